This design comes from an exercise in tuning for small area and a short achievable clock period on the open sky130 flow, not from production work. In this exercise RTL edits were held to simulation tests only and were not proved equivalent to the original. The runs stand in the order in which they began. Some may have run side by side, so a run need not build on the results above it, and the first need not be the original design. Some runs may be left out. An edit can pass the tests and still lose a function that they never use. Power is estimated from default activity; no workload was simulated.

File: design/flow/config.mk
export PLATFORM = sky130hd
export DESIGN_NAME = fifo
export DESIGN_NICKNAME = fifo
export VERILOG_FILES = /design/flow/design.v
export SDC_FILE = /design/flow/constraint.sdc
export NUM_CORES = 4
export LEC_CHECK = 0
export CAP_MARGIN = 20
export CORE_MARGIN = 2
export CORE_UTILIZATION = 40
export SETUP_SLACK_MARGIN = 0.7
export SLEW_MARGIN = 20
File: design/flow/run.sh
#!/bin/bash
# synth_recipe.tcl (not shown) runs the flow's synth.tcl, then flattens the netlist and writes it again
# the make line also repeats each setting of config.mk as NAME=value (left out here)
make -C /OpenROAD-flow-scripts/flow DESIGN_CONFIG=/design/flow/config.mk WORK_HOME=/design/flow/orfs CLKGATE_MAP_FILE= SYNTH_SCRIPT=/design/flow/synth_recipe.tcl finish
File: design/flow/constraint.sdc
create_clock -name core_clock -period 2.4 [get_ports {clk}]
set_input_delay 0.4800 -clock core_clock [delete_from_list [all_inputs] [get_ports {clk}]]
set_output_delay 0.4800 -clock core_clock [all_outputs]
set_load 0.01 [all_outputs]
File: design/flow/design.v
module fifo(clk,rst,din,dout,wen,ren,full,empty,fifo_cnt);
 input clk,rst;     
 input [31:0] din;  
 input wen,ren;               
 output reg [4:0] fifo_cnt;   
 output reg [31:0] dout;      
 output full,empty;           
 reg [31:0] mem [0:15];       
 reg [3:0] rptr,wptr;         
 assign empty = (fifo_cnt == 0)? 1 : 0;
 assign full  = (fifo_cnt == 16)? 1 : 0;
 always @(posedge clk)begin
  if(!rst)
   fifo_cnt <= 0;   
  else begin
   case ({wen,ren})
    2'b00: fifo_cnt <= fifo_cnt;   
    2'b01: fifo_cnt <= (fifo_cnt==0) ? 0: fifo_cnt - 1;    
    2'b10: fifo_cnt <= (fifo_cnt==16) ? 16: fifo_cnt + 1;  
    2'b11: fifo_cnt <= (fifo_cnt==0) ? 1: fifo_cnt;   
   endcase
  end
 end
always @(posedge clk) begin
 if(!rst) begin
  wptr <=0;   
  rptr <=0;   
 end
 else begin
  wptr <= ((wen && !full)) || ((wen && ren)) ? wptr + 1 : wptr;
  rptr <= ((ren && !empty)) ? rptr + 1 : rptr;
 end
end
always @(posedge clk) begin
 if(wen && !full)
  mem[wptr] <=din;  
 else if (wen && ren)
  mem[wptr] <=din;
end
always @(posedge clk) begin
 if(ren && !empty) begin
  dout <= mem[rptr];   
end
end
endmodule
==> reports/metrics.yaml, run 1 <==
timing:
  fin_ws_ps: 150
  fin_tns_setup_ps: 0
  relSlewSlack_pct: 50.6
  timing.final.crit_share_pct: 93.7
  finalSetupViolCount: 0
  finalHoldViolations: 0
  period_minus_slack_ps: 2250
  tightestPinTransition_ps: 738
  finClkSkew_ps: 15.9
  rsz0062_at_grt: "true"
  maxSlewViolCount: 0
  timing.fmax_mhz: 445
global_route:
  track_usage_pct: 19.6
  grt_overflow: 0
  antenna_found_initial: 0
  grt_pass1_vias: 10889
  grt_pass1_wl_um: 75500
  grt_max_degree: 37
power:
  swShare_pct: 24.1
  p_leak_uw: 0.00918
  p_seq_share_pct: 45.4
  clkPwrFrac_pct: 35.4
  peakVddDrop_uv: 588
  internal_power_uw: 18700
  p_comb_share_pct: 19.3
  power_density_nw_per_um2: 882
  p_sw_uw: 5920
yosys:
  yosysMostFrequentCell: "edfxtp_1"
  synthTopCellsByArea: "edfxtp_1, mux4_2, a22oi_1"
  synth_cells: 947
  synth.avg_cell_area_um2: 22.2
  yosys.area.top_type_share_pct: 77.6
  synth_flop_cell: "edfxtp_1"
  synth-seq-area-share_pct: 78.9
  synth_edf_count: 544
  yosysWarnings: 1
  synth-seq-cells: 557
  synth_common_cells: "edfxtp_1, mux4_2, a22oi_1"
  synth_area_leader_cell: "edfxtp_1"
  syn_area_um2: 21000
  ys_types: 41
  synthesis.nets: 991
  synthArstFlopShare_pct: 0
finish:
  fill_cells: 3947
  seqCellArea_um2: 16600
  n_antenna_cell: 0
  drive_gt1_share_pct: 40.8
  final_util_pct: 53.3
  finalNonFillerCells: 1954
  finalNetCount: 1265
  syn_to_final_growth_pct: 32.4
  multi_input_area_um2: 4700
clock_network:
  cts_tree: "done"
  clkTransAtPathRegs_ps: 60
  ctsLongestPathBuffers: 3
  clk_latency_ps: 600
  cts.sinks: 557
  cts_htree_levels: 2
  hold_buffers: 0
  numCtsBuffers: 56
  cts_root_buf: "clkbuf_16"
place:
  gp_congestion: 0.774
  dp_hpwl_um: 29800
  dp.cells: 1732
  pre_cts_ws_ps: -9.71
  portBuffers: 74
die:
  io_pins: 75
  die_h_um: 233
  die_w_um: 233
  rows: 84
  dieArea_um2: 54500
  start_util_pct: 40.3
  core_um2: 52200
worst_setup_path:
  worst-setup-path-type: "register to register"
  endpoint_kind: "register"
  crit_top_cell: "buf_12"
  crit_buf_inv: 7
  ff2ff_setup_slack_ps: 150
  crit_chain: "inv_4 > ha_4 > buf_4 > or3b_4 > o211ai_4 > buf_6 > buf_12 > nor2_4 > buf_12 > buf_8 > buf_16"
  r2r_start: "fifo_cnt[0]$_SDFFE_PN0P_"
  critPathArrivalTime_ps: 2610
  cp_max_fo: 4
  crit_required_ps: 2760
  setup.worst_path.start_class: "register"
  r2r-end: "mem[15][4]$_DFFE_PP_"
  crit_family: "buffers and inverters"
  slowest_stage: "or3b_4"
  crit_path_max_incr_delay_ps: 410
  rr_worst_depth: 11
detailed_routing:
  dr.pass1.iters: 5
  num_vias: 10637
  ant_nets: 0
  wirelength_um: 52600
  viasPerCell: 5.44
  drcViolationCount: 0
  drt-wirelength-per-cell_um: 26.9
  drt-initial-drc-count: 854
worst_hold_path:
  hp-start: "wptr[1]$_SDFFE_PN0P_"
  whs_endpoint: "wptr[1]$_SDFFE_PN0P_"
  holdPathStages: 2
  hp-class: "register to register"
outcome:
  status: "timing/DRC/antenna clean"
job:
  cap_violations: 0
[cell type report]
cell class / instances / area share [%]
clock buffers: 64 / 5.21
inverters: 9 / 0.233
repair inverters: 1 / 0.0404
well taps: 688 / 3.09
clock inverters: 39 / 1.34
repair buffers: 268 / 13.6
flip-flops and latches: 557 / 59.6
multi-input cells: 328 / 16.9
[layer usage]
layer	part of all wire [%]	track usage, %	wire (um)	vias up
met1	40	25.5	21000	5617
met4	3.3	7.29	1710	0
met2	51	33.5	27000	385
li1	-	-	-	4548
met3	5.4	2.75	2840	87
met5	0	0	0	-
[metrics by stage]
step	power, uW	hold slack, ps	instance area (um2)
after floorplan	13600	512	21400
after global placement	14700	515	23700
after detailed placement	14700	518	23700
after CTS	24500	585	27300
after global routing	25400	629	27900
final	24600	606	27900
[cells by family after synthesis]
| kind of cell | share of synthesized area (%) |
|---|---|
| AOI/OAI and AO/OA | 2.97 |
| DFF | 78.9 |
| and+or+nand+nor | 2.27 |
| adders and majority gates | 0.476 |
| xor gates and xnor gates | 0.333 |
| buffers and inverters | 1.29 |
| muxes | 13.8 |
[sequential cells by signal, indices dropped and copies added (netlist names)]
signal,count
rptr,4
fifo_cnt,5
dout,32
mem,512
wptr,4
[tightest hold or removal path: cells and delay by family (launching register included)]
family           cells  cell delay (ps)
DFF                  1              360
muxes                1              140
and+or+nand+nor      1               60
[placed cells by master (no fill, tap or decap), types with 5 or more instances in the layout]
| cell type | netlist | final |
|---|---|---|
| a22oi_1 | 65 | 14 |
| a22oi_2 | 0 | 51 |
| inv_1 | 8 | 5 |
| dfxtp_4 | 0 | 6 |
| buf_4 | 0 | 68 |
| clkbuf_1 | 31 | 7 |
| buf_6 | 2 | 31 |
| mux4_2 | 128 | 128 |
| nand2_1 | 45 | 37 |
| clkinv_2 | 0 | 11 |
| bufinv_16 | 0 | 6 |
| clkbuf_16 | 0 | 61 |
| o21ai_0 | 5 | 5 |
| ha_1 | 8 | 7 |
| dfxtp_1 | 13 | 5 |
| xnor2_1 | 7 | 6 |
| nor2_4 | 0 | 13 |
| clkinvlp_4 | 0 | 6 |
| buf_12 | 0 | 64 |
| clkinv_1 | 0 | 10 |
| buf_8 | 0 | 6 |
| buf_16 | 0 | 25 |
| dlymetal6s2s_1 | 0 | 31 |
| edfxtp_1 | 544 | 544 |
| and2_1 | 7 | 6 |
| clkdlybuf4s50_1 | 0 | 35 |
[power groups by stage]
stage | logic [uW] | registers (uW) | clock network [uW]
2_1_floorplan | 2200 | 11400 | 0
3_3_place_gp | 3340 | 11400 | 0
3_5_place_dp | 3350 | 11400 | 0
4_1_cts | 4520 | 11200 | 8840
5_1_grt | 5000 | 11200 | 9200
6_report | 4740 | 11100 | 8690
[worst max-delay path by stage]
stage | start | end | cells after the start | slack [ps]
2_1_floorplan | fifo_cnt[1]$_SDFFE_PN0P_ | mem[0][0]$_DFFE_PP_ | 6 | -20
3_3_place_gp | ren | mem[1][8]$_DFFE_PP_ | 6 | -10
3_5_place_dp | ren | mem[1][8]$_DFFE_PP_ | 6 | -10
4_1_cts | fifo_cnt[0]$_SDFFE_PN0P_ | empty | 5 | 120
5_1_grt | fifo_cnt[0]$_SDFFE_PN0P_ | mem[7][11]$_DFFE_PP_ | 11 | 110
6_report | fifo_cnt[0]$_SDFFE_PN0P_ | mem[15][4]$_DFFE_PP_ | 11 | 150
[repair_timing]
action | in CTS | in global routing
setup endpoints to repair | 586 | 619
buffers inserted | 71 | 20
cloned | 22 | 6
resized for setup | 123 | 84
pin swaps | 22 | 21
==> run 2, diff against run 1 <==
==> design/flow/design.v (replaced) <==
module fifo(clk,rst,din,dout,wen,ren,full,empty,fifo_cnt);
 input clk,rst;
 input [31:0] din;
 input wen,ren;
 output reg [4:0] fifo_cnt;
 output reg [31:0] dout;
 output full;
 output reg empty;
 reg [31:0] mem [0:15];
 reg [3:0]  rptr, wptr;
 assign full = fifo_cnt[4];
 wire rd = ren & ~empty;            
 wire wr = wen & (~full | ren);     
 always @(posedge clk) begin
  if (!rst) begin
   fifo_cnt <= 5'd0;
   empty    <= 1'b1;
   wptr     <= 4'd0;
   rptr     <= 4'd0;
  end else begin
   fifo_cnt <= fifo_cnt + {4'd0, wr} - {4'd0, rd};
   empty    <= empty ? ~wen : (fifo_cnt == 5'd1 && rd && !wr);
   if (wr) wptr <= wptr + 4'd1;
   if (rd) rptr <= rptr + 4'd1;
  end
 end
 wire slot_we = ~full | (wen & ren);
 integer i;
 always @(posedge clk) begin
  for (i = 0; i < 16; i = i + 1)
   if (slot_we && wptr == i) mem[i] <= din;
 end
 always @(posedge clk) begin
  if (rd) dout <= mem[rptr];
 end
endmodule
--- a/design/flow/config.mk
+++ b/design/flow/config.mk
@@ -7,6 +7,6 @@
 export LEC_CHECK = 0
 export CAP_MARGIN = 20
 export CORE_MARGIN = 2
-export CORE_UTILIZATION = 40
-export SETUP_SLACK_MARGIN = 0.7
+export CORE_UTILIZATION = 55
+export SETUP_SLACK_MARGIN = 1.0
 export SLEW_MARGIN = 20
==> run 2 against run 1 <==
Compared with the run above:
- still clean on timing, DRC and antenna
- global-route usage up 14 points
- combinational power down 34%
- die area down 27%
- hold slack worse by 130 ps
- core utilization up 25 points
- total power down 2.0%
- first-iteration DRC count up 120%
==> reports/metrics.yaml, run 2 <==
outcome:
  status: "timing/DRC/antenna clean"  # unchanged
power:
  p_seq_share_pct: 47.4  # was 45.4%
  p_leak_uw: 0.00992  # was 0.00918 uW
  power_density_nw_per_um2: 814  # was 882 nW/um2
  peakVddDrop_uv: 802  # was 588 uV
  internal_power_uw: 18600  # was 18700 uW
  p_comb_share_pct: 13.0  # was 19.3%
  p_sw_uw: 5510  # was 5920 uW
  swShare_pct: 22.9  # was 24.1%
  clkPwrFrac_pct: 39.6  # was 35.4%
finish:
  drive_gt1_share_pct: 36.2  # was 40.8%
  top_regs: "mem (512), dout (32), fifo_cnt (5)"  # unchanged
  final_common_cell: "edfxtp_1"  # unchanged
  largest_register_ffs: 512  # unchanged
  fill_cells: 1942  # was 3947
  n_antenna_cell: 0  # unchanged
  top_register: "mem"  # unchanged
  syn_to_final_growth_pct: 41.1  # was 32.4%
  mostFrequentLayoutCells: "edfxtp_1, buf_12, a22oi_1, buf_6, clkbuf_16"  # was edfxtp_1, mux4_2, buf_4, buf_12, clkbuf_16
  finalNetCount: 1584  # was 1265
  fin_area_um2: 29600  # was 27900 um2
detailed_routing:
  drt-wirelength-per-cell_um: 33.9  # was 26.9 um
  drt-initial-drc-count: 1843  # was 854
  ant_nets: 0  # unchanged
  num_vias: 13949  # was 10637
  dr.pass1.iters: 5  # unchanged
  wirelength_um: 70800  # was 52600 um
  drcViolationCount: 0  # unchanged
  viasPerCell: 6.67  # was 5.44
worst_setup_path:
  crit_required_ps: 2760  # about the same
  setup.worst_path.start_class: "register"  # unchanged
  worst-setup-path-type: "register to register"  # unchanged
  critPathArrivalTime_ps: 2500  # was 2610 ps
  cp_max_fo: 16  # was 4
  endpoint_kind: "register"  # unchanged
clock_network:
  clkTransAtPathRegs_ps: 70  # was 60 ps
  clk_latency_ps: 620  # was 600 ps
  cts_tree: "done"  # unchanged
  numCtsBuffers: 54  # was 56
  cts_root_buf: "clkbuf_16"  # unchanged
  cts.sinks: 558  # was 557
  ctsLongestPathBuffers: 3  # unchanged
  cts_htree_levels: 2  # unchanged
  hold_buffers: 0  # unchanged
yosys:
  synth-seq-cells: 558  # was 557
  synthesis.nets: 1251  # was 991
  yosys.area.top_type_share_pct: 77.9  # was 77.6%
  synth_flop_cell: "edfxtp_1"  # unchanged
  synth_common_cells: "edfxtp_1, a22oi_1, nor2_1"  # was edfxtp_1, mux4_2, a22oi_1
  syn_area_um2: 21000  # about the same
  synth_edf_count: 544  # unchanged
  synth.avg_cell_area_um2: 17.5  # was 22.2 um2
  yosysWarnings: 2  # was 1
  synthTopCellsByArea: "edfxtp_1, a22oi_1, a221oi_1"  # was edfxtp_1, mux4_2, a22oi_1
  synthArstFlopShare_pct: 0  # unchanged
  yosysMostFrequentCell: "edfxtp_1"  # unchanged
  synth_area_leader_cell: "edfxtp_1"  # unchanged
  synth-seq-area-share_pct: 79.2  # was 78.9%
  ys_types: 47  # was 41
  synth_cells: 1201  # was 947
timing:
  rsz0062_at_grt: "true"  # unchanged
  timing.fmax_mhz: 469  # was 445 MHz
  relSlewSlack_pct: 52.9  # was 50.6%
  tightestPinTransition_ps: 704  # was 738 ps
  hold_ws_ps: 474  # was 606 ps
  timing.final.crit_share_pct: 88.9  # was 93.7%
  finalSetupViolCount: 0  # unchanged
  maxSlewViolCount: 0  # unchanged
  finalHoldViolations: 0  # unchanged
  finClkSkew_ps: 21.0  # was 15.9 ps
  period_minus_slack_ps: 2130  # was 2250 ps
  fin_ws_ps: 266  # was 150 ps
global_route:
  met1_usage_pct: 45.3  # was 25.5%
  met3_usage_pct: 8.64  # was 2.75%
  top_usage_layer: "met2"  # unchanged
  met2_usage_pct: 52.7  # was 33.5%
  grt_pass1_wl_um: 93300  # was 75500 um
  grt_max_degree: 37  # unchanged
  grt_pass1_vias: 13507  # was 10889
  grt_overflow: 0  # unchanged
  antenna_found_initial: 1  # was 0
  track_usage_pct: 33.9  # was 19.6%
die:
  io_pins: 75  # unchanged
  die_h_um: 199  # was 233 um
  start_util_pct: 55.8  # was 40.3%
  dieArea_um2: 39700  # was 54500 um2
  rows: 71  # was 84
  die_w_um: 199  # was 233 um
  core_um2: 37600  # was 52200 um2
place:
  place_area_um2: 23800  # was 23700 um2
  portBuffers: 74  # unchanged
  pre_cts_ws_ps: -189  # was -9.71 ps
  gp_congestion: 0.795  # was 0.774
  dp_hpwl_um: 30700  # was 29800 um
worst_hold_path:
  hp-class: "primary input to register"  # was register to register
job:
  cap_violations: 0  # unchanged
==> run 2: changes by cell type in the layout (fill, tap and decap cells not counted), moves of 35 or more <==
cell	previous run	this run
mux4_2	128	0
a22oi_1	14	78
a221oi_2	0	45
buf_6	31	71
nor2_1	2	40
a22oi_2	51	16
==> run 2: path summary, 6_finish.rpt <==
| check | depth (start not counted) | slack (ps) | endpoint | from |
|---|---|---|---|---|
| hold / removal | 3 | 470 | empty$_SDFF_PN1_ | wen |
| setup reg to reg | 7 | 270 | dout[0]$_DFFE_PP_ | rptr[1]$_SDFFE_PN0P_ |
| hold reg to reg | 1 | 550 | dout[10]$_DFFE_PP_ | mem[0][10]$_DFFE_PP_ |
| setup / recovery | 7 | 270 | dout[0]$_DFFE_PP_ | rptr[1]$_SDFFE_PN0P_ |
==> run 2: final cells by class <==
class / count / area (um2) / area share, %
Sequential cell: 558 / 16600 / 56.2
Timing Repair Buffer: 362 / 5380 / 18.2
Multi-Input combinational cell: 551 / 4910 / 16.6
Clock buffer: 61 / 1430 / 4.83
Tap cell: 511 / 639 / 2.16
Clock inverter: 40 / 556 / 1.88
Inverter: 7 / 31.3 / 0.106
==> run 2: layer usage <==
layer  vias up  routed length [um]  share of wire (%)
met2       983               33300                 47
met4         2                3670                5.2
met5         -                  16              0.023
met1      7088               25600                 36
li1       5675                   -                  -
met3       201                8240                 12
==> run 2: metrics by stage <==
stage	std cells	power, uW	TNS, ps	utilization [%]
3_3_place_gp	1792	13400	-188	63.3
6_report	2090	24100	0	78.8
4_1_cts	2044	23700	0	76.2
2_1_floorplan	1201	12600	0	-
5_1_grt	2090	24700	0	78.8
3_5_place_dp	1792	13500	-189	63.3
==> run 2: cell families (layout without fill, tap and decap cells) <==
kind of cell | Yosys count | after routing | share of synthesized area [%]
AOI/OAI and AO/OA | 358 | 358 | 13.1
xor gates and xnor gates | 9 | 9 | 0.376
adders and majority gates | 14 | 14 | 0.871
buffers and inverters | 93 | 470 | 1.88
DFF | 558 | 558 | 79.2
muxes | 34 | 34 | 1.65
and+or+nand+nor | 135 | 136 | 2.92
==> run 2: power groups by stage <==
stage / logic, uW / clock network [uW] / registers [uW]
2_1_floorplan: 1040 / 0 / 11600
3_3_place_gp: 1880 / 0 / 11600
3_5_place_dp: 1900 / 0 / 11600
4_1_cts: 2830 / 9500 / 11400
5_1_grt: 3260 / 9970 / 11400
6_report: 3130 / 9540 / 11400
==> run 2: worst max-delay path, stage by stage, from the launching register on <==
cell,delay [ps]
dfxtp_4,380
inv_4,100
ha_4,250
buf_12,140
a2111o_2,260
buf_12,220
o211ai_1,130
o32a_1,360
==> run 2: repair_timing <==
action	in CTS	in global routing
setup endpoints to repair	606	589
pin swaps	22	18
gates cloned	47	17
buffers inserted	104	29
resized for setup	352	57
==> run 3, diff against run 2 <==
==> design/flow/design.v (replaced) <==
module fifo(clk,rst,din,dout,wen,ren,full,empty,fifo_cnt);
 input clk,rst;
 input [31:0] din;
 input wen,ren;
 output reg [4:0] fifo_cnt;
 output reg [31:0] dout;
 output reg full;
 output reg empty;
 reg [31:0] mem [0:15];
 reg [15:0] rsel, wsel;      
 reg        ne, nf;          
 wire rd  = ren & ne;                
 wire wr  = wen & (nf | ren);        
 wire inc = wr & ~rd;
 wire dec = rd & ~wr;
 wire [4:0] cnt_up = fifo_cnt + 5'd1;
 wire [4:0] cnt_dn = fifo_cnt - 5'd1;
 wire is1  = (fifo_cnt == 5'd1);
 wire is15 = (fifo_cnt == 5'd15);
 wire empty_n = ne ? (is1 & dec) : ~wen;
 wire full_n  = nf ? (is15 & inc) : ~dec;
 always @(posedge clk) begin
  if (!rst) begin
   fifo_cnt <= 5'd0;
   empty    <= 1'b1;
   full     <= 1'b0;
   ne       <= 1'b0;
   nf       <= 1'b1;
   wsel     <= 16'd1;
   rsel     <= 16'd1;
  end else begin
   fifo_cnt <= inc ? cnt_up : dec ? cnt_dn : fifo_cnt;
   empty <= empty_n;
   full  <= full_n;
   ne    <= ~empty_n;
   nf    <= ~full_n;
   if (wr) wsel <= {wsel[14:0], wsel[15]};
   if (rd) rsel <= {rsel[14:0], rsel[15]};
  end
 end
 wire slot_we = nf | (wen & ren);
 integer i;
 always @(posedge clk) begin
  for (i = 0; i < 16; i = i + 1)
   if (slot_we && wsel[i]) mem[i] <= din;
 end
 reg [31:0] rdata;
 always @(*) begin
  rdata = 32'd0;
  for (i = 0; i < 16; i = i + 1)
   rdata = rdata | (mem[i] & {32{rsel[i]}});
 end
 always @(posedge clk) begin
  if (rd) dout <= rdata;
 end
endmodule
--- a/design/flow/config.mk
+++ b/design/flow/config.mk
@@ -7,6 +7,6 @@
 export LEC_CHECK = 0
 export CAP_MARGIN = 20
 export CORE_MARGIN = 2
-export CORE_UTILIZATION = 55
-export SETUP_SLACK_MARGIN = 1.0
+export CORE_UTILIZATION = 40
+export SETUP_SLACK_MARGIN = 0.7
 export SLEW_MARGIN = 20
==> run 3 against run 2 <==
Compared with the run above:
- critical path type unchanged
- global-route usage fell by 14 points
- design area is 16% lower
- still clean on timing, DRC and antenna
- via count fell by 19%
- largest cell class unchanged
==> reports/metrics.yaml, run 3 <==
outcome:
  status: "timing/DRC/antenna clean"  # unchanged
timing:
  relSlewSlack_pct: 50.1  # was 52.9%
  maxSlewViolCount: 0  # unchanged
  fin_ws_ps: 671  # was 266 ps
  finalSetupViolCount: 0  # unchanged
  timing.fmax_mhz: 578  # was 469 MHz
  finClkSkew_ps: 26.0  # was 21.0 ps
  timing.final.crit_share_pct: 72.1  # was 88.9%
  finalHoldViolations: 0  # unchanged
  fin_tns_setup_ps: 0  # unchanged
  tightestPinTransition_ps: 749  # was 704 ps
  period_minus_slack_ps: 1730  # was 2130 ps
  rsz0062_at_grt: "true"  # unchanged
place:
  pre_cts_ws_ps: -36.7  # was -189 ps
  dp_hpwl_um: 28200  # was 30700 um
  portBuffers: 74  # unchanged
  dp.cells: 1836  # was 1792
  gp_congestion: 0.757  # was 0.795
global_route:
  grt_max_degree: 36  # was 37
  grt_overflow: 0  # unchanged
  grt_pass1_vias: 11503  # was 13507
  antenna_found_initial: 1  # unchanged
  grt_pass1_wl_um: 78100  # was 93300 um
  track_usage_pct: 20.0  # was 33.9%
yosys:
  synth-seq-cells: 585  # was 558
  synth.avg_cell_area_um2: 18.8  # was 17.5 um2
  yosysMostFrequentCell: "edfxtp_1"  # unchanged
  synth_area_leader_cell: "edfxtp_1"  # unchanged
  synth_edf_count: 544  # unchanged
  ys_types: 33  # was 47
  synth_flop_cell: "edfxtp_1"  # unchanged
  syn_area_um2: 20800  # was 21000 um2
  yosysWarnings: 2  # unchanged
  yosys.area.top_type_share_pct: 78.7  # was 77.9%
  synthesis.nets: 1148  # was 1251
  synthTopCellsByArea: "edfxtp_1, a221oi_1, a22o_1"  # was edfxtp_1, a22oi_1, a221oi_1
  synthArstFlopShare_pct: 0  # unchanged
  synth_common_cells: "edfxtp_1, a221oi_1, a22o_1"  # was edfxtp_1, a22oi_1, nor2_1
  synth-seq-area-share_pct: 82.6  # was 79.2%
  synth_cells: 1106  # was 1201
worst_setup_path:
  ff2ff_setup_slack_ps: 670  # was 270 ps
  r2r_start: "nf$_SDFF_PN1_"  # was rptr[1]$_SDFFE_PN0P_
  worst-setup-path-type: "register to register"  # unchanged
  crit_required_ps: 2630  # was 2760 ps
  rr_worst_depth: 2  # was 7
  cp_max_fo: 32  # was 16
  endpoint_kind: "register"  # unchanged
  setup.worst_path.start_class: "register"  # unchanged
  startpoint: "nf$_SDFF_PN1_"  # was rptr[1]$_SDFFE_PN0P_
  critPathArrivalTime_ps: 1960  # was 2500 ps
  r2r-end: "mem[0][20]$_DFFE_PP_"  # was dout[0]$_DFFE_PP_
finish:
  top_regs: "mem (512), dout (32)"  # was mem (512), dout (32), fifo_cnt (5)
  n_antenna_cell: 0  # unchanged
  syn_to_final_growth_pct: 19.5  # was 41.1%
  finalNonFillerCells: 1958  # was 2090
  final_common_cell: "edfxtp_1"  # unchanged
  finalNetCount: 1276  # was 1584
  drive_gt1_share_pct: 19.0  # was 36.2%
  mostFrequentLayoutCells: "edfxtp_1, a22o_1, a221oi_1, nand2_1, clkbuf_16"  # was edfxtp_1, buf_12, a22oi_1, buf_6, clkbuf_16
  largest_register_ffs: 512  # unchanged
  top_register: "mem"  # unchanged
  final_util_pct: 48.4  # was 78.8%
clock_network:
  cts.sinks: 585  # was 558
  hold_buffers: 0  # unchanged
  ctsLongestPathBuffers: 3  # unchanged
  cts_root_buf: "clkbuf_16"  # unchanged
  clkTransAtPathRegs_ps: 60  # was 70 ps
  cts_htree_levels: 2  # unchanged
  clk_latency_ps: 620  # about the same
  cts_tree: "done"  # unchanged
  numCtsBuffers: 57  # was 54
detailed_routing:
  drt-initial-drc-count: 1192  # was 1843
  wirelength_um: 54200  # was 70800 um
  viasPerCell: 5.80  # was 6.67
  drt-wirelength-per-cell_um: 27.7  # was 33.9 um
  dr.pass1.iters: 5  # unchanged
  ant_nets: 0  # unchanged
  drcViolationCount: 0  # unchanged
  num_vias: 11347  # was 13949
die:
  start_util_pct: 40.5  # was 55.8%
  die_h_um: 232  # was 199 um
  core_um2: 51300  # was 37600 um2
  rows: 83  # was 71
  io_pins: 75  # unchanged
  dieArea_um2: 53800  # was 39700 um2
  die_w_um: 232  # was 199 um
worst_hold_path:
  whs_endpoint: "wsel[11]$_SDFFE_PN0P_"  # was empty$_SDFF_PN1_
  hp-class: "register to register"  # was primary input to register
  holdPathStages: 2  # was 3
  hp-start: "wsel[11]$_SDFFE_PN0P_"  # was wen
power:
  p_leak_uw: 0.00792  # was 0.00992 uW
  peakVddDrop_uv: 523  # was 802 uV
  p_seq_share_pct: 54.3  # was 47.4%
  internal_power_uw: 16700  # was 18600 uW
  power_density_nw_per_um2: 844  # was 814 nW/um2
  p_comb_share_pct: 3.6  # was 13.0%
  clkPwrFrac_pct: 42.1  # was 39.6%
  p_sw_uw: 4220  # was 5510 uW
  swShare_pct: 20.1  # was 22.9%
job:
  cap_violations: 0  # unchanged
## run 3: per-stage QoR
step | area [um2] | hold slack [ps] | power [uW]
floorplan | 20900 | 441 | 11900
global placement | 22700 | 453 | 12300
detailed placement | 22800 | 460 | 12400
CTS | 24600 | 469 | 21100
global route | 24800 | 484 | 21500
finish | 24800 | 471 | 20900
## run 3: cell families (layout without fill, tap and decap cells)
group	after synthesis	after routing	synth area share, %
AO/OA/AOI/OAI	296	296	11.8
XOR/XNOR	2	2	0.0844
adder cells (fa/ha/maj)	6	6	0.361
buffers and inverters	82	249	1.72
flip-flops	585	585	82.6
multiplexers	4	4	0.193
AND/OR/NAND/NOR	131	136	3.19
## run 3: power by group through the flow
stage | clock [uW] | sequential [uW] | combinational, uW
2_1_floorplan | 0 | 11600 | 321
3_3_place_gp | 0 | 11600 | 725
3_5_place_dp | 0 | 11600 | 740
4_1_cts | 8950 | 11400 | 743
5_1_grt | 9320 | 11400 | 820
6_report | 8810 | 11400 | 752
## run 3: worst max path at each step
| stage | slack (ps) | depth (start not counted) | to |
|---|---|---|---|
| after floorplan | 420 | 8 | fifo_cnt[3]$_SDFFE_PN0P_ |
| after global routing | 630 | 2 | mem[0][20]$_DFFE_PP_ |
| after detailed placement | -40 | 4 | mem[2][5]$_DFFE_PP_ |
| after CTS | 620 | 1 | fifo_cnt[0] |
| final | 670 | 2 | mem[0][20]$_DFFE_PP_ |
| after global placement | -170 | 3 | mem[3][31]$_DFFE_PP_ |
## run 3: area by class of cell
cell class,count,area [um2]
clock inverter,29,315
clock buffer,74,1530
multi-input combinational,444,3480
timing repair buffer,139,1380
tap,680,851
inverter,7,26.3
fill,4262,26500
sequential,585,17200
## run 3: timing repair
item                                    CTS  global route
endpoints found under the setup margin  280            80
setup buffers                             5             9
pin swaps                                 1             3
gates resized for setup                 182            12
cloned                                    5             0
## run 3: per-layer routing
metal | wire [um] | track usage (%) | vias up
met5 | 0 | 0 | -
met4 | 1250 | 5.81 | 0
met3 | 3630 | 2.78 | 75
met2 | 26600 | 33.4 | 409
met1 | 22700 | 27.4 | 5971
li1 | - | - | 4892
## run 3: worst max-delay path, stage by stage, from the launching register on
cell,delay (ps)
dfxtp_1,470
a21oi_4,110
and2b_4,760
==> run 4, diff against run 3 <==
--- a/design/flow/config.mk
+++ b/design/flow/config.mk
@@ -7,6 +7,6 @@
 export LEC_CHECK = 0
 export CAP_MARGIN = 20
 export CORE_MARGIN = 2
-export CORE_UTILIZATION = 40
-export SETUP_SLACK_MARGIN = 0.7
+export CORE_UTILIZATION = 55
+export SETUP_SLACK_MARGIN = 0.9
 export SLEW_MARGIN = 20
==> run 4 against run 3 <==
Compared with the run above:
- sequential share of layout area down 5.8 points
- die area shrank 27%
- area after synthesis is the same
- register-to-register slack improved by 130 ps
- routed wire length rose by 18%
- critical endpoint is now dout[20]
- largest power group unchanged
==> reports/metrics.yaml, run 4 <==
finish:
  n_antenna_cell: 0  # unchanged
  seqCellArea_um2: 17200  # about the same
  fill_cells: 2250  # was 4262
  drive_gt1_share_pct: 33.2  # was 19.0%
  final_common_cell: "edfxtp_1"  # unchanged
  largest_register_ffs: 512  # unchanged
  top_regs: "mem (512), dout (32)"  # unchanged
  mostFrequentLayoutCells: "edfxtp_1, a22o_1, a221oi_2, buf_12, nand2_1"  # was edfxtp_1, a22o_1, a221oi_1, nand2_1, clkbuf_16
  syn_to_final_growth_pct: 30.5  # was 19.5%
  top_register: "mem"  # unchanged
  finalNetCount: 1387  # was 1276
  multi_input_area_um2: 4230  # was 3480 um2
timing:
  finalSetupViolCount: 0  # unchanged
  tightestPinTransition_ps: 797  # was 749 ps
  timing.final.crit_share_pct: 68.9  # was 72.1%
  period_minus_slack_ps: 1650  # was 1730 ps
  fin_tns_setup_ps: 0  # unchanged
  maxSlewViolCount: 0  # unchanged
  timing.fmax_mhz: 605  # was 578 MHz
  relSlewSlack_pct: 46.9  # was 50.1%
  hold_ws_ps: 363  # was 471 ps
  finClkSkew_ps: 20.1  # was 26.0 ps
  finalHoldViolations: 0  # unchanged
  rsz0062_at_grt: "true"  # unchanged
yosys:
  synth_flop_cell: "edfxtp_1"  # unchanged
  yosysMostFrequentCell: "edfxtp_1"  # unchanged
  synthesis.nets: 1148  # unchanged
  synth-seq-cells: 585  # unchanged
  synth_area_leader_cell: "edfxtp_1"  # unchanged
  yosysWarnings: 2  # unchanged
  yosys.area.top_type_share_pct: 78.7  # unchanged
  synthTopCellsByArea: "edfxtp_1, a221oi_1, a22o_1"  # unchanged
  synth-seq-area-share_pct: 82.6  # unchanged
  ys_types: 33  # unchanged
  syn_area_um2: 20800  # unchanged
  synth_edf_count: 544  # unchanged
  synth_common_cells: "edfxtp_1, a221oi_1, a22o_1"  # unchanged
  synth_cells: 1106  # unchanged
  synthArstFlopShare_pct: 0  # unchanged
  synth.avg_cell_area_um2: 18.8  # unchanged
die:
  io_pins: 75  # unchanged
  core_um2: 37400  # was 51300 um2
  die_h_um: 198  # was 232 um
  dieArea_um2: 39300  # was 53800 um2
  rows: 71  # was 83
  start_util_pct: 55.5  # was 40.5%
  die_w_um: 198  # was 232 um
power:
  swShare_pct: 20.5  # was 20.1%
  internal_power_uw: 17300  # was 16700 uW
  peakVddDrop_uv: 613  # was 523 uV
  p_total_uw: 21700  # was 20900 uW
  p_seq_share_pct: 52.4  # was 54.3%
  power_density_nw_per_um2: 801  # was 844 nW/um2
  p_sw_uw: 4440  # was 4220 uW
  clkPwrFrac_pct: 42.8  # was 42.1%
  p_comb_share_pct: 4.8  # was 3.6%
  p_leak_uw: 0.00906  # was 0.00792 uW
worst_setup_path:
  endpoint_kind: "output pin"  # was register
  setup.worst_path.start_class: "register"  # unchanged
  worst-setup-path-type: "register to output pin"  # was register to register
  cp_max_fo: 1  # was 32
  crit_chain: "buf_2"  # was a21oi_4 > and2b_4
  slowest_stage: "edfxtp_1"  # was and2b_4
  crit_required_ps: 1920  # was 2630 ps
  crit_path_max_incr_delay_ps: 400  # was 760 ps
  critPathArrivalTime_ps: 1170  # was 1960 ps
  crit_family: "flip-flops"  # was simple AND/OR/NAND/NOR gates
  crit_buf_inv: 1  # was 0
detailed_routing:
  wirelength_um: 64100  # was 54200 um
  viasPerCell: 6.56  # was 5.80
  highest-signal-layer: "met4"  # unchanged
  drcViolationCount: 0  # unchanged
  ant_nets: 0  # unchanged
  wl_met1_um: 25500  # was 22700 um
  drt-initial-drc-count: 1418  # was 1192
  num_vias: 12492  # was 11347
  drt-wirelength-per-cell_um: 33.7  # was 27.7 um
  wl_met2_um: 30800  # was 26600 um
  dr.pass1.iters: 5  # unchanged
  wl_met3_um: 4960  # was 3630 um
global_route:
  grt_max_degree: 35  # was 36
  grt_overflow: 0  # unchanged
  grt_pass1_vias: 12122  # was 11503
  antenna_found_initial: 0  # was 1
  track_usage_pct: 32.9  # was 20.0%
  grt_pass1_wl_um: 88600  # was 78100 um
clock_network:
  cts.sinks: 585  # unchanged
  numCtsBuffers: 58  # was 57
  clk_latency_ps: 620  # about the same
  clkTransAtPathRegs_ps: 60  # about the same
  cts_tree: "done"  # unchanged
  cts_htree_levels: 2  # unchanged
  cts_root_buf: "clkbuf_16"  # unchanged
  ctsLongestPathBuffers: 3  # unchanged
worst_hold_path:
  hp-class: "primary input to register"  # was register to register
place:
  gp_congestion: 0.774  # was 0.757
  portBuffers: 74  # unchanged
  dp_hpwl_um: 26900  # was 28200 um
outcome:
  status: "timing/DRC/antenna clean"  # unchanged
job:
  cap_violations: 0  # unchanged
## run 4: cell types whose count changed in the layout (fill, tap and decap cells not counted), moves of 5 or more
| cell | before | now |
|---|---|---|
| a221oi_1 | 117 | 28 |
| a221oi_2 | 11 | 97 |
| buf_12 | 21 | 70 |
| buf_4 | 39 | 64 |
| buf_6 | 3 | 25 |
| and2b_4 | 10 | 18 |
| buf_16 | 1 | 8 |
| clkinv_2 | 8 | 13 |
## run 4: cells by family (layout without fill, tap and decap cells)
| logic type | Yosys count | count (layout) | synth area share (%) |
|---|---|---|---|
| AOI/OAI and AO/OA | 296 | 299 | 11.8 |
| xor gates and xnor gates | 2 | 2 | 0.0844 |
| adders and majority gates | 6 | 6 | 0.361 |
| buffers and inverters | 82 | 357 | 1.72 |
| DFF | 585 | 585 | 82.6 |
| muxes | 4 | 4 | 0.193 |
| and+or+nand+nor | 131 | 140 | 3.19 |
## run 4: power by group through the flow
stage          registers, uW  logic (uW)  clock network, uW
3_5_place_dp           11600         719                  0
2_1_floorplan          11600         324                  0
4_1_cts                11400         974               9330
3_3_place_gp           11600         715                  0
6_report               11400        1030               9290
5_1_grt                11400        1090               9750
## run 4: area by class of cell
cell class	count	share of cell area (%)
sequential	585	63.6
clock buffer	74	5.85
tap	511	2.36
multi-input combinational	451	15.6
inverter	7	0.102
timing repair buffer	242	11.1
clock inverter	34	1.35
## run 4: worst paths after layout
| path | start | end | slack [ps] | cells past startpoint |
|---|---|---|---|---|
| hold reg to reg | wsel[10]$_SDFFE_PN0P_ | wsel[10]$_SDFFE_PN0P_ | 480 | 2 |
| hold / removal | wen | empty$_SDFF_PN1_ | 360 | 2 |
| setup reg to reg | rsel[0]$_SDFFE_PN1P_ | dout[12]$_DFFE_PP_ | 800 | 4 |
| setup / recovery | dout[20]$_DFFE_PP_ | dout[20] | 750 | 1 |
## run 4: per-stage QoR
stage               setup slack (ps)  std cells  area (um2)  utilization, %
floorplan                        419       1106       20900               -
CTS                              720       1874       26400            70.7
detailed placement             -37.6       1657       22400            60.0
global route                     709       1904       27100            72.5
finish                           747       1904       27100            72.5
global placement               -15.7       1657       22400            60.0
## run 4: per-layer routing
| metal | vias to the layer above | global-route usage, % |
|---|---|---|
| met2 | 705 | 53.1 |
| met3 | 144 | 4.26 |
| li1 | 5145 | - |
| met4 | 0 | 14.0 |
| met1 | 6498 | 45.6 |
| met5 | - | 0 |
## run 4: what timing repair did
action	4_1_cts	5_1_grt
endpoints found under the setup margin	513	332
pin swaps	34	27
gates resized for setup	319	54
hold buffers	0	0
gates cloned	15	2
endpoints found under the hold margin	0	0
buffers inserted	94	28
==> run 5, diff against run 4 <==
==> design/flow/design.v (replaced) <==
module fifo(clk,rst,din,dout,wen,ren,full,empty,fifo_cnt);
 input clk,rst;
 input [31:0] din;
 input wen,ren;
 output reg [4:0] fifo_cnt;
 output reg [31:0] dout;
 output reg full;
 output reg empty;
 reg [31:0] mem [0:16];
 reg [16:0] rsel, wsel;      
 reg        ne, nf;          
 reg [4:0]  ncnt;            
 wire rd  = ren & ne;                
 wire wr  = wen & (nf | ren);        
 wire inc = wr & ~rd;
 wire dec = rd & ~wr;
 wire [4:0] cnt    = ~ncnt;
 wire [4:0] cnt_up = cnt + 5'd1;
 wire [4:0] cnt_dn = cnt - 5'd1;
 wire [4:0] cnt_n  = inc ? cnt_up : dec ? cnt_dn : cnt;
 wire is1  = (cnt == 5'd1);
 wire is15 = (cnt == 5'd15);
 wire empty_n = ne ? (is1 & dec) : ~wen;
 wire full_n  = nf ? (is15 & inc) : ~dec;
 always @(posedge clk) begin
  if (!rst) begin
   fifo_cnt <= 5'd0;
   ncnt     <= 5'h1f;
   empty    <= 1'b1;
   full     <= 1'b0;
   ne       <= 1'b0;
   nf       <= 1'b1;
   wsel     <= 17'd1;
   rsel     <= 17'd1;
  end else begin
   fifo_cnt <= cnt_n;
   ncnt     <= ~cnt_n;
   empty    <= empty_n;
   full     <= full_n;
   ne       <= ~empty_n;
   nf       <= ~full_n;
   if (wr) wsel <= {wsel[15:0], wsel[16]};
   if (rd) rsel <= {rsel[15:0], rsel[16]};
  end
 end
 integer i;
 always @(posedge clk) begin
  for (i = 0; i < 17; i = i + 1)
   if (wsel[i]) mem[i] <= din;
 end
 wire [16:0] rs = rsel & {17{rd}};
 reg [31:0] dout_n;
 always @(*) begin
  dout_n = dout & {32{~rd}};
  for (i = 0; i < 17; i = i + 1)
   dout_n = dout_n | (mem[i] & {32{rs[i]}});
 end
 always @(posedge clk) dout <= dout_n;
endmodule
--- a/design/flow/config.mk
+++ b/design/flow/config.mk
@@ -7,6 +7,8 @@
 export LEC_CHECK = 0
 export CAP_MARGIN = 20
 export CORE_MARGIN = 2
-export CORE_UTILIZATION = 55
-export SETUP_SLACK_MARGIN = 0.9
+export CORE_UTILIZATION = 40
+export CTS_CLUSTER_DIAMETER = 100
+export CTS_CLUSTER_SIZE = 30
+export SETUP_SLACK_MARGIN = 0.8
 export SLEW_MARGIN = 20
==> run 5 against run 4 <==
Compared with the run above:
- still clean
- total power shrank 16%
- die area is 45% higher
- clock power decreased by 45%
- final cell count increased by 9.7%
- critical path depth up 4
- worst setup slack improved by 39 ps
- flip-flop and latch count increased by 39
- design area is 8.0% lower
- register-to-register slack hardly changed
- non-clock buffer count decreased by 89
==> reports/metrics.yaml, run 5 <==
job:
  cap_violations: 0  # unchanged
detailed_routing:
  ant_nets: 0  # unchanged
  drt-wirelength-per-cell_um: 27.4  # was 33.7 um
  num_vias: 12286  # was 12492
  drcViolationCount: 0  # unchanged
  drt-initial-drc-count: 1522  # was 1418
  wirelength_um: 57300  # was 64100 um
  viasPerCell: 5.88  # was 6.56
  dr.pass1.iters: 7  # was 5
clock_network:
  clkTransAtPathRegs_ps: 110  # was 60 ps
  hold_buffers: 0  # unchanged
  cts.sinks: 624  # was 585
  cts_root_buf: "clkbuf_16"  # unchanged
  numCtsBuffers: 24  # was 58
  cts_htree_levels: 1  # was 2
  cts_tree: "done"  # unchanged
  clk_latency_ps: 590  # was 620 ps
  ctsLongestPathBuffers: 3  # unchanged
finish:
  mostFrequentLayoutCells: "edfxtp_1, a22oi_1, nand2_1, dfxtp_2, buf_4"  # was edfxtp_1, a22o_1, a221oi_2, buf_12, nand2_1
  top_register: "mem"  # unchanged
  drive_gt1_share_pct: 17.7  # was 33.2%
  finalNetCount: 1414  # was 1387
  top_regs: "mem (544), dout (32)"  # was mem (512), dout (32)
  final_common_cell: "edfxtp_1"  # unchanged
  final_util_pct: 46.1  # was 72.5%
  largest_register_ffs: 544  # was 512
  syn_to_final_growth_pct: 13.4  # was 30.5%
worst_setup_path:
  setup.worst_path.start_class: "register"  # unchanged
  rr_worst_depth: 5  # was 4
  worst-setup-path-type: "register to register"  # was register to output pin
  endpoint_kind: "register"  # was output pin
  critPathArrivalTime_ps: 2090  # was 1170 ps
  crit_required_ps: 2880  # was 1920 ps
  cp_max_fo: 8  # was 1
die:
  die_h_um: 238  # was 198 um
  core_um2: 54000  # was 37400 um2
  dieArea_um2: 56900  # was 39300 um2
  start_util_pct: 40.7  # was 55.5%
  io_pins: 75  # unchanged
  die_w_um: 238  # was 198 um
  rows: 85  # was 71
yosys:
  synthArstFlopShare_pct: 0  # unchanged
  synth_common_cells: "edfxtp_1, a22oi_1, nand2_1"  # was edfxtp_1, a221oi_1, a22o_1
  synth_flop_cell: "edfxtp_1"  # unchanged
  yosysMostFrequentCell: "edfxtp_1"  # unchanged
  synthesis.nets: 1323  # was 1148
  synth_area_leader_cell: "edfxtp_1"  # unchanged
  synth_cells: 1283  # was 1106
  synth.avg_cell_area_um2: 17.1  # was 18.8 um2
  ys_types: 32  # was 33
  yosys.area.top_type_share_pct: 74.3  # was 78.7%
  syn_area_um2: 22000  # was 20800 um2
  synth_edf_count: 544  # unchanged
  yosysWarnings: 2  # unchanged
  synth-seq-area-share_pct: 81.6  # was 82.6%
  synthTopCellsByArea: "edfxtp_1, dfxtp_1, a22oi_1"  # was edfxtp_1, a221oi_1, a22o_1
  synth-seq-cells: 624  # was 585
timing:
  finalHoldViolations: 0  # unchanged
  period_minus_slack_ps: 1610  # was 1650 ps
  tightestPinTransition_ps: 780  # was 797 ps
  rsz0062_at_grt: "true"  # unchanged
  finalSetupViolCount: 0  # unchanged
  relSlewSlack_pct: 48.0  # was 46.9%
  fin_tns_setup_ps: 0  # unchanged
  timing.final.crit_share_pct: 67.3  # was 68.9%
  timing.fmax_mhz: 620  # was 605 MHz
  maxSlewViolCount: 0  # unchanged
  finClkSkew_ps: 16.9  # was 20.1 ps
global_route:
  grt_overflow: 0  # unchanged
  met1_usage_pct: 28.6  # was 45.6%
  grt_pass1_wl_um: 82000  # was 88600 um
  antenna_found_initial: 4  # was 0
  met3_usage_pct: 3.00  # was 4.26%
  grt_max_degree: 51  # was 35
  grt_pass1_vias: 12018  # was 12122
  met2_usage_pct: 31.9  # was 53.1%
  top_usage_layer: "met2"  # unchanged
  track_usage_pct: 19.8  # was 32.9%
power:
  p_leak_uw: 0.00789  # was 0.00906 uW
  peakVddDrop_uv: 548  # was 613 uV
  p_total_uw: 18200  # was 21700 uW
  power_density_nw_per_um2: 730  # was 801 nW/um2
place:
  gp_congestion: 0.747  # was 0.774
  portBuffers: 74  # unchanged
  dp_hpwl_um: 30200  # was 26900 um
outcome:
  status: "timing/DRC/antenna clean"  # unchanged
worst_hold_path:
  holdPathStages: 2  # unchanged
  hp-class: "register to register"  # was primary input to register
==> run 5: changes by cell type in the layout (fill, tap and decap cells not counted), moves of 24 or more <==
cell | before | now
nand2_1 | 65 | 114
a221oi_2 | 97 | 17
nand3_1 | 2 | 39
clkbuf_16 | 62 | 26
a22oi_1 | 0 | 158
a222oi_1 | 0 | 31
buf_12 | 70 | 19
dfxtp_2 | 1 | 55
a21oi_1 | 32 | 4
nor2_1 | 3 | 27
a21boi_0 | 0 | 32
a22o_1 | 125 | 31
==> run 5: routing by layer <==
layer  wire length, um  up-vias  part of all wire, %
li1                  -     5339                    -
met1             24700     6382                   43
met2             26700      490                   47
met3              4670       69                  8.2
met4              1190        6                  2.1
met5                41        -                0.072
==> run 5: final timing paths <==
kind / startpoint / to / slack [ps]
worst max register to register: rsel[11]$_SDFFE_PN0P_ / dout[30]$_DFF_P_ / 790
worst min register to register: dout[4]$_DFF_P_ / dout[4]$_DFF_P_ / 440
worst max-delay path: rsel[11]$_SDFFE_PN0P_ / dout[30]$_DFF_P_ / 790
worst min-delay path: dout[4]$_DFF_P_ / dout[4]$_DFF_P_ / 440
==> run 5: final cells by class <==
cell class | count | area, um2
multi-input combinational | 566 | 3820
tap | 696 | 871
fill | 4593 | 29100
clock buffer | 43 | 693
sequential | 624 | 18100
timing repair buffer | 153 | 1450
antenna | 1 | 2.50
inverter | 5 | 18.8
clock inverter | 1 | 8.76
==> run 5: cells by family after synthesis <==
family	share of synthesized area, %
compound gates	11.5
xor+xnor	0.120
fa+ha+maj	0.228
buf+inv	1.68
flops	81.6
simple gates	4.92
==> run 5: power breakdown <==
group / switching [uW] / internal, uW / total, uW
Clock: 3100 / 2000 / 5100
Combinational: 549 / 381 / 930
Sequential: 146 / 12000 / 12200
Total: 3800 / 14400 / 18200
==> run 5: what timing repair did <==
action	in CTS	in global routing
cloned	0	1
pin swaps	3	18
setup buffers	19	7
gates resized for setup	218	38
endpoints found under the setup margin	71	33
==> run 5: stage by stage <==
stage               worst slack (ps)  instance area (um2)  hold WS, ps  instances
CTS                              727                24700          440       2080
global route                     674                24900          452       2089
global placement                 233                23900          427       2017
detailed placement               264                23900          429       2017
floorplan                        849                22000          463       1283
finish                           786                24900          437       2089
==> run 5: critical path, cell delays in order, from the launching register on <==
cell and delay, ps:
dfxtp_4 420, a22oi_2 170, nand2_1 90, or4_4 540, a221oi_2 170, o21ai_1 100
==> run 6, diff against run 5 <==
--- a/design/flow/config.mk
+++ b/design/flow/config.mk
@@ -7,7 +7,7 @@
 export LEC_CHECK = 0
 export CAP_MARGIN = 20
 export CORE_MARGIN = 2
-export CORE_UTILIZATION = 40
+export CORE_UTILIZATION = 60
 export CTS_CLUSTER_DIAMETER = 100
 export CTS_CLUSTER_SIZE = 30
 export SETUP_SLACK_MARGIN = 0.8
==> run 6 against run 5 <==
Compared with the run above:
- clock skew decreased by 3.2 ps
- design area decreased by 0.40%
- critical path type unchanged
- flip-flop and latch count unchanged
- global-route usage increased by 11 points
- sequential power about the same
- register-to-register slack about the same
- highest routed layer is now met4
- worst setup slack got worse by 7.7 ps
- core utilization increased by 22 points
- area after synthesis unchanged
==> reports/metrics.yaml, run 6 <==
finish:
  syn_to_final_growth_pct: 13.0  # was 13.4%
  finalNonFillerCells: 1881  # was 2089
  top_regs: "mem (544), dout (32)"  # unchanged
  finalNetCount: 1435  # was 1414
  mostFrequentLayoutCells: "edfxtp_1, a22oi_1, nand2_1, buf_4, dfxtp_2"  # was edfxtp_1, a22oi_1, nand2_1, dfxtp_2, buf_4
  largest_register_ffs: 544  # unchanged
  drive_gt1_share_pct: 18.8  # was 17.7%
  fill_cells: 2434  # was 4593
  top_register: "mem"  # unchanged
  final_common_cell: "edfxtp_1"  # unchanged
worst_setup_path:
  slowest_stage: "or4_4"  # unchanged
  crit_family: "simple AND/OR/NAND/NOR gates"  # unchanged
  cp_max_fo: 4  # was 8
  cp_num_cells: 5  # unchanged
  rr_worst_depth: 5  # unchanged
  critPathArrivalTime_ps: 2100  # was 2090 ps
  setup.worst_path.start_class: "register"  # unchanged
  crit_path_max_incr_delay_ps: 540  # about the same
  endpoint_kind: "register"  # unchanged
  crit_required_ps: 2880  # about the same
  crit_buf_inv: 0  # unchanged
  worst-setup-path-type: "register to register"  # unchanged
  crit_chain: "a22oi_2 > nand2_1 > or4_4 > a221oi_2 > o21ai_1"  # unchanged
yosys:
  synthSimpleGateAreaFrac_pct: 4.92  # unchanged
  synth_common_cells: "edfxtp_1, a22oi_1, nand2_1"  # unchanged
  synth_edf_count: 544  # unchanged
  synthMuxAreaShare_pct: 0  # unchanged
  yosys.area.top_type_share_pct: 74.3  # unchanged
  synthTopCellsByArea: "edfxtp_1, dfxtp_1, a22oi_1"  # unchanged
  yosysMostFrequentCell: "edfxtp_1"  # unchanged
  synth_top_family_by_area: "compound AO/OA/AOI/OAI gates"  # unchanged
  synth_area_leader_cell: "edfxtp_1"  # unchanged
  synthesis.nets: 1323  # unchanged
  synthArstFlopShare_pct: 0  # unchanged
  ys_types: 32  # unchanged
  syn_area_um2: 22000  # unchanged
  synth-seq-area-share_pct: 81.6  # unchanged
  synth-seq-cells: 624  # unchanged
  synth_xor_area_share_pct: 0.120  # unchanged
  synth_compound_area_share_pct: 11.5  # unchanged
  yosysWarnings: 2  # unchanged
  synth_flop_cell: "edfxtp_1"  # unchanged
  synth_cells: 1283  # unchanged
  synth.avg_cell_area_um2: 17.1  # unchanged
  synthAdderAreaFrac_pct: 0.228  # unchanged
power:
  power_density_nw_per_um2: 732  # was 730 nW/um2
  p_total_uw: 18200  # about the same
  p_leak_uw: 0.00801  # was 0.00789 uW
  peakVddDrop_uv: 554  # was 548 uV
timing:
  relSlewSlack_pct: 45.6  # was 48.0%
  finClkSkew_ps: 13.7  # was 16.9 ps
  timing.fmax_mhz: 617  # was 620 MHz
  fin_tns_setup_ps: 0  # unchanged
  finalHoldViolations: 0  # unchanged
  timing.final.crit_share_pct: 67.6  # was 67.3%
  finalSetupViolCount: 0  # unchanged
  fin_ws_ps: 778  # was 786 ps
  rsz0062_at_grt: "true"  # unchanged
  maxSlewViolCount: 0  # unchanged
  period_minus_slack_ps: 1620  # was 1610 ps
  tightestPinTransition_ps: 816  # was 780 ps
clock_network:
  ctsLongestPathBuffers: 3  # unchanged
  cts_htree_levels: 1  # unchanged
  clk_latency_ps: 570  # was 590 ps
  cts_root_buf: "clkbuf_16"  # unchanged
  numCtsBuffers: 24  # unchanged
  cts_tree: "done"  # unchanged
  hold_buffers: 0  # unchanged
  clkTransAtPathRegs_ps: 110  # about the same
  cts.sinks: 624  # unchanged
detailed_routing:
  drt-initial-drc-count: 1614  # was 1522
  ant_nets: 0  # unchanged
  drcViolationCount: 0  # unchanged
  wl_met3_um: 5580  # was 4670 um
  wirelength_um: 57900  # was 57300 um
  drt-wirelength-per-cell_um: 30.8  # was 27.4 um
  num_vias: 12552  # was 12286
  viasPerCell: 6.67  # was 5.88
  highest-signal-layer: "met4"  # was met5
  dr.pass1.iters: 6  # was 7
  wl_met2_um: 27500  # was 26700 um
  wl_met1_um: 23700  # was 24700 um
die:
  io_pins: 75  # unchanged
  dieArea_um2: 38200  # was 56900 um2
  rows: 70  # was 85
  start_util_pct: 60.5  # was 40.7%
  die_w_um: 195  # was 238 um
  core_um2: 36300  # was 54000 um2
  die_h_um: 195  # was 238 um
global_route:
  grt_pass1_vias: 12064  # was 12018
  grt_pass1_wl_um: 82900  # was 82000 um
  antenna_found_initial: 0  # was 4
  grt_max_degree: 40  # was 51
  grt_overflow: 0  # unchanged
  track_usage_pct: 30.6  # was 19.8%
place:
  dp_hpwl_um: 30700  # was 30200 um
  gp_congestion: 0.787  # was 0.747
  pre_cts_ws_ps: 305  # was 264 ps
  portBuffers: 74  # unchanged
  dp.cells: 1794  # was 2017
worst_hold_path:
  holdPathStages: 2  # unchanged
  hp-class: "register to register"  # unchanged
outcome:
  status: "timing/DRC/antenna clean"  # unchanged
job:
  cap_violations: 0  # unchanged
run 6: changes by cell type in the layout (fill, tap and decap cells not counted), moves of 2 or more:
cell | previous run | this run
dfxtp_2 | 55 | 53
buf_2 | 34 | 37
buf_6 | 10 | 8
nor3_1 | 11 | 8
a221oi_2 | 17 | 13
buf_4 | 53 | 68
o21ai_2 | 4 | 2
o21ai_0 | 4 | 7
buf_12 | 19 | 24
a221oi_1 | 15 | 19
dfxtp_4 | 15 | 17
nor3_2 | 3 | 6
run 6: final cells by class:
class                      count  area, um2  area share, %
clock inverter                 1       8.76         0.0353
clock buffer                  42        689           2.78
tap                          468        586           2.36
antenna                        1       2.50         0.0101
multi-input combinational    566       3800           15.3
sequential                   624      18100           72.8
timing repair buffer         174       1660           6.68
inverter                       5       18.8         0.0756
run 6: per-layer routing:
metal  GRT usage (%)  vias to the layer above
met5               0                        -
met4            5.88                        0
met3            5.16                       69
met2            48.7                      617
met1            45.8                     6493
li1                -                     5373
run 6: tightest hold or removal path, cell delays in order (launching register included):
cell and delay [ps]:
dfxtp_2 330, nand2_1 50, nand2_1 40
run 6: cells by family (layout without fill, tap and decap cells):
kind of cell	Yosys count	count (layout)
fa+ha+maj	4	4
other cells	0	1
buf+inv	93	222
flops	624	624
simple gates	239	239
compound gates	320	320
xor+xnor	3	3
run 6: repair_timing:
| action | in CTS | in global routing |
|---|---|---|
| pin swaps | 4 | 7 |
| setup buffers | 36 | 7 |
| resized for setup | 211 | 31 |
| endpoints found under the setup margin | 72 | 33 |
run 6: per-stage QoR:
step | instance area [um2] | hold WS, ps | util, %
2_1_floorplan | 22000 | 463 | -
3_3_place_gp | 23700 | 425 | 65.1
3_5_place_dp | 23700 | 431 | 65.1
4_1_cts | 24600 | 442 | 67.8
5_1_grt | 24800 | 450 | 68.3
6_report | 24800 | 437 | 68.3
run 6: worst paths after layout:
kind	startpoint	endpoint	slack, ps
worst min-delay path	dout[8]$_DFF_P_	dout[8]$_DFF_P_	440
worst min register to register	dout[8]$_DFF_P_	dout[8]$_DFF_P_	440
worst max register to register	rsel[4]$_SDFFE_PN0P_	dout[30]$_DFF_P_	780
worst max-delay path	rsel[4]$_SDFFE_PN0P_	dout[30]$_DFF_P_	780
run 6: power by group:
group / internal (uW) / switching (uW)
combinational: 385 / 559
clock: 1990 / 3050
sequential: 12000 / 150
==> run 7, diff against run 6 <==
==> design/flow/flow/run.sh (new file) <==
#!/bin/bash
# The standard layout (standard.sh: the standard flow's synthesis and ORFS steps), with
# three changes:
#  - CTS clusters up to 25 sinks within 100 um and inserts no dummy loads,
#  - port buffers start as buf_4 instead of a delay-cell buffer,
#  - the resizer may swap cells across footprints.
set -euo pipefail
export CTS_ARGS="-sink_clustering_enable -repair_clock_nets -sink_clustering_size 25 -sink_clustering_max_diameter 100 -dont_use_dummy_load"
export BUFFER_PORTS_ARGS="-buffer_cell sky130_fd_sc_hd__buf_4"
bash standard.sh MATCH_CELL_FOOTPRINT=0 finish > standard_flow.log 2>&1
==> design/flow/standard.sh (new file) <==
#!/bin/bash
# synth_recipe.tcl (not shown) runs the flow's synth.tcl, then flattens the netlist and writes it again
# the make line also repeats each setting of config.mk as NAME=value (left out here)
make -C /OpenROAD-flow-scripts/flow DESIGN_CONFIG=/design/flow/config.mk WORK_HOME=/design/flow/orfs CLKGATE_MAP_FILE= SYNTH_SCRIPT=/design/flow/synth_recipe.tcl "${@:-finish}"
--- a/design/flow/config.mk
+++ b/design/flow/config.mk
@@ -7,8 +7,6 @@
 export LEC_CHECK = 0
 export CAP_MARGIN = 20
 export CORE_MARGIN = 2
-export CORE_UTILIZATION = 60
-export CTS_CLUSTER_DIAMETER = 100
-export CTS_CLUSTER_SIZE = 30
+export CORE_UTILIZATION = 40
 export SETUP_SLACK_MARGIN = 0.8
 export SLEW_MARGIN = 20
removed: design/flow/run.sh
==> run 7 against run 6 <==
Compared with the run above:
- total power rose by 0.95%
- flip-flop and latch count did not move
- combinational power rose by 1%
- critical path depth fell by 4
- non-clock buffer count fell by 11
- sequential power barely moved
- register-to-register slack improved by 30 ps
- routed wire length rose by 2.3%
- sequential share of layout area fell by 0.87 points
- fmax rose by 0.57%
- die area rose by 49%
- worst setup slack improved by 9.2 ps
- largest cell class unchanged
==> reports/metrics.yaml, run 7 <==
outcome:
  status: "timing/DRC/antenna clean"  # unchanged
yosys:
  synth_area_leader_cell: "edfxtp_1"  # unchanged
  synth-seq-cells: 624  # unchanged
  synth_flop_cell: "edfxtp_1"  # unchanged
  synthArstFlopShare_pct: 0  # unchanged
  ys_types: 32  # unchanged
  yosys.area.top_type_share_pct: 74.3  # unchanged
  yosysWarnings: 2  # unchanged
  synth_cells: 1283  # unchanged
  synth-seq-area-share_pct: 81.6  # unchanged
  synth.avg_cell_area_um2: 17.1  # unchanged
  syn_area_um2: 22000  # unchanged
  synth_edf_count: 544  # unchanged
  yosysMostFrequentCell: "edfxtp_1"  # unchanged
  synthesis.nets: 1323  # unchanged
  synth_common_cells: "edfxtp_1, a22oi_1, nand2_1"  # unchanged
  synthTopCellsByArea: "edfxtp_1, dfxtp_1, a22oi_1"  # unchanged
clock_network:
  cts_htree_levels: 1  # unchanged
  cts.sinks: 624  # unchanged
  clk_latency_ps: 600  # was 570 ps
  cts_root_buf: "clkbuf_16"  # unchanged
  numCtsBuffers: 28  # was 24
  hold_buffers: 0  # unchanged
  clkTransAtPathRegs_ps: 90  # was 110 ps
  cts_tree: "done"  # unchanged
  ctsLongestPathBuffers: 3  # unchanged
worst_setup_path:
  crit_buf_inv: 1  # was 0
  slowest_stage: "dfxtp_1"  # was or4_4
  crit_required_ps: 1920  # was 2880 ps
  cp_max_fo: 2  # was 4
  crit_family: "flip-flops"  # was simple AND/OR/NAND/NOR gates
  worst-setup-path-type: "register to output pin"  # was register to register
  critPathArrivalTime_ps: 1130  # was 2100 ps
  setup.worst_path.start_class: "register"  # unchanged
  crit_chain: "buf_4"  # was a22oi_2 > nand2_1 > or4_4 > a221oi_2 > o21ai_1
  crit_path_max_incr_delay_ps: 390  # was 540 ps
  endpoint_kind: "output pin"  # was register
place:
  gp_congestion: 0.761  # was 0.787
  portBuffers: 74  # unchanged
  dp_hpwl_um: 32200  # was 30700 um
detailed_routing:
  wirelength_um: 59200  # was 57900 um
  num_vias: 12528  # was 12552
  drt-initial-drc-count: 1624  # was 1614
  drcViolationCount: 0  # unchanged
  ant_nets: 0  # unchanged
  viasPerCell: 6.02  # was 6.67
  drt-wirelength-per-cell_um: 28.4  # was 30.8 um
  dr.pass1.iters: 5  # was 6
finish:
  largest_register_ffs: 544  # unchanged
  final_common_cell: "edfxtp_1"  # unchanged
  finalNetCount: 1428  # was 1435
  drive_gt1_share_pct: 20.3  # was 18.8%
  syn_to_final_growth_pct: 14.2  # was 13.0%
  top_register: "mem"  # unchanged
  mostFrequentLayoutCells: "edfxtp_1, a22oi_1, buf_4, nand2_1"  # was edfxtp_1, a22oi_1, nand2_1, buf_4, dfxtp_2
  n_antenna_cell: 0  # was 1
  top_regs: "mem (544), dout (32)"  # unchanged
timing:
  fin_tns_setup_ps: 0  # unchanged
  tightestPinTransition_ps: 749  # was 816 ps
  finalHoldViolations: 0  # unchanged
  rsz0062_at_grt: "true"  # unchanged
  relSlewSlack_pct: 50.0  # was 45.6%
  timing.fmax_mhz: 620  # was 617 MHz
  timing.final.crit_share_pct: 67.2  # was 67.6%
  finalSetupViolCount: 0  # unchanged
  period_minus_slack_ps: 1610  # was 1620 ps
  maxSlewViolCount: 0  # unchanged
  finClkSkew_ps: 12.2  # was 13.7 ps
power:
  power_density_nw_per_um2: 731  # was 732 nW/um2
  peakVddDrop_uv: 502  # was 554 uV
  p_total_uw: 18300  # was 18200 uW
  p_leak_uw: 0.00803  # was 0.00801 uW
global_route:
  grt_overflow: 0  # unchanged
  grt_pass1_vias: 12344  # was 12064
  grt_pass1_wl_um: 84300  # was 82900 um
  grt_max_degree: 51  # was 40
  track_usage_pct: 20.3  # was 30.6%
  antenna_found_initial: 1  # was 0
die:
  die_w_um: 238  # was 195 um
  rows: 85  # was 70
  start_util_pct: 40.7  # was 60.5%
  io_pins: 75  # unchanged
  dieArea_um2: 56900  # was 38200 um2
  die_h_um: 238  # was 195 um
  core_um2: 54000  # was 36300 um2
job:
  cap_violations: 0  # unchanged
worst_hold_path:
  hp-class: "primary input to register"  # was register to register
## run 7: cell counts after synthesis
Identical to the previous run, type by type.
## run 7: worst paths after layout
check,from,to,slack [ps],cells after the start
max reg2reg,rsel[2]$_SDFFE_PN0P_,dout[30]$_DFF_P_,810,6
min reg2reg,dout[14]$_DFF_P_,dout[14]$_DFF_P_,450,2
min,wen,empty$_SDFF_PN1_,180,2
max,dout[19]$_DFF_P_,dout[19],790,1
## run 7: through the flow
step	worst slack (ps)	cell area (um2)	std cells	hold slack (ps)	util, %
CTS	739	24600	2054	160	45.5
global placement	509	23700	2013	432	43.8
global route	710	25100	2082	182	46.5
detailed placement	474	23700	2013	435	43.8
floorplan	849	22000	1283	463	-
finish	787	25100	2082	178	46.5
## run 7: per-layer routing
layer / up-vias / GRT usage (%) / wire (um) / part of all wire (%)
li1: 5350 / - / - / -
met1: 6510 / 28.7 / 24600 / 42
met2: 590 / 33.7 / 28700 / 49
met3: 76 / 2.75 / 4750 / 8.0
met4: 2 / 4.60 / 1110 / 1.9
met5: - / 0 / 8 / 0.014
## run 7: area by class of cell
type	instances	area, um2
fill	4539	28900
sequential	624	18000
multi-input combinational	566	3840
timing repair buffer	163	1630
tap	696	871
clock buffer	28	701
inverter	5	18.8
## run 7: kinds of logic (layout without fill, tap and decap cells)
family | count (synthesis) | after routing | synth area share (%)
compound gates | 320 | 320 | 11.5
xor+xnor | 3 | 3 | 0.120
fa+ha+maj | 4 | 4 | 0.228
buf+inv | 93 | 196 | 1.68
flops | 624 | 624 | 81.6
simple gates | 239 | 239 | 4.92
## run 7: where the power goes
group          leakage [uW]  total [uW]  internal, uW  switching [uW]
registers           0.00562       12200         12000             178
logic               0.00207         957           415             542
clock network      0.000345        5190          2090            3100
total               0.00803       18300         14500            3830
## run 7: repair_timing
item                       4_1_cts  5_1_grt
setup endpoints to repair       49       39
pin swaps                        1       20
buffers inserted                13       26
gates cloned                     0        2
gates resized for setup         40       55
==> run 8, diff against run 7 <==
--- a/design/flow/design.v
+++ b/design/flow/design.v
@@ -6,8 +6,8 @@
  output reg [31:0] dout;
  output reg full;
  output reg empty;
- reg [31:0] mem [0:16];
- reg [16:0] rsel, wsel;      
+ reg [31:0] mem [0:15];
+ reg [15:0] rsel, wsel;      
  reg        ne, nf;          
  reg [4:0]  ncnt;            
  wire rd  = ren & ne;                
@@ -30,8 +30,8 @@
    full     <= 1'b0;
    ne       <= 1'b0;
    nf       <= 1'b1;
-   wsel     <= 17'd1;
-   rsel     <= 17'd1;
+   wsel     <= 16'd1;
+   rsel     <= 16'd1;
   end else begin
    fifo_cnt <= cnt_n;
    ncnt     <= ~cnt_n;
@@ -39,21 +39,23 @@
    full     <= full_n;
    ne       <= ~empty_n;
    nf       <= ~full_n;
-   if (wr) wsel <= {wsel[15:0], wsel[16]};
-   if (rd) rsel <= {rsel[15:0], rsel[16]};
+   if (wr) wsel <= {wsel[14:0], wsel[15]};
+   if (rd) rsel <= {rsel[14:0], rsel[15]};
   end
  end
+ wire slot_we = nf | (wen & ren);
  integer i;
  always @(posedge clk) begin
-  for (i = 0; i < 17; i = i + 1)
-   if (wsel[i]) mem[i] <= din;
+  for (i = 0; i < 16; i = i + 1)
+   if (slot_we && wsel[i]) mem[i] <= din;
  end
- wire [16:0] rs = rsel & {17{rd}};
- reg [31:0] dout_n;
+ reg [31:0] rdata;
  always @(*) begin
-  dout_n = dout & {32{~rd}};
-  for (i = 0; i < 17; i = i + 1)
-   dout_n = dout_n | (mem[i] & {32{rs[i]}});
+  rdata = 32'd0;
+  for (i = 0; i < 16; i = i + 1)
+   rdata = rdata | (mem[i] & {32{rsel[i]}});
  end
- always @(posedge clk) dout <= dout_n;
+ always @(posedge clk) begin
+  if (rd) dout <= rdata;
+ end
 endmodule
==> run 8 against run 7 <==
Compared with the run above:
- still clean on timing, DRC and antenna
- die area decreased by 4.6%
- global-route usage barely moved
- flip-flop and latch count fell by 34
- final cell count shrank 7.9%
- synthesized cell count decreased by 13%
- hold slack better by 11 ps
- critical path type unchanged
- largest cell class unchanged
==> reports/metrics.yaml, run 8 <==
outcome:
  status: "timing/DRC/antenna clean"  # unchanged
finish:
  top_regs: "mem (512), dout (32)"  # was mem (544), dout (32)
  drive_gt1_share_pct: 21.2  # was 20.3%
  finalNetCount: 1280  # was 1428
  largest_register_ffs: 512  # was 544
  final_util_pct: 47.8  # was 46.5%
  mostFrequentLayoutCells: "edfxtp_1, a22o_1, a221oi_1, buf_4, nand2_1"  # was edfxtp_1, a22oi_1, buf_4, nand2_1
  syn_to_final_growth_pct: 17.5  # was 14.2%
  n_antenna_cell: 0  # unchanged
  final_common_cell: "edfxtp_1"  # unchanged
  top_register: "mem"  # unchanged
detailed_routing:
  drt-initial-drc-count: 1394  # was 1624
  viasPerCell: 6.07  # was 6.02
  num_vias: 11634  # was 12528
  dr.pass1.iters: 5  # unchanged
  wirelength_um: 56900  # was 59200 um
  ant_nets: 0  # unchanged
  drt-wirelength-per-cell_um: 29.7  # was 28.4 um
  drcViolationCount: 0  # unchanged
yosys:
  syn_area_um2: 21000  # was 22000 um2
  synth_cells: 1117  # was 1283
  synth_area_leader_cell: "edfxtp_1"  # unchanged
  yosysWarnings: 2  # unchanged
  synthArstFlopShare_pct: 0  # unchanged
  synth-seq-cells: 590  # was 624
  synthesis.nets: 1157  # was 1323
  synth.avg_cell_area_um2: 18.8  # was 17.1 um2
  ys_types: 37  # was 32
  yosysMostFrequentCell: "edfxtp_1"  # unchanged
  synthTopCellsByArea: "edfxtp_1, a221oi_1, a22o_1"  # was edfxtp_1, dfxtp_1, a22oi_1
  yosys.area.top_type_share_pct: 78.0  # was 74.3%
  synth_edf_count: 544  # unchanged
  synth_common_cells: "edfxtp_1, a221oi_1, a22o_1"  # was edfxtp_1, a22oi_1, nand2_1
  synth_flop_cell: "edfxtp_1"  # unchanged
  synth-seq-area-share_pct: 82.3  # was 81.6%
timing:
  finalSetupViolCount: 0  # unchanged
  hold_ws_ps: 189  # was 178 ps
  period_minus_slack_ps: 1660  # was 1610 ps
  timing.fmax_mhz: 602  # was 620 MHz
  finalHoldViolations: 0  # unchanged
  rsz0062_at_grt: "true"  # unchanged
  fin_tns_setup_ps: 0  # unchanged
  maxSlewViolCount: 0  # unchanged
  relSlewSlack_pct: 55.7  # was 50.0%
  finClkSkew_ps: 28.6  # was 12.2 ps
  timing.final.crit_share_pct: 69.2  # was 67.2%
  tightestPinTransition_ps: 664  # was 749 ps
worst_setup_path:
  worst-setup-path-type: "register to output pin"  # unchanged
  crit_family: "flip-flops"  # unchanged
  endpoint_kind: "output pin"  # unchanged
  r2r_start: "rsel[12]$_SDFFE_PN0P_"  # was rsel[2]$_SDFFE_PN0P_
  startpoint: "dout[26]$_DFFE_PP_"  # was dout[19]$_DFF_P_
  slowest_stage: "edfxtp_1"  # was dfxtp_1
  cp_max_fo: 1  # was 2
  crit_chain: "buf_6"  # was buf_4
  crit_buf_inv: 1  # unchanged
  crit_path_max_incr_delay_ps: 450  # was 390 ps
  rr_worst_depth: 4  # was 6
  setup.worst_path.start_class: "register"  # unchanged
  r2r-end: "dout[21]$_DFFE_PP_"  # was dout[30]$_DFF_P_
  critPathArrivalTime_ps: 1180  # was 1130 ps
  ff2ff_setup_slack_ps: 780  # was 810 ps
  crit_required_ps: 1920  # about the same
die:
  dieArea_um2: 54200  # was 56900 um2
  core_um2: 51500  # was 54000 um2
  die_h_um: 233  # was 238 um
  die_w_um: 233  # was 238 um
  rows: 83  # was 85
  io_pins: 75  # unchanged
  start_util_pct: 40.7  # about the same
job:
  cap_violations: 0  # unchanged
clock_network:
  cts_htree_levels: 1  # unchanged
  ctsLongestPathBuffers: 3  # unchanged
  clk_latency_ps: 590  # was 600 ps
  cts_tree: "done"  # unchanged
  cts.sinks: 590  # was 624
  clkTransAtPathRegs_ps: 100  # was 90 ps
  cts_root_buf: "clkbuf_16"  # unchanged
  numCtsBuffers: 27  # was 28
global_route:
  grt_pass1_wl_um: 78500  # was 84300 um
  grt_pass1_vias: 11173  # was 12344
  grt_overflow: 0  # unchanged
  grt_max_degree: 49  # was 51
  antenna_found_initial: 1  # unchanged
  track_usage_pct: 20.3  # about the same
place:
  gp_congestion: 0.721  # was 0.761
  dp_hpwl_um: 27400  # was 32200 um
  portBuffers: 74  # unchanged
worst_hold_path:
  whs_endpoint: "mem[0][18]$_DFFE_PP_"  # was empty$_SDFF_PN1_
  hp-class: "primary input to register"  # unchanged
  hp-start: "din[18]"  # was wen
  holdPathStages: 1  # was 2
power:
  p_total_uw: 17100  # was 18300 uW
  peakVddDrop_uv: 458  # was 502 uV
  power_density_nw_per_um2: 695  # was 731 nW/um2
  p_leak_uw: 0.00784  # was 0.00803 uW
## run 8: how the worst max path moves through the flow
stage	endpoint	slack (ps)	cells after the start
floorplan	mem[0][0]$_DFFE_PP_	590	4
global placement	mem[8][17]$_DFFE_PP_	170	5
detailed placement	mem[8][11]$_DFFE_PP_	100	5
CTS	dout[26]	710	1
global route	dout[26]	700	1
finish	dout[26]	740	1
## run 8: power by group
part           switching [uW]  internal (uW)
clock                    2940           2010
combinational             436            293
sequential               68.7          11400
## run 8: area by class of cell
class                      count  area (um2)
tap                          680         851
multi-input combinational    448        3670
timing repair buffer         169        2080
clock buffer                  27         676
inverter                       4        15.0
fill                        4284       26900
sequential                   590       17300
## run 8: kinds of logic after synthesis
kind of cell             count (synthesis)  share of synthesized area [%]
flip-flops                             590                           82.3
AO/OA/AOI/OAI                          300                           12.4
AND/OR/NAND/NOR                        138                           3.28
buffers and inverters                   79                           1.46
multiplexers                             6                          0.322
adder cells (fa/ha/maj)                  4                          0.239
## run 8: layer usage
layer | GRT usage [%] | wire (um) | vias up
met4 | 4.56 | 1400 | 2
li1 | - | - | 4877
met3 | 3.68 | 4520 | 73
met1 | 29.2 | 24500 | 6122
met2 | 32.2 | 26500 | 560
met5 | 0 | 13 | -
## run 8: timing repair
item	CTS	global route
cloned	0	1
hold buffers	0	0
endpoints found under the setup margin	514	255
pin swaps	1	3
setup buffers	32	29
resized for setup	58	31
## run 8: metrics by stage
step / setup WS, ps / area (um2) / instances
floorplan: 588 / 21100 / 1117
global placement: 166 / 22600 / 1828
detailed placement: 104 / 22600 / 1829
CTS: 708 / 24000 / 1888
global route: 698 / 24600 / 1918
finish: 739 / 24600 / 1918
==> run 9, diff against run 8 <==
--- a/design/flow/design.v
+++ b/design/flow/design.v
@@ -49,13 +49,12 @@
   for (i = 0; i < 16; i = i + 1)
    if (slot_we && wsel[i]) mem[i] <= din;
  end
- reg [31:0] rdata;
+ wire [15:0] rs = rsel & {16{rd}};
+ reg [31:0] dout_n;
  always @(*) begin
-  rdata = 32'd0;
+  dout_n = dout & {32{~rd}};
   for (i = 0; i < 16; i = i + 1)
-   rdata = rdata | (mem[i] & {32{rsel[i]}});
+   dout_n = dout_n | (mem[i] & {32{rs[i]}});
  end
- always @(posedge clk) begin
-  if (rd) dout <= rdata;
- end
+ always @(posedge clk) dout <= dout_n;
 endmodule
==> run 9 against run 8 <==
Compared with the run above:
- critical path type is now register to register
- critical endpoint is now mem[8][14]$_DFFE_PP_
- core utilization decreased by 1.3 points
- critical path depth unchanged
- global-route usage increased by 1.1 points
- highest routed layer unchanged
- sequential power about the same
- fmax increased by 1.9%
- largest power group unchanged
- combinational power increased by 43%
- still clean
- clock skew increased by 11 ps
- register-to-register slack about the same
==> reports/metrics.yaml, run 9 <==
place:
  portBuffers: 74  # unchanged
  dp.cells: 1922  # was 1829
  gp_congestion: 0.726  # was 0.721
  dp_hpwl_um: 28300  # was 27400 um
worst_hold_path:
  hp-start: "din[22]"  # was din[18]
  holdPathStages: 1  # unchanged
  hp-class: "primary input to register"  # unchanged
  whs_endpoint: "mem[11][22]$_DFFE_PP_"  # was mem[0][18]$_DFFE_PP_
worst_setup_path:
  crit_required_ps: 2640  # was 1920 ps
  ff2ff_setup_slack_ps: 770  # was 780 ps
  crit_buf_inv: 0  # was 1
  crit_family: "simple AND/OR/NAND/NOR gates"  # was flip-flops
  slowest_stage: "nor2b_4"  # was edfxtp_1
  r2r_start: "wsel[8]$_SDFFE_PN0P_"  # was rsel[12]$_SDFFE_PN0P_
  setup.worst_path.start_class: "register"  # unchanged
  r2r-end: "mem[8][14]$_DFFE_PP_"  # was dout[21]$_DFFE_PP_
  rr_worst_depth: 1  # was 4
  endpoint_kind: "register"  # was output pin
  crit_chain: "nor2b_4"  # was buf_6
  worst-setup-path-type: "register to register"  # was register to output pin
  critPathArrivalTime_ps: 1870  # was 1180 ps
  crit_path_max_incr_delay_ps: 650  # was 450 ps
  cp_max_fo: 13  # was 1
timing:
  fin_tns_setup_ps: 0  # unchanged
  rsz0062_at_grt: "true"  # unchanged
  relSlewSlack_pct: 57.4  # was 55.7%
  period_minus_slack_ps: 1630  # was 1660 ps
  finalHoldViolations: 0  # unchanged
  finClkSkew_ps: 39.1  # was 28.6 ps
  maxSlewViolCount: 0  # unchanged
  timing.final.crit_share_pct: 67.9  # was 69.2%
  finalSetupViolCount: 0  # unchanged
  tightestPinTransition_ps: 638  # was 664 ps
  timing.fmax_mhz: 614  # was 602 MHz
yosys:
  synth.avg_cell_area_um2: 17.3  # was 18.8 um2
  synth_edf_count: 512  # was 544
  synth_common_cells: "edfxtp_1, a22oi_1, nand2_1"  # was edfxtp_1, a221oi_1, a22o_1
  ys_types: 53  # was 37
  yosys.area.top_type_share_pct: 73.3  # was 78.0%
  synth_cells: 1216  # was 1117
  synth-seq-area-share_pct: 80.7  # was 82.3%
  synthTopCellsByArea: "edfxtp_1, dfxtp_1, a22oi_1"  # was edfxtp_1, a221oi_1, a22o_1
  syn_area_um2: 21000  # about the same
  synthesis.nets: 1256  # was 1157
  yosysWarnings: 2  # unchanged
  synthArstFlopShare_pct: 0  # unchanged
  synth_flop_cell: "edfxtp_1"  # unchanged
  synth_area_leader_cell: "edfxtp_1"  # unchanged
  synth-seq-cells: 590  # unchanged
  yosysMostFrequentCell: "edfxtp_1"  # unchanged
power:
  peakVddDrop_uv: 680  # was 458 uV
  p_leak_uw: 0.00745  # was 0.00784 uW
  internal_power_uw: 13900  # was 13700 uW
  power_density_nw_per_um2: 734  # was 695 nW/um2
  swShare_pct: 21.3  # was 20.1%
  p_seq_share_pct: 65.7  # was 66.8%
  p_comb_share_pct: 5.9  # was 4.3%
  p_sw_uw: 3750  # was 3440 uW
  clkPwrFrac_pct: 28.4  # was 28.9%
clock_network:
  cts_tree: "done"  # unchanged
  cts_htree_levels: 1  # unchanged
  clk_latency_ps: 610  # was 590 ps
  cts.sinks: 590  # unchanged
  ctsLongestPathBuffers: 3  # unchanged
  cts_root_buf: "clkbuf_16"  # unchanged
  numCtsBuffers: 27  # unchanged
  clkTransAtPathRegs_ps: 100  # about the same
  hold_buffers: 0  # unchanged
global_route:
  grt_overflow: 0  # unchanged
  grt_max_degree: 46  # was 49
  grt_pass1_vias: 11608  # was 11173
  antenna_found_initial: 1  # unchanged
  grt_pass1_wl_um: 83000  # was 78500 um
  track_usage_pct: 21.4  # was 20.3%
finish:
  largest_register_ffs: 512  # unchanged
  fill_cells: 4355  # was 4284
  final_common_cell: "edfxtp_1"  # unchanged
  finalNonFillerCells: 2009  # was 1918
  mostFrequentLayoutCells: "edfxtp_1, a22oi_1, buf_4, nand2_1, nand3_1"  # was edfxtp_1, a22o_1, a221oi_1, buf_4, nand2_1
  syn_to_final_growth_pct: 14.4  # was 17.5%
  top_regs: "mem (512), dout (32)"  # unchanged
  finalNetCount: 1369  # was 1280
  top_register: "mem"  # unchanged
  drive_gt1_share_pct: 20.0  # was 21.2%
detailed_routing:
  drcViolationCount: 0  # unchanged
  viasPerCell: 6.09  # was 6.07
  ant_nets: 0  # unchanged
  wirelength_um: 60400  # was 56900 um
  drt-wirelength-per-cell_um: 30.0  # was 29.7 um
  dr.pass1.iters: 6  # was 5
  num_vias: 12243  # was 11634
  drt-initial-drc-count: 1717  # was 1394
die:
  start_util_pct: 40.7  # about the same
  die_h_um: 233  # about the same
  io_pins: 75  # unchanged
  core_um2: 51600  # was 51500 um2
  die_w_um: 233  # about the same
  rows: 83  # unchanged
  dieArea_um2: 54300  # was 54200 um2
job:
  cap_violations: 0  # unchanged
outcome:
  status: "timing/DRC/antenna clean"  # unchanged
-- run 9: changes by cell type in the layout (fill, tap and decap cells not counted), sizes merged, moves of 32 or more --
cell / before / now
a22oi: 1 / 176
a22o: 128 / 5
a221oi: 128 / 10
nand3: 5 / 41
a222oi: 0 / 34
dfxtp: 46 / 78
edfxtp: 544 / 512
-- run 9: power groups by stage --
stage               Sequential [uW]  Combinational [uW]  Clock [uW]
floorplan                     11800                 395           0
global placement              11800                 921           0
detailed placement            11800                 945           0
CTS                           11600                1010        5060
global route                  11600                1120        5390
finish                        11600                1040        5010
-- run 9: final cells by class --
| cell class | count | area (um2) | area share [%] |
|---|---|---|---|
| flip-flops and latches | 590 | 17000 | 70.9 |
| multi-input cells | 554 | 3880 | 16.2 |
| repair buffers | 153 | 1550 | 6.47 |
| well taps | 680 | 851 | 3.54 |
| clock buffers | 27 | 676 | 2.81 |
| inverters | 3 | 11.3 | 0.0469 |
| diodes | 2 | 5.00 | 0.0208 |
-- run 9: worst max path at each step --
stage / from / end / slack (ps) / depth (start not counted)
after floorplan: ren / mem[0][0]$_DFFE_PP_ / 680 / 4
after global placement: wen / mem[8][12]$_DFFE_PP_ / 150 / 4
after detailed placement: wen / mem[8][12]$_DFFE_PP_ / 70 / 4
after CTS: dout[5]$_DFF_P_ / dout[5] / 790 / 1
after global routing: rsel[12]$_SDFFE_PN0P_ / dout[14]$_DFF_P_ / 730 / 5
final: wsel[8]$_SDFFE_PN0P_ / mem[8][14]$_DFFE_PP_ / 770 / 1
-- run 9: metal layers --
| metal | vias to the layer above | GRT usage [%] | wire length [um] |
|---|---|---|---|
| met3 | 93 | 3.80 | 5540 |
| met2 | 618 | 34.1 | 28000 |
| li1 | 5147 | - | - |
| met5 | - | 0 | 13 |
| met4 | 2 | 5.31 | 1650 |
| met1 | 6383 | 30.4 | 25100 |
-- run 9: through the flow --
stage	util (%)	worst slack (ps)	power, uW	hold WS (ps)	instance area (um2)
floorplan	-	683	12200	418	21100
global placement	43.4	150	12700	429	22400
detailed placement	43.4	73.3	12700	448	22400
CTS	45.9	793	17700	145	23700
global route	46.5	732	18100	167	24000
finish	46.5	770	17600	177	24000
-- run 9: timing repair --
item                       in CTS  in global routing
cloned                         16                  3
setup endpoints to repair     555                121
resized for setup              81                 28
setup buffers                  28                 11
pin swaps                       1                  6
-- run 9: logic make-up (layout without fill, tap and decap cells) --
family          Yosys count  count (layout)  share of synthesized area [%]
flops                   590             590                           80.7
mux                       2               2                          0.119
compound gates          316             316                           11.5
simple gates            214             230                           5.29
other cells               0               2                              0
buf+inv                  88             183                           2.05
xor+xnor                  2               2                         0.0835
fa+ha+maj                 4               4                          0.239
==> run 10, diff against run 9 <==
--- a/design/flow/config.mk
+++ b/design/flow/config.mk
@@ -8,5 +8,5 @@
 export CAP_MARGIN = 20
 export CORE_MARGIN = 2
 export CORE_UTILIZATION = 40
-export SETUP_SLACK_MARGIN = 0.8
+export SETUP_SLACK_MARGIN = 0.9
 export SLEW_MARGIN = 20
==> run 10 against run 9 <==
Compared with the run above:
- first-iteration DRC count decreased by 9.6%
- critical endpoint is now dout[5]
- final cell count increased by 3.0%
- via count increased by 1.7%
- largest cell class unchanged
- sequential power about the same
- global-route usage increased by 0.68 points
- critical path depth unchanged
==> reports/metrics.yaml, run 10 <==
outcome:
  status: "timing/DRC/antenna clean"  # unchanged
timing:
  timing.fmax_mhz: 630  # was 614 MHz
  fin_tns_setup_ps: 0  # unchanged
  finalSetupViolCount: 0  # unchanged
  rsz0062_at_grt: "true"  # unchanged
  maxSlewViolCount: 0  # unchanged
  relSlewSlack_pct: 65.7  # was 57.4%
  finalHoldViolations: 0  # unchanged
  finClkSkew_ps: 35.7  # was 39.1 ps
  timing.final.crit_share_pct: 66.2  # was 67.9%
  period_minus_slack_ps: 1590  # was 1630 ps
  tightestPinTransition_ps: 513  # was 638 ps
worst_setup_path:
  setup.worst_path.start_class: "register"  # unchanged
  crit_chain: "buf_6"  # was nor2b_4
  crit_buf_inv: 1  # was 0
  worst-setup-path-type: "register to output pin"  # was register to register
  endpoint_kind: "output pin"  # was register
  slowest_stage: "dfxtp_4"  # was nor2b_4
  cp_max_fo: 2  # was 13
  critPathArrivalTime_ps: 1110  # was 1870 ps
  crit_family: "flip-flops"  # was simple AND/OR/NAND/NOR gates
  crit_required_ps: 1920  # was 2640 ps
  crit_path_max_incr_delay_ps: 380  # was 650 ps
job:
  cap_violations: 0  # unchanged
detailed_routing:
  drt-wirelength-per-cell_um: 29.4  # was 30.0 um
  viasPerCell: 6.02  # was 6.09
  wirelength_um: 60900  # was 60400 um
  dr.pass1.iters: 5  # was 6
  drt-initial-drc-count: 1553  # was 1717
  ant_nets: 0  # unchanged
  drcViolationCount: 0  # unchanged
  num_vias: 12457  # was 12243
place:
  place_area_um2: 22400  # unchanged
  dp_hpwl_um: 28300  # unchanged
  gp_congestion: 0.726  # unchanged
  portBuffers: 74  # unchanged
yosys:
  yosysWarnings: 2  # unchanged
  synthArstFlopShare_pct: 0  # unchanged
  synth_cells: 1216  # unchanged
  synth_flop_cell: "edfxtp_1"  # unchanged
  synth_common_cells: "edfxtp_1, a22oi_1, nand2_1"  # unchanged
  synth-seq-cells: 590  # unchanged
  synthesis.nets: 1256  # unchanged
  synthTopCellsByArea: "edfxtp_1, dfxtp_1, a22oi_1"  # unchanged
  yosys.area.top_type_share_pct: 73.3  # unchanged
  synth.avg_cell_area_um2: 17.3  # unchanged
  ys_types: 53  # unchanged
  synth-seq-area-share_pct: 80.7  # unchanged
  synth_area_leader_cell: "edfxtp_1"  # unchanged
  yosysMostFrequentCell: "edfxtp_1"  # unchanged
  syn_area_um2: 21000  # unchanged
  synth_edf_count: 512  # unchanged
power:
  p_leak_uw: 0.00793  # was 0.00745 uW
  power_density_nw_per_um2: 707  # was 734 nW/um2
  p_sw_uw: 3760  # was 3750 uW
  clkPwrFrac_pct: 28.0  # was 28.4%
  peakVddDrop_uv: 675  # was 680 uV
  swShare_pct: 21.1  # was 21.3%
  internal_power_uw: 14000  # was 13900 uW
  p_comb_share_pct: 6.9  # was 5.9%
  p_seq_share_pct: 65.2  # was 65.7%
global_route:
  grt_max_degree: 46  # unchanged
  track_usage_pct: 22.1  # was 21.4%
  grt_pass1_vias: 11822  # was 11608
  antenna_found_initial: 4  # was 1
  grt_overflow: 0  # unchanged
  grt_pass1_wl_um: 85500  # was 83000 um
clock_network:
  cts_root_buf: "clkbuf_16"  # unchanged
  cts_htree_levels: 1  # unchanged
  cts.sinks: 590  # unchanged
  ctsLongestPathBuffers: 3  # unchanged
  numCtsBuffers: 27  # unchanged
  hold_buffers: 0  # unchanged
  clk_latency_ps: 610  # about the same
  cts_tree: "done"  # unchanged
  clkTransAtPathRegs_ps: 100  # about the same
finish:
  finalNetCount: 1432  # was 1369
  mostFrequentLayoutCells: "edfxtp_1, a22oi_1, buf_4, nand2_1, buf_12"  # was edfxtp_1, a22oi_1, buf_4, nand2_1, nand3_1
  fin_area_um2: 25200  # was 24000 um2
  final_common_cell: "edfxtp_1"  # unchanged
  drive_gt1_share_pct: 26.3  # was 20.0%
  n_antenna_cell: 0  # was 2
  top_register: "mem"  # unchanged
  syn_to_final_growth_pct: 19.9  # was 14.4%
  largest_register_ffs: 512  # unchanged
  top_regs: "mem (512), dout (32)"  # unchanged
die:
  core_um2: 51600  # unchanged
  die_w_um: 233  # unchanged
  rows: 83  # unchanged
  io_pins: 75  # unchanged
  dieArea_um2: 54300  # unchanged
  start_util_pct: 40.7  # unchanged
  die_h_um: 233  # unchanged
worst_hold_path:
  hp-class: "primary input to register"  # unchanged
[run 10: cell types whose count changed in the layout (fill, tap and decap cells not counted), sizes merged]
cell    delta
and2b      -2
buf       +66
clkbuf     -1
diode      -2
[run 10: path summary, 6_finish.rpt]
path                            end           startpoint  slack, ps  cells past startpoint
max                         dout[5]      dout[5]$_DFF_P_        810                      1
min            mem[6][25]$_DFFE_PP_              din[25]        170                      1
max reg2reg  fifo_cnt[4]$_SDFF_PN0_   ncnt[0]$_SDFF_PN1_        890                      6
min reg2reg         dout[3]$_DFF_P_  mem[6][3]$_DFFE_PP_        460                      2
[run 10: area by class of cell]
type                       count  area, um2
clock buffer                  27        676
fill                        4219      26500
inverter                       3       11.3
multi-input combinational    552       3970
sequential                   590      17100
tap                          680        851
timing repair buffer         218       2580
[run 10: cells by family (layout without fill, tap and decap cells)]
family	Yosys count	after routing	synth area share, %
compound gates	316	316	11.5
flops	590	590	80.7
mux	2	2	0.119
buf+inv	88	248	2.05
fa+ha+maj	4	4	0.239
xor+xnor	2	2	0.0835
simple gates	214	228	5.29
[run 10: power groups by stage]
stage	Sequential, uW	Clock, uW	Combinational, uW
2_1_floorplan	11800	0	395
3_3_place_gp	11800	0	921
3_5_place_dp	11800	0	945
4_1_cts	11600	5060	1140
5_1_grt	11600	5390	1310
6_report	11600	4970	1220
[run 10: timing repair]
| action | CTS | global route |
|---|---|---|
| resized for setup | 135 | 56 |
| gates cloned | 15 | 0 |
| pin swaps | 3 | 23 |
| setup endpoints to repair | 577 | 461 |
| buffers inserted | 78 | 28 |
[run 10: stage by stage]
stage          hold slack, ps  utilization [%]  total power, uW  std cells  setup slack [ps]
4_1_cts                   145             47.7            17800       2042               793
3_5_place_dp              448             43.4            12700       1922              73.3
5_1_grt                   167             48.7            18300       2070               781
3_3_place_gp              429             43.4            12700       1922               150
6_report                  169             48.7            17800       2070               812
2_1_floorplan             418                -            12200       1216               683
[run 10: metal layers]
metal,vias to the layer above,share of wire (%),GRT usage [%]
met1,6448,40,31.7
met3,91,9.9,3.53
met5,-,0.043,0
li1,5274,-,-
met2,640,47,35.2
met4,4,2.6,5.25
==> run 11, diff against run 10 <==
--- a/design/flow/config.mk
+++ b/design/flow/config.mk
@@ -8,5 +8,5 @@
 export CAP_MARGIN = 20
 export CORE_MARGIN = 2
 export CORE_UTILIZATION = 40
-export SETUP_SLACK_MARGIN = 0.9
+export SETUP_SLACK_MARGIN = 1.0
 export SLEW_MARGIN = 20
==> run 11 against run 10 <==
Compared with the run above:
- still clean on timing, DRC and antenna
- first-iteration DRC count rose by 27%
- via count rose by 4.7%
- core utilization rose by 2.6 points
- sequential share of layout area fell by 3.4 points
- fmax rose by 0.44%
- die area did not move
- total power rose by 1.0%
- hold slack got worse by 4.6 ps
- combinational power rose by 11%
- largest cell class unchanged
- largest power group unchanged
==> reports/metrics.yaml, run 11 <==
yosys:
  yosysMostFrequentCell: "edfxtp_1"  # unchanged
  synth_flop_cell: "edfxtp_1"  # unchanged
  synthesis.nets: 1256  # unchanged
  synth_edf_count: 512  # unchanged
  synth_cells: 1216  # unchanged
  synthTopCellsByArea: "edfxtp_1, dfxtp_1, a22oi_1"  # unchanged
  synth-seq-area-share_pct: 80.7  # unchanged
  syn_area_um2: 21000  # unchanged
  synthArstFlopShare_pct: 0  # unchanged
  synth_common_cells: "edfxtp_1, a22oi_1, nand2_1"  # unchanged
  synth_area_leader_cell: "edfxtp_1"  # unchanged
  synth.avg_cell_area_um2: 17.3  # unchanged
  synth-seq-cells: 590  # unchanged
  ys_types: 53  # unchanged
  yosysWarnings: 2  # unchanged
  yosys.area.top_type_share_pct: 73.3  # unchanged
die:
  die_h_um: 233  # unchanged
  rows: 83  # unchanged
  die_w_um: 233  # unchanged
  start_util_pct: 40.7  # unchanged
  core_um2: 51600  # unchanged
  dieArea_um2: 54300  # unchanged
  io_pins: 75  # unchanged
detailed_routing:
  drt-wirelength-per-cell_um: 31.3  # was 29.4 um
  drt-initial-drc-count: 1971  # was 1553
  num_vias: 13046  # was 12457
  drcViolationCount: 0  # unchanged
  ant_nets: 0  # unchanged
  wirelength_um: 66500  # was 60900 um
  viasPerCell: 6.15  # was 6.02
  dr.pass1.iters: 6  # was 5
timing:
  hold_ws_ps: 164  # was 169 ps
  tightestPinTransition_ps: 489  # was 513 ps
  finClkSkew_ps: 25.2  # was 35.7 ps
  relSlewSlack_pct: 67.4  # was 65.7%
  timing.final.crit_share_pct: 65.9  # was 66.2%
  fin_tns_setup_ps: 0  # unchanged
  period_minus_slack_ps: 1580  # was 1590 ps
  finalSetupViolCount: 0  # unchanged
  fin_ws_ps: 819  # was 812 ps
  maxSlewViolCount: 0  # unchanged
  timing.fmax_mhz: 633  # was 630 MHz
  rsz0062_at_grt: "true"  # unchanged
  finalHoldViolations: 0  # unchanged
worst_setup_path:
  crit_buf_inv: 1  # unchanged
  endpoint_kind: "output pin"  # unchanged
  worst-setup-path-type: "register to output pin"  # unchanged
  cp_max_fo: 2  # unchanged
  crit_path_max_incr_delay_ps: 370  # was 380 ps
  setup.worst_path.start_class: "register"  # unchanged
  crit_required_ps: 1920  # about the same
  r2r_start: "rsel[0]$_SDFFE_PN1P_"  # was ncnt[0]$_SDFF_PN1_
  critPathArrivalTime_ps: 1100  # was 1110 ps
  rr_worst_depth: 6  # unchanged
  crit_chain: "buf_6"  # unchanged
  cp_num_cells: 1  # unchanged
  crit_family: "flip-flops"  # unchanged
  startpoint: "dout[9]$_DFF_P_"  # was dout[5]$_DFF_P_
  slowest_stage: "dfxtp_4"  # unchanged
finish:
  largest_register_ffs: 512  # unchanged
  top_regs: "mem (512), dout (32)"  # unchanged
  mostFrequentLayoutCells: "edfxtp_1, a22oi_1, buf_4, nand2_1, buf_12"  # unchanged
  final_util_pct: 51.3  # was 48.7%
  finalNonFillerCells: 2122  # was 2070
  drive_gt1_share_pct: 30.3  # was 26.3%
  top_register: "mem"  # unchanged
  syn_to_final_growth_pct: 26.2  # was 19.9%
  finalNetCount: 1481  # was 1432
  final_common_cell: "edfxtp_1"  # unchanged
  fill_cells: 3934  # was 4219
worst_hold_path:
  holdPathStages: 1  # unchanged
  hp-start: "din[26]"  # was din[25]
  hp-class: "primary input to register"  # unchanged
outcome:
  status: "timing/DRC/antenna clean"  # unchanged
clock_network:
  cts_root_buf: "clkbuf_16"  # unchanged
  cts_htree_levels: 1  # unchanged
  numCtsBuffers: 27  # unchanged
  hold_buffers: 0  # unchanged
  cts_tree: "done"  # unchanged
  ctsLongestPathBuffers: 3  # unchanged
  cts.sinks: 590  # unchanged
  clkTransAtPathRegs_ps: 100  # about the same
  clk_latency_ps: 600  # was 610 ps
global_route:
  grt_pass1_vias: 12241  # was 11822
  track_usage_pct: 23.0  # was 22.1%
  grt_pass1_wl_um: 87900  # was 85500 um
  antenna_found_initial: 7  # was 4
  grt_overflow: 0  # unchanged
  grt_max_degree: 46  # unchanged
power:
  internal_power_uw: 14100  # was 14000 uW
  p_seq_share_pct: 64.6  # was 65.2%
  peakVddDrop_uv: 697  # was 675 uV
  clkPwrFrac_pct: 27.9  # was 28.0%
  p_comb_share_pct: 7.5  # was 6.9%
  swShare_pct: 21.5  # was 21.1%
  p_leak_uw: 0.00844  # was 0.00793 uW
  p_sw_uw: 3860  # was 3760 uW
  power_density_nw_per_um2: 678  # was 707 nW/um2
place:
  dp_hpwl_um: 27400  # was 28300 um
  dp.cells: 1910  # was 1922
  pre_cts_ws_ps: 297  # was 73.3 ps
  gp_congestion: 0.746  # was 0.726
  portBuffers: 74  # unchanged
job:
  cap_violations: 0  # unchanged
-- run 11: cell counts after synthesis --
No cell type changed its count.
-- run 11: path summary, 6_finish.rpt --
kind | slack (ps) | to
setup reg to reg | 850 | dout[29]$_DFF_P_
hold reg to reg | 470 | dout[30]$_DFF_P_
setup / recovery | 820 | dout[9]
hold / removal | 160 | mem[14][26]$_DFFE_PP_
-- run 11: what timing repair did --
action	in CTS	in global routing
endpoints found under the setup margin	609	590
gates resized for setup	198	75
pin swaps	47	39
setup buffers	120	23
gates cloned	29	10
-- run 11: cell families after synthesis --
logic type	count (synthesis)	share of synthesized area, %
DFF	590	80.7
muxes	2	0.119
and+or+nand+nor	214	5.29
AOI/OAI and AO/OA	316	11.5
xor gates and xnor gates	2	0.0835
buffers and inverters	88	2.05
adders and majority gates	4	0.239
-- run 11: through the flow --
step	instance area, um2	power [uW]
floorplan	21100	12200
global placement	22300	12700
detailed placement	22300	12700
CTS	25700	17900
global route	26500	18400
finish	26500	18000
-- run 11: area by class of cell --
class	count	area, um2	area share, %
antenna	3	7.51	0.0283
clock buffer	27	676	2.55
inverter	3	13.8	0.0520
multi-input combinational	550	4090	15.4
sequential	590	17100	64.5
tap	680	851	3.21
timing repair buffer	269	3780	14.3
-- run 11: routing by layer --
metal	GRT usage, %	vias up	share of wire [%]
met5	0	-	0.22
met4	8.12	10	4.1
met3	7.94	151	13
met2	35.5	837	46
met1	30.2	6665	37
li1	-	5383	-
-- run 11: power groups by stage --
stage | sequential (uW) | clock [uW] | combinational (uW)
2_1_floorplan | 11800 | 0 | 396
3_3_place_gp | 11800 | 0 | 890
3_5_place_dp | 11800 | 0 | 911
4_1_cts | 11600 | 5040 | 1240
5_1_grt | 11600 | 5360 | 1430
6_report | 11600 | 5020 | 1350
==> run 12, diff against run 11 <==
==> design/flow/flow/run.sh (replaced) <==
#!/bin/bash
# The standard layout (standard.sh: the standard flow's synthesis and ORFS steps), with
# three changes:
#  - CTS clusters up to 20 sinks within 80 um and inserts no dummy loads,
#  - port buffers start as buf_4 instead of a delay-cell buffer,
#  - the resizer may swap cells across footprints.
set -euo pipefail
export CTS_ARGS="-sink_clustering_enable -repair_clock_nets -sink_clustering_size 20 -sink_clustering_max_diameter 80 -dont_use_dummy_load"
export BUFFER_PORTS_ARGS="-buffer_cell sky130_fd_sc_hd__buf_4"
bash standard.sh MATCH_CELL_FOOTPRINT=0 finish > standard_flow.log 2>&1
--- a/design/flow/config.mk
+++ b/design/flow/config.mk
@@ -8,5 +8,5 @@
 export CAP_MARGIN = 20
 export CORE_MARGIN = 2
 export CORE_UTILIZATION = 40
-export SETUP_SLACK_MARGIN = 1.0
+export SETUP_SLACK_MARGIN = 0.9
 export SLEW_MARGIN = 20
==> run 12 against run 11 <==
Compared with the run above:
- register-to-register slack better by 40 ps
- total power is 3.0% higher
- synthesized cell count is the same
- first-iteration DRC count fell by 18%
- clock skew up 45 ps
- via count fell by 4.9%
- global-route usage down 1.0 points
- sequential power about the same
- sequential share of layout area up 3.1 points
- design area down 4.7%
- final cell count decreased by 2.3%
==> reports/metrics.yaml, run 12 <==
outcome:
  status: "timing/DRC/antenna clean"  # unchanged
timing:
  relSlewSlack_pct: 60.7  # was 67.4%
  timing.fmax_mhz: 646  # was 633 MHz
  timing.final.crit_share_pct: 64.5  # was 65.9%
  period_minus_slack_ps: 1550  # was 1580 ps
  finClkSkew_ps: 69.8  # was 25.2 ps
  fin_tns_setup_ps: 0  # unchanged
  finalHoldViolations: 0  # unchanged
  hold_ws_ps: 203  # was 164 ps
  maxSlewViolCount: 0  # unchanged
  rsz0062_at_grt: "true"  # unchanged
  finalSetupViolCount: 0  # unchanged
  tightestPinTransition_ps: 588  # was 489 ps
yosys:
  yosys.area.top_type_share_pct: 73.3  # unchanged
  synthTopCellsByArea: "edfxtp_1, dfxtp_1, a22oi_1"  # unchanged
  synth_top_family_by_area: "compound AO/OA/AOI/OAI gates"  # unchanged
  ys_types: 53  # unchanged
  synthAdderAreaFrac_pct: 0.239  # unchanged
  synth_flop_cell: "edfxtp_1"  # unchanged
  yosysWarnings: 2  # unchanged
  synth_area_leader_cell: "edfxtp_1"  # unchanged
  synth-seq-area-share_pct: 80.7  # unchanged
  synthSimpleGateAreaFrac_pct: 5.29  # unchanged
  synthesis.nets: 1256  # unchanged
  synth.avg_cell_area_um2: 17.3  # unchanged
  synth-seq-cells: 590  # unchanged
  synth_common_cells: "edfxtp_1, a22oi_1, nand2_1"  # unchanged
  syn_area_um2: 21000  # unchanged
  synth_edf_count: 512  # unchanged
  synthArstFlopShare_pct: 0  # unchanged
  synthMuxAreaShare_pct: 0.119  # unchanged
  synth_xor_area_share_pct: 0.0835  # unchanged
  synth_cells: 1216  # unchanged
  synth_compound_area_share_pct: 11.5  # unchanged
  yosysMostFrequentCell: "edfxtp_1"  # unchanged
worst_setup_path:
  critPathArrivalTime_ps: 1070  # was 1100 ps
  cp_num_cells: 1  # unchanged
  worst-setup-path-type: "register to output pin"  # unchanged
  endpoint_kind: "output pin"  # unchanged
  crit_path_max_incr_delay_ps: 370  # about the same
  crit_family: "flip-flops"  # unchanged
  cp_max_fo: 2  # unchanged
  setup.worst_path.start_class: "register"  # unchanged
  crit_required_ps: 1920  # about the same
  rr_worst_depth: 5  # was 6
  crit_buf_inv: 1  # unchanged
  slowest_stage: "dfxtp_4"  # unchanged
  crit_chain: "buf_6"  # unchanged
clock_network:
  cts_htree_levels: 2  # was 1
  clkTransAtPathRegs_ps: 90  # was 100 ps
  hold_buffers: 0  # unchanged
  cts_tree: "done"  # unchanged
  cts_root_buf: "clkbuf_16"  # unchanged
  cts.sinks: 590  # unchanged
  ctsLongestPathBuffers: 3  # unchanged
  clk_latency_ps: 580  # was 600 ps
  numCtsBuffers: 35  # was 27
global_route:
  grt_pass1_vias: 12070  # was 12241
  track_usage_pct: 22.0  # was 23.0%
  grt_overflow: 0  # unchanged
  grt_pass1_wl_um: 85000  # was 87900 um
  antenna_found_initial: 2  # was 7
  grt_max_degree: 46  # unchanged
die:
  dieArea_um2: 54300  # unchanged
  core_um2: 51600  # unchanged
  io_pins: 75  # unchanged
  die_h_um: 233  # unchanged
  start_util_pct: 40.7  # unchanged
  rows: 83  # unchanged
  die_w_um: 233  # unchanged
detailed_routing:
  dr.pass1.iters: 6  # unchanged
  wirelength_um: 60700  # was 66500 um
  drcViolationCount: 0  # unchanged
  drt-initial-drc-count: 1613  # was 1971
  drt-wirelength-per-cell_um: 29.3  # was 31.3 um
  num_vias: 12407  # was 13046
  viasPerCell: 5.99  # was 6.15
  ant_nets: 0  # unchanged
power:
  power_density_nw_per_um2: 733  # was 678 nW/um2
  clkPwrFrac_pct: 30.9  # was 27.9%
  p_seq_share_pct: 62.7  # was 64.6%
  peakVddDrop_uv: 491  # was 697 uV
  swShare_pct: 21.1  # was 21.5%
  p_comb_share_pct: 6.4  # was 7.5%
  p_leak_uw: 0.00799  # was 0.00844 uW
  p_sw_uw: 3900  # was 3860 uW
  internal_power_uw: 14600  # was 14100 uW
  p_total_uw: 18500  # was 18000 uW
finish:
  syn_to_final_growth_pct: 20.3  # was 26.2%
  mostFrequentLayoutCells: "edfxtp_1, a22oi_1, buf_4, nand2_1, buf_12"  # unchanged
  finalNetCount: 1435  # was 1481
  top_regs: "mem (512), dout (32)"  # unchanged
  final_common_cell: "edfxtp_1"  # unchanged
  drive_gt1_share_pct: 25.6  # was 30.3%
  n_antenna_cell: 0  # was 3
  fill_cells: 4223  # was 3934
  largest_register_ffs: 512  # unchanged
  top_register: "mem"  # unchanged
worst_hold_path:
  hp-class: "primary input to register"  # unchanged
  holdPathStages: 1  # unchanged
job:
  cap_violations: 0  # unchanged
place:
  dp_hpwl_um: 28300  # was 27400 um
  portBuffers: 74  # unchanged
  gp_congestion: 0.726  # was 0.746
[run 12: cells by family (layout without fill, tap and decap cells)]
logic type | Yosys count | in the layout
XOR/XNOR | 2 | 2
multiplexers | 2 | 2
buffers and inverters | 88 | 251
AO/OA/AOI/OAI | 316 | 316
adder cells (fa/ha/maj) | 4 | 4
AND/OR/NAND/NOR | 214 | 228
flip-flops | 590 | 590
[run 12: final cells by class]
class | instances | area [um2] | area share [%]
multi-input combinational | 552 | 3940 | 15.6
inverter | 3 | 11.3 | 0.0446
sequential | 590 | 17100 | 67.6
tap | 680 | 851 | 3.37
clock buffer | 35 | 876 | 3.47
timing repair buffer | 213 | 2510 | 9.94
[run 12: what timing repair did]
action	in CTS	in global routing
pin swaps	1	26
buffers inserted	80	18
gates resized for setup	117	39
setup endpoints to repair	571	253
cloned	16	2
[run 12: final timing paths]
check / slack, ps / to / start
worst max-delay path: 850 / dout[19] / dout[19]$_DFF_P_
worst min-delay path: 200 / mem[0][29]$_DFFE_PP_ / din[29]
worst max register to register: 890 / rsel[2]$_SDFFE_PN0P_ / ne$_SDFF_PN0_
worst min register to register: 460 / dout[30]$_DFF_P_ / mem[2][30]$_DFFE_PP_
[run 12: power by group through the flow]
stage                     clock (uW)  sequential (uW)  combinational, uW
after floorplan                    0            11800                395
after global placement             0            11800                921
after detailed placement           0            11800                945
after CTS                       5800            11600               1150
after global routing            6100            11600               1270
final                           5720            11600               1180
[run 12: metrics by stage]
step / utilization, % / setup WS (ps) / instance area (um2) / std cells
global placement: 43.4 / 150 / 22400 / 1922
floorplan: - / 683 / 21100 / 1216
detailed placement: 43.4 / 73.3 / 22400 / 1922
CTS: 48.1 / 831 / 24800 / 2053
global route: 48.9 / 836 / 25200 / 2073
finish: 48.9 / 852 / 25200 / 2073
[run 12: routing by layer]
| metal | track usage [%] | routed length, um | up-vias |
|---|---|---|---|
| li1 | - | - | 5280 |
| met1 | 30.0 | 24000 | 6372 |
| met2 | 35.3 | 28800 | 628 |
| met3 | 4.19 | 5860 | 123 |
| met4 | 7.62 | 2060 | 4 |
| met5 | 0 | 24 | - |
==> run 13, diff against run 12 <==
--- a/design/flow/design.v
+++ b/design/flow/design.v
@@ -6,8 +6,8 @@
  output reg [31:0] dout;
  output reg full;
  output reg empty;
- reg [31:0] mem [0:15];
- reg [15:0] rsel, wsel;      
+ reg [31:0] mem [0:16];
+ reg [16:0] rsel, wsel;      
  reg        ne, nf;          
  reg [4:0]  ncnt;            
  wire rd  = ren & ne;                
@@ -30,8 +30,8 @@
    full     <= 1'b0;
    ne       <= 1'b0;
    nf       <= 1'b1;
-   wsel     <= 16'd1;
-   rsel     <= 16'd1;
+   wsel     <= 17'd1;
+   rsel     <= 17'd1;
   end else begin
    fifo_cnt <= cnt_n;
    ncnt     <= ~cnt_n;
@@ -39,21 +39,20 @@
    full     <= full_n;
    ne       <= ~empty_n;
    nf       <= ~full_n;
-   if (wr) wsel <= {wsel[14:0], wsel[15]};
-   if (rd) rsel <= {rsel[14:0], rsel[15]};
+   if (wr) wsel <= {wsel[15:0], wsel[16]};
+   if (rd) rsel <= {rsel[15:0], rsel[16]};
   end
  end
- wire slot_we = nf | (wen & ren);
  integer i;
  always @(posedge clk) begin
-  for (i = 0; i < 16; i = i + 1)
-   if (slot_we && wsel[i]) mem[i] <= din;
+  for (i = 0; i < 17; i = i + 1)
+   if (wsel[i]) mem[i] <= din;
  end
- wire [15:0] rs = rsel & {16{rd}};
+ wire [16:0] rs = rsel & {17{rd}};
  reg [31:0] dout_n;
  always @(*) begin
   dout_n = dout & {32{~rd}};
-  for (i = 0; i < 16; i = i + 1)
+  for (i = 0; i < 17; i = i + 1)
    dout_n = dout_n | (mem[i] & {32{rs[i]}});
  end
  always @(posedge clk) dout <= dout_n;
==> run 13 against run 12 <==
Compared with the run above:
- highest routed layer unchanged
- flip-flop and latch count up 34
- register-to-register slack worse by 60 ps
- via count is 0.74% higher
- sequential power is 5% higher
- fmax fell by 1.6%
- critical endpoint is now dout[18]$_DFF_P_
- clock power is 5.1% higher
- area after synthesis rose by 4.8%
==> reports/metrics.yaml, run 13 <==
clock_network:
  clkTransAtPathRegs_ps: 80  # was 90 ps
  clk_latency_ps: 570  # was 580 ps
  cts_root_buf: "clkbuf_16"  # unchanged
  cts_tree: "done"  # unchanged
  cts.sinks: 624  # was 590
  numCtsBuffers: 37  # was 35
  cts_htree_levels: 2  # unchanged
  ctsLongestPathBuffers: 3  # unchanged
  hold_buffers: 0  # unchanged
worst_setup_path:
  rr_worst_depth: 5  # unchanged
  critPathArrivalTime_ps: 2030  # was 1070 ps
  crit_required_ps: 2850  # was 1920 ps
  worst-setup-path-type: "register to register"  # was register to output pin
  endpoint_kind: "register"  # was output pin
  setup.worst_path.start_class: "register"  # unchanged
  cp_max_fo: 12  # was 2
timing:
  timing.fmax_mhz: 636  # was 646 MHz
  relSlewSlack_pct: 50.9  # was 60.7%
  tightestPinTransition_ps: 736  # was 588 ps
  period_minus_slack_ps: 1570  # was 1550 ps
  rsz0062_at_grt: "true"  # unchanged
  finalHoldViolations: 0  # unchanged
  maxSlewViolCount: 0  # unchanged
  fin_tns_setup_ps: 0  # unchanged
  fin_ws_ps: 827  # was 852 ps
  finalSetupViolCount: 0  # unchanged
  timing.final.crit_share_pct: 65.6  # was 64.5%
  finClkSkew_ps: 25.7  # was 69.8 ps
power:
  power_density_nw_per_um2: 753  # was 733 nW/um2
  peakVddDrop_uv: 342  # was 491 uV
  p_leak_uw: 0.00828  # was 0.00799 uW
yosys:
  synthesis.nets: 1323  # was 1256
  yosysWarnings: 2  # unchanged
  synth-seq-cells: 624  # was 590
  synth_area_leader_cell: "edfxtp_1"  # unchanged
  synth-seq-area-share_pct: 81.6  # was 80.7%
  yosys.area.top_type_share_pct: 74.3  # was 73.3%
  synth.avg_cell_area_um2: 17.1  # was 17.3 um2
  synthTopCellsByArea: "edfxtp_1, dfxtp_1, a22oi_1"  # unchanged
  synth_flop_cell: "edfxtp_1"  # unchanged
  synthArstFlopShare_pct: 0  # unchanged
  ys_types: 32  # was 53
  syn_area_um2: 22000  # was 21000 um2
  synth_common_cells: "edfxtp_1, a22oi_1, nand2_1"  # unchanged
  synth_cells: 1283  # was 1216
  yosysMostFrequentCell: "edfxtp_1"  # unchanged
  synth_edf_count: 544  # was 512
global_route:
  track_usage_pct: 20.2  # was 22.0%
  grt_pass1_wl_um: 83700  # was 85000 um
  grt_pass1_vias: 12205  # was 12070
  grt_max_degree: 54  # was 46
  grt_overflow: 0  # unchanged
  antenna_found_initial: 1  # was 2
job:
  cap_violations: 0  # unchanged
finish:
  n_antenna_cell: 0  # unchanged
  top_register: "mem"  # unchanged
  finalNetCount: 1452  # was 1435
  top_regs: "mem (544), dout (32)"  # was mem (512), dout (32)
  fin_area_um2: 25600  # was 25200 um2
  largest_register_ffs: 544  # was 512
  drive_gt1_share_pct: 23.3  # was 25.6%
  fill_cells: 4525  # was 4223
  final_common_cell: "edfxtp_1"  # unchanged
  mostFrequentLayoutCells: "edfxtp_1, a22oi_1, nand2_1, buf_4, buf_6"  # was edfxtp_1, a22oi_1, buf_4, nand2_1, buf_12
  syn_to_final_growth_pct: 16.4  # was 20.3%
die:
  core_um2: 54000  # was 51600 um2
  start_util_pct: 40.7  # about the same
  io_pins: 75  # unchanged
  dieArea_um2: 56900  # was 54300 um2
  die_h_um: 238  # was 233 um
  die_w_um: 238  # was 233 um
  rows: 85  # was 83
place:
  portBuffers: 74  # unchanged
  pre_cts_ws_ps: 495  # was 73.3 ps
  dp_hpwl_um: 32000  # was 28300 um
  place_area_um2: 23700  # was 22400 um2
  gp_congestion: 0.770  # was 0.726
detailed_routing:
  wirelength_um: 58500  # was 60700 um
  ant_nets: 0  # unchanged
  drcViolationCount: 0  # unchanged
  drt-initial-drc-count: 1469  # was 1613
  viasPerCell: 5.93  # was 5.99
  dr.pass1.iters: 8  # was 6
  num_vias: 12499  # was 12407
  drt-wirelength-per-cell_um: 27.8  # was 29.3 um
outcome:
  status: "timing/DRC/antenna clean"  # unchanged
worst_hold_path:
  hp-class: "primary input to register"  # unchanged
  holdPathStages: 1  # unchanged
-- run 13: changes by cell type after synthesis, moves of 11 or more --
cell,change
a21oi_1,-13
a221oi_1,+21
a22o_1,+26
a22oi_1,-16
and2b_1,-11
buf_2,-18
clkbuf_1,+30
edfxtp_1,+32
nand2_1,+30
nor2_1,+22
nor2b_1,-11
nor3_1,+12
o21ai_1,+15
o22ai_1,-16
-- run 13: metal layers --
metal | track usage [%] | wire length (um) | vias up
met5 | 0 | 9 | -
met4 | 5.40 | 1200 | 2
met3 | 4.41 | 5610 | 76
met2 | 32.7 | 27800 | 583
met1 | 27.9 | 23900 | 6446
li1 | - | - | 5392
-- run 13: through the flow --
step	hold slack (ps)	util, %	std cells	power, uW
final	211	47.4	2106	19300
after global routing	220	47.4	2106	19900
after CTS	180	46.7	2089	19400
after detailed placement	431	43.8	2020	13300
after global placement	429	43.8	2020	13300
after floorplan	463	-	1283	12800
-- run 13: area by class of cell --
cell class	count	area (um2)	area share, %
Timing Repair Buffer	178	1810	7.08
Sequential cell	624	18100	70.7
Multi-Input combinational cell	566	3870	15.1
Clock buffer	37	926	3.62
Inverter	5	18.8	0.0734
Tap cell	696	871	3.40
-- run 13: cell families (layout without fill, tap and decap cells) --
family | after synthesis | count (layout) | share of synthesized area, %
fa+ha+maj | 4 | 4 | 0.228
buf+inv | 93 | 220 | 1.68
compound gates | 320 | 320 | 11.5
flops | 624 | 624 | 81.6
simple gates | 239 | 239 | 4.92
xor+xnor | 3 | 3 | 0.120
-- run 13: worst max-delay path, cell delays in order, from the launching register on --
cell      delay, ps
dfxtp_4         390
buf_12          160
a222oi_1        430
nand4_1         230
o21ai_2         180
nand2_1          70
-- run 13: final timing paths --
path	to	slack [ps]	startpoint
worst max-delay path	dout[18]$_DFF_P_	830	rsel[3]$_SDFFE_PN0P_
worst min-delay path	mem[7][5]$_DFFE_PP_	210	din[5]
worst max register to register	dout[18]$_DFF_P_	830	rsel[3]$_SDFFE_PN0P_
worst min register to register	dout[14]$_DFF_P_	440	dout[14]$_DFF_P_
-- run 13: timing repair --
item / 4_1_cts / 5_1_grt
hold endpoints to repair: 0 / 0
gates cloned: 0 / 1
setup endpoints to repair: 73 / 101
resized for setup: 123 / 37
pin swaps: 12 / 23
setup buffers: 32 / 16
-- run 13: report_power, final --
part | leakage (uW) | internal (uW) | total, uW | switching, uW
clock network | 0.000456 | 2750 | 6010 | 3260
logic | 0.00220 | 489 | 1040 | 556
registers | 0.00562 | 12000 | 12200 | 182
==> run 14, diff against run 13 <==
--- a/design/flow/design.v
+++ b/design/flow/design.v
@@ -6,8 +6,8 @@
  output reg [31:0] dout;
  output reg full;
  output reg empty;
- reg [31:0] mem [0:16];
- reg [16:0] rsel, wsel;      
+ reg [31:0] mem [0:15];
+ reg [15:0] rsel, wsel;      
  reg        ne, nf;          
  reg [4:0]  ncnt;            
  wire rd  = ren & ne;                
@@ -30,8 +30,8 @@
    full     <= 1'b0;
    ne       <= 1'b0;
    nf       <= 1'b1;
-   wsel     <= 17'd1;
-   rsel     <= 17'd1;
+   wsel     <= 16'd1;
+   rsel     <= 16'd1;
   end else begin
    fifo_cnt <= cnt_n;
    ncnt     <= ~cnt_n;
@@ -39,20 +39,21 @@
    full     <= full_n;
    ne       <= ~empty_n;
    nf       <= ~full_n;
-   if (wr) wsel <= {wsel[15:0], wsel[16]};
-   if (rd) rsel <= {rsel[15:0], rsel[16]};
+   if (wr) wsel <= {wsel[14:0], wsel[15]};
+   if (rd) rsel <= {rsel[14:0], rsel[15]};
   end
  end
+ wire slot_we = nf | (wen & ren);
  integer i;
  always @(posedge clk) begin
-  for (i = 0; i < 17; i = i + 1)
-   if (wsel[i]) mem[i] <= din;
+  for (i = 0; i < 16; i = i + 1)
+   if (slot_we && wsel[i]) mem[i] <= din;
  end
- wire [16:0] rs = rsel & {17{rd}};
+ wire [15:0] rs = rsel & {16{rd}};
  reg [31:0] dout_n;
  always @(*) begin
   dout_n = dout & {32{~rd}};
-  for (i = 0; i < 17; i = i + 1)
+  for (i = 0; i < 16; i = i + 1)
    dout_n = dout_n | (mem[i] & {32{rs[i]}});
  end
  always @(posedge clk) dout <= dout_n;
==> design/flow/flow/run.sh (replaced) <==
#!/bin/bash
# The standard layout (standard.sh: the standard flow's synthesis and ORFS steps), with
# three changes:
#  - CTS clusters up to 15 sinks within 60 um and inserts no dummy loads,
#  - port buffers start as buf_4 instead of a delay-cell buffer,
#  - the resizer may swap cells across footprints.
set -euo pipefail
export CTS_ARGS="-sink_clustering_enable -repair_clock_nets -sink_clustering_size 15 -sink_clustering_max_diameter 60 -dont_use_dummy_load"
export BUFFER_PORTS_ARGS="-buffer_cell sky130_fd_sc_hd__buf_4"
bash standard.sh MATCH_CELL_FOOTPRINT=0 finish > standard_flow.log 2>&1
==> run 14 against run 13 <==
Compared with the run above:
- final cell count fell by 0.90%
- hold slack worse by 31 ps
- register-to-register slack is essentially flat
- count of clock-buffer cells in the layout increased by 10
- sequential share of layout area fell by 3.5 points
- clock power increased by 12%
- area after synthesis down 4.6%
- via count grew 2.3%
- global-route usage is 2.4 points higher
- critical endpoint is now mem[7][26]$_DFFE_PP_
- highest routed layer is now met4
==> reports/metrics.yaml, run 14 <==
worst_hold_path:
  hp-class: "primary input to register"  # unchanged
  holdPathStages: 1  # unchanged
  whs_endpoint: "mem[7][29]$_DFFE_PP_"  # was mem[7][5]$_DFFE_PP_
  hp-start: "din[29]"  # was din[5]
global_route:
  antenna_found_initial: 0  # was 1
  track_usage_pct: 22.7  # was 20.2%
  grt_pass1_wl_um: 87500  # was 83700 um
  grt_max_degree: 46  # was 54
  grt_overflow: 0  # unchanged
  grt_pass1_vias: 12149  # was 12205
timing:
  hold_ws_ps: 181  # was 211 ps
  finalSetupViolCount: 0  # unchanged
  rsz0062_at_grt: "true"  # unchanged
  finalHoldViolations: 0  # unchanged
  tightestPinTransition_ps: 629  # was 736 ps
  timing.final.crit_share_pct: 65.0  # was 65.6%
  finClkSkew_ps: 78.6  # was 25.7 ps
  timing.fmax_mhz: 641  # was 636 MHz
  period_minus_slack_ps: 1560  # was 1570 ps
  fin_tns_setup_ps: 0  # unchanged
  maxSlewViolCount: 0  # unchanged
  relSlewSlack_pct: 58.0  # was 50.9%
worst_setup_path:
  critPathArrivalTime_ps: 1780  # was 2030 ps
  crit_family: "simple AND/OR/NAND/NOR gates"  # was compound AO/OA/AOI/OAI gates
  crit_top_cell: "buf_6"
  setup.worst_path.start_class: "register"  # unchanged
  startpoint: "nf$_SDFF_PN1_"  # was rsel[3]$_SDFFE_PN0P_
  r2r-end: "mem[7][26]$_DFFE_PP_"  # was dout[18]$_DFF_P_
  rr_worst_depth: 5  # unchanged
  worst-setup-path-type: "register to register"  # unchanged
  endpoint_kind: "register"  # unchanged
  crit_required_ps: 2620  # was 2850 ps
  ff2ff_setup_slack_ps: 840  # was 830 ps
  crit_path_max_incr_delay_ps: 420  # was 430 ps
  r2r_start: "nf$_SDFF_PN1_"  # was rsel[3]$_SDFFE_PN0P_
  slowest_stage: "and2b_4"  # was a222oi_1
  crit_chain: "a21oi_4 > buf_6 > buf_8 > buf_6 > and2b_4"  # was buf_12 > a222oi_1 > nand4_1 > o21ai_2 > nand2_1
  crit_buf_inv: 3  # was 1
  cp_max_fo: 8  # was 12
yosys:
  synth-seq-area-share_pct: 80.7  # was 81.6%
  synth_cells: 1216  # was 1283
  yosysWarnings: 2  # unchanged
  synthArstFlopShare_pct: 0  # unchanged
  synth_area_leader_cell: "edfxtp_1"  # unchanged
  synth_edf_count: 512  # was 544
  synth_flop_cell: "edfxtp_1"  # unchanged
  yosysMostFrequentCell: "edfxtp_1"  # unchanged
  syn_area_um2: 21000  # was 22000 um2
  synth.avg_cell_area_um2: 17.3  # was 17.1 um2
  yosys.area.top_type_share_pct: 73.3  # was 74.3%
  synth_common_cells: "edfxtp_1, a22oi_1, nand2_1"  # unchanged
  synth-seq-cells: 590  # was 624
  ys_types: 53  # was 32
  synthTopCellsByArea: "edfxtp_1, dfxtp_1, a22oi_1"  # unchanged
  synthesis.nets: 1256  # was 1323
finish:
  mostFrequentLayoutCells: "edfxtp_1, a22oi_1, buf_4, nand2_1, clkbuf_16"  # was edfxtp_1, a22oi_1, nand2_1, buf_4, buf_6
  finalNetCount: 1448  # was 1452
  top_register: "mem"  # unchanged
  fill_cells: 4224  # was 4525
  syn_to_final_growth_pct: 21.0  # was 16.4%
  final_common_cell: "edfxtp_1"  # unchanged
  seqCellArea_um2: 17100  # was 18100 um2
  multi_input_area_um2: 4030  # was 3870 um2
  top_regs: "mem (512), dout (32)"  # was mem (544), dout (32)
  largest_register_ffs: 512  # was 544
  drive_gt1_share_pct: 25.8  # was 23.3%
  finalNonFillerCells: 2087  # was 2106
detailed_routing:
  num_vias: 12781  # was 12499
  drt-initial-drc-count: 1625  # was 1469
  wirelength_um: 63400  # was 58500 um
  drt-wirelength-per-cell_um: 30.4  # was 27.8 um
  drcViolationCount: 0  # unchanged
  ant_nets: 0  # unchanged
  viasPerCell: 6.12  # was 5.93
  dr.pass1.iters: 8  # unchanged
job:
  cap_violations: 0  # unchanged
clock_network:
  numCtsBuffers: 47  # was 37
  hold_buffers: 0  # unchanged
  cts_htree_levels: 2  # unchanged
  cts_root_buf: "clkbuf_16"  # unchanged
  ctsLongestPathBuffers: 3  # unchanged
  clkTransAtPathRegs_ps: 70  # was 80 ps
  cts.sinks: 590  # was 624
  clk_latency_ps: 600  # was 570 ps
  cts_tree: "done"  # unchanged
die:
  rows: 83  # was 85
  die_h_um: 233  # was 238 um
  start_util_pct: 40.7  # about the same
  die_w_um: 233  # was 238 um
  core_um2: 51600  # was 54000 um2
  io_pins: 75  # unchanged
  dieArea_um2: 54300  # was 56900 um2
place:
  gp_congestion: 0.726  # was 0.770
  dp_hpwl_um: 28300  # was 32000 um
  dp.cells: 1922  # was 2020
  portBuffers: 74  # unchanged
power:
  power_density_nw_per_um2: 768  # was 753 nW/um2
  p_leak_uw: 0.00809  # was 0.00828 uW
  peakVddDrop_uv: 454  # was 342 uV
outcome:
  status: "timing/DRC/antenna clean"  # unchanged
run 14: cell types whose count changed after synthesis, sizes merged, moves of 13 or more:
cell	delta
a22oi	+14
clkbuf	-30
nor2	-22
o22ai	+16
nand2	-29
a21oi	+13
a22o	-26
edfxtp	-32
buf	+27
a221oi	-22
run 14: worst max-delay path by stage:
| stage | slack [ps] | cells past startpoint | endpoint |
|---|---|---|---|
| floorplan | 680 | 4 | mem[0][0]$_DFFE_PP_ |
| global placement | 150 | 4 | mem[8][12]$_DFFE_PP_ |
| detailed placement | 70 | 4 | mem[8][12]$_DFFE_PP_ |
| CTS | 820 | 1 | dout[12] |
| global route | 820 | 1 | dout[12] |
| finish | 840 | 5 | mem[7][26]$_DFFE_PP_ |
run 14: area by class of cell:
type                    count  share of cell area, %
well taps                 680                   3.35
repair buffers            201                   8.92
clock buffers              47                   4.63
inverters                   3                 0.0443
flip-flops and latches    590                   67.2
diodes                      1                0.00985
multi-input cells         565                   15.9
run 14: worst reg2reg max path, cell delays in order, from the launching register on:
cell and delay (ps):
dfxtp_4 360, a21oi_4 50, buf_6 140, buf_8 140, buf_6 110, and2b_4 420
run 14: layer usage:
| layer | up-vias | global-route usage [%] | routed length, um |
|---|---|---|---|
| met2 | 710 | 36.3 | 29700 |
| met4 | 0 | 7.13 | 1910 |
| met5 | - | 0 | 0 |
| met1 | 6622 | 31.7 | 25300 |
| met3 | 120 | 4.00 | 6560 |
| li1 | 5329 | - | - |
run 14: kinds of logic (layout without fill, tap and decap cells):
| logic type | count (synthesis) | after routing | synth area share (%) |
|---|---|---|---|
| flip-flops | 590 | 590 | 80.7 |
| AO/OA/AOI/OAI | 316 | 316 | 11.5 |
| AND/OR/NAND/NOR | 214 | 241 | 5.29 |
| buffers and inverters | 88 | 251 | 2.05 |
| adder cells (fa/ha/maj) | 4 | 4 | 0.239 |
| XOR/XNOR | 2 | 2 | 0.0835 |
| multiplexers | 2 | 2 | 0.119 |
| other | 0 | 1 | 0 |
run 14: metrics by stage:
stage	cell area [um2]	utilization, %	setup WS, ps	power, uW
5_1_grt	25400	49.2	819	20100
6_report	25400	49.2	840	19500
2_1_floorplan	21100	-	683	12200
3_5_place_dp	22400	43.4	73.3	12700
3_3_place_gp	22400	43.4	150	12700
4_1_cts	24900	48.2	816	19600
run 14: power by group:
group	switching [uW]	total (uW)	internal, uW
clock network	3300	6750	3440
registers	200	11600	11400
logic	590	1160	571
run 14: what timing repair did:
| item | in CTS | in global routing |
|---|---|---|
| gates cloned | 28 | 4 |
| resized for setup | 175 | 41 |
| pin swaps | 1 | 19 |
| endpoints found under the setup margin | 571 | 168 |
| buffers inserted | 60 | 25 |
==> run 15, diff against run 14 <==
==> design/flow/flow/run.sh (replaced) <==
#!/bin/bash
# The standard layout (standard.sh: the standard flow's synthesis and ORFS steps), with
# three changes:
#  - CTS clusters up to 20 sinks within 80 um and inserts no dummy loads,
#  - port buffers start as buf_4 instead of a delay-cell buffer,
#  - the resizer may swap cells across footprints.
set -euo pipefail
export CTS_ARGS="-sink_clustering_enable -repair_clock_nets -sink_clustering_size 20 -sink_clustering_max_diameter 80 -dont_use_dummy_load"
export BUFFER_PORTS_ARGS="-buffer_cell sky130_fd_sc_hd__buf_4"
bash standard.sh MATCH_CELL_FOOTPRINT=0 finish > standard_flow.log 2>&1
--- a/design/flow/config.mk
+++ b/design/flow/config.mk
@@ -8,5 +8,5 @@
 export CAP_MARGIN = 20
 export CORE_MARGIN = 2
 export CORE_UTILIZATION = 40
-export SETUP_SLACK_MARGIN = 0.9
+export SETUP_SLACK_MARGIN = 0.85
 export SLEW_MARGIN = 20
==> run 15 against run 14 <==
Compared with the run above:
- still clean on timing, DRC and antenna
- flip-flop and latch count stayed put
- register-to-register slack gained 30 ps
- synthesized cell count unchanged
- count of clock-buffer cells in the layout shrank 12
- die area is the same
- clock skew down 11 ps
- total power down 6.1%
- area after synthesis did not move
- hold slack improved by 27 ps
- combinational power is 9% lower
- critical path type is now register to output pin
- highest routed layer is now met5
==> reports/metrics.yaml, run 15 <==
worst_hold_path:
  hp-class: "primary input to register"  # unchanged
die:
  die_h_um: 233  # unchanged
  core_um2: 51600  # unchanged
  dieArea_um2: 54300  # unchanged
  start_util_pct: 40.7  # unchanged
  io_pins: 75  # unchanged
  die_w_um: 233  # unchanged
  rows: 83  # unchanged
finish:
  top_register: "mem"  # unchanged
  syn_to_final_growth_pct: 14.7  # was 21.0%
  top_regs: "mem (512), dout (32)"  # unchanged
  final_common_cell: "edfxtp_1"  # unchanged
  mostFrequentLayoutCells: "edfxtp_1, a22oi_1, buf_4, nand2_1, nand3_1"  # was edfxtp_1, a22oi_1, buf_4, nand2_1, clkbuf_16
  fill_cells: 4356  # was 4224
  finalNetCount: 1369  # was 1448
  drive_gt1_share_pct: 20.5  # was 25.8%
  largest_register_ffs: 512  # unchanged
detailed_routing:
  drt-wirelength-per-cell_um: 28.9  # was 30.4 um
  drcViolationCount: 0  # unchanged
  num_vias: 12054  # was 12781
  ant_nets: 0  # unchanged
  drt-initial-drc-count: 1476  # was 1625
  wirelength_um: 58000  # was 63400 um
  viasPerCell: 6.00  # was 6.12
  dr.pass1.iters: 6  # was 8
yosys:
  syn_area_um2: 21000  # unchanged
  yosys.area.top_type_share_pct: 73.3  # unchanged
  synth_area_leader_cell: "edfxtp_1"  # unchanged
  synth.avg_cell_area_um2: 17.3  # unchanged
  synthTopCellsByArea: "edfxtp_1, dfxtp_1, a22oi_1"  # unchanged
  synth-seq-area-share_pct: 80.7  # unchanged
  synth_flop_cell: "edfxtp_1"  # unchanged
  yosysWarnings: 2  # unchanged
  synthArstFlopShare_pct: 0  # unchanged
  synth_cells: 1216  # unchanged
  synth_common_cells: "edfxtp_1, a22oi_1, nand2_1"  # unchanged
  synth-seq-cells: 590  # unchanged
  synthesis.nets: 1256  # unchanged
  ys_types: 53  # unchanged
  synth_edf_count: 512  # unchanged
  yosysMostFrequentCell: "edfxtp_1"  # unchanged
timing:
  timing.final.crit_share_pct: 64.3  # was 65.0%
  relSlewSlack_pct: 55.1  # was 58.0%
  timing.fmax_mhz: 648  # was 641 MHz
  finClkSkew_ps: 67.9  # was 78.6 ps
  period_minus_slack_ps: 1540  # was 1560 ps
  finalSetupViolCount: 0  # unchanged
  rsz0062_at_grt: "true"  # unchanged
  tightestPinTransition_ps: 672  # was 629 ps
  finalHoldViolations: 0  # unchanged
  maxSlewViolCount: 0  # unchanged
  fin_tns_setup_ps: 0  # unchanged
place:
  portBuffers: 74  # unchanged
  gp_congestion: 0.726  # unchanged
  dp_hpwl_um: 28300  # unchanged
worst_setup_path:
  critPathArrivalTime_ps: 1060  # was 1780 ps
  crit_chain: "buf_6"  # was a21oi_4 > buf_6 > buf_8 > buf_6 > and2b_4
  slowest_stage: "dfxtp_4"  # was and2b_4
  setup.worst_path.start_class: "register"  # unchanged
  cp_max_fo: 2  # was 8
  endpoint_kind: "output pin"  # was register
  crit_required_ps: 1920  # was 2620 ps
  crit_family: "flip-flops"  # was simple AND/OR/NAND/NOR gates
  crit_buf_inv: 1  # was 3
  crit_path_max_incr_delay_ps: 370  # was 420 ps
  worst-setup-path-type: "register to output pin"  # was register to register
clock_network:
  clkTransAtPathRegs_ps: 80  # was 70 ps
  cts.sinks: 590  # unchanged
  cts_tree: "done"  # unchanged
  numCtsBuffers: 35  # was 47
  clk_latency_ps: 580  # was 600 ps
  cts_htree_levels: 2  # unchanged
  hold_buffers: 0  # unchanged
  ctsLongestPathBuffers: 3  # unchanged
  cts_root_buf: "clkbuf_16"  # unchanged
global_route:
  track_usage_pct: 21.1  # was 22.7%
  grt_pass1_wl_um: 82300  # was 87500 um
  grt_pass1_vias: 11672  # was 12149
  antenna_found_initial: 4  # was 0
  grt_max_degree: 46  # unchanged
  grt_overflow: 0  # unchanged
power:
  peakVddDrop_uv: 487  # was 454 uV
  p_leak_uw: 0.00749  # was 0.00809 uW
  power_density_nw_per_um2: 761  # was 768 nW/um2
  p_total_uw: 18300  # was 19500 uW
job:
  cap_violations: 0  # unchanged
outcome:
  status: "timing/DRC/antenna clean"  # unchanged
## run 15: cell types whose count changed in the layout (fill, tap and decap cells not counted), sizes merged
cell,change
and2,-1
clkbuf,-16
buf,-50
and2b,-12
## run 15: logic make-up after synthesis
logic type      Yosys count  share of synthesized area, %
flops                   590                          80.7
simple gates            214                          5.29
compound gates          316                          11.5
fa+ha+maj                 4                         0.239
xor+xnor                  2                        0.0835
mux                       2                         0.119
buf+inv                  88                          2.05
## run 15: area by class of cell
class	instances	area (um2)	area share, %
multi-input cells	552	3860	16.1
flip-flops and latches	590	17000	70.8
well taps	680	851	3.53
clock buffers	35	876	3.64
repair buffers	147	1430	5.95
inverters	3	11.3	0.0468
diodes	1	2.50	0.0104
## run 15: report_power, final
part           leakage, uW  internal (uW)  switching [uW]  total, uW
sequential         0.00530          11400             185      11600
clock             0.000431           2610            3090       5700
combinational      0.00175            487             562       1050
## run 15: metrics by stage
stage	hold slack [ps]	setup slack (ps)	util, %	area, um2	cells
global placement	429	150	43.4	22400	1922
global route	204	823	46.6	24100	2007
detailed placement	448	73.3	43.4	22400	1922
finish	207	857	46.6	24100	2008
floorplan	418	683	-	21100	1216
CTS	181	808	46.3	23900	2000
## run 15: timing repair
| item | in CTS | in global routing |
|---|---|---|
| pin swaps | 1 | 8 |
| setup buffers | 28 | 7 |
| gates resized for setup | 83 | 23 |
| cloned | 15 | 0 |
| setup endpoints to repair | 563 | 92 |
## run 15: worst paths after layout
check / start / to / slack, ps / cells past startpoint
worst max register to register: nf$_SDFF_PN1_ / mem[9][21]$_DFFE_PP_ / 870 / 3
worst max-delay path: dout[19]$_DFF_P_ / dout[19] / 860 / 1
worst min-delay path: din[29] / mem[0][29]$_DFFE_PP_ / 210 / 1
worst min register to register: mem[2][30]$_DFFE_PP_ / dout[30]$_DFF_P_ / 460 / 2
## run 15: routing by layer
metal | routed length [um] | share of wire (%) | GRT usage, % | vias up
li1 | - | - | - | 5151
met1 | 24000 | 41 | 29.6 | 6247
met2 | 27600 | 48 | 34.1 | 539
met3 | 4680 | 8.1 | 3.21 | 113
met4 | 1680 | 2.9 | 6.37 | 4
met5 | 31 | 0.053 | 0 | -

[port drivers added, routing unchanged]
The flow's constraints put no driver on any port. The routed layouts listed below were extracted and timed again, unchanged, in two steps. Step 1: set_driving_cell puts a clkbuf_16 on clk and a buf_2 on each other input, an assumption about the parent block. Step 2 also shifts input and output timing later by t, the mid clock arrival at the registers, as if the neighbouring blocks saw the same clock. Three values: no drivers, after step 1, after step 2; two values: the first two.
| run | t, ns | slack for setup (ns) | worst setup path after step 2 | clock arrival spread, ns | worst slew at a driven data input, ns |
|---|---|---|---|---|---|
| run 1 | 0.639 | 0.150 / 0.110 / -0.139 | input to register | 0.020 / 0.019 | 0.08 |
| run 2 | 0.665 | 0.266 / 0.266 / 0.028 | input to register | 0.024 / 0.024 | 0.09 |
| run 3 | 0.659 | 0.671 / 0.621 / 0.092 | input to register | 0.026 / 0.026 | 0.08 |
| run 4 | 0.663 | 0.747 / 0.691 / 0.148 | input to register | 0.021 / 0.022 | 0.05 |
| run 5 | 0.645 | 0.786 / 0.747 / 0.278 | input to register | 0.019 / 0.019 | 0.10 |
| run 6 | 0.626 | 0.778 / 0.755 / 0.238 | input to register | 0.022 / 0.022 | 0.09 |
| run 7 | 0.649 | 0.787 / 0.732 / 0.644 | input to register | 0.013 / 0.013 | 0.10 |
| run 8 | 0.635 | 0.739 / 0.683 / 0.568 | input to register | 0.029 / 0.029 | 0.12 |
| run 9 | 0.640 | 0.770 / 0.760 / 0.449 | input to register | 0.042 / 0.042 | 0.08 |
| run 10 | 0.641 | 0.812 / 0.759 / 0.457 | input to register | 0.040 / 0.040 | 0.09 |
| run 11 | 0.647 | 0.819 / 0.762 / 0.398 | input to register | 0.029 / 0.029 | 0.04 |
| run 12 | 0.599 | 0.852 / 0.799 / 0.418 | input to register | 0.071 / 0.071 | 0.09 |
| run 13 | 0.615 | 0.827 / 0.789 / 0.678 | input to register | 0.025 / 0.026 | 0.10 |
| run 14 | 0.613 | 0.840 / 0.791 / 0.415 | input to register | 0.079 / 0.079 | 0.09 |
| run 15 | 0.598 | 0.857 / 0.804 / 0.435 | input to register | 0.068 / 0.068 | 0.08 |
Met with ideal ports but missed after step 2: setup timing in run 1. The setup slack of run 4, which loses most, moves by -0.056 ns with the drivers and by -0.599 ns with both steps.
